What follows belongs to an exercise in optimizing a design on an open flow for small area; a production flow would make more cautious choices. At most, simulation tests tie the RTL to the original design; equivalence was not proved. Order is by start time. A run may have started before the one above it ended, and the first run may already hold edits. The series may have gaps, and a smaller design here may also do less where the tests do not look. Function not checked in runs 3 to 6: the RTL went through the layout flow alone. The clock port is modelled as an ideal driver; clocking choices that lean on that would not hold on a real chip. Power figures rest on the tool's default switching activity, not on a simulated workload.

==> design.v <==
module clock_divider(reset, clk, enable, clkdiv4);
  input reset, clk, enable;
  output clkdiv4;
  reg [1:0] cnt;
  assign clkdiv4 = (cnt==2'd3);
  always@ (posedge reset or posedge clk)
    if (reset) cnt <= 0;
    else if(enable) 
      if(clkdiv4) cnt <= 0; 
		else cnt <= cnt + 1;
endmodule
module TwentyFiveMHz(clk, reset, en_nxt);
	input clk, reset;
	output en_nxt;
	wire clk25MHz;
	clock_divider i1 (reset, clk, 1'b1, clk25MHz);
	assign en_nxt = clk25MHz;
endmodule
module HorizontalCnt(vga_clk, en, reset, HcntValue, VcntEnable);
	input vga_clk, en, reset;
	output reg [9:0] HcntValue;
	output reg VcntEnable;
	always @(posedge vga_clk or posedge reset) begin
		if (reset) begin
			HcntValue <= 0;
			VcntEnable <= 0;
		end
		else if (en) begin
			if(HcntValue < 800) begin
				HcntValue <= HcntValue + 1;
				VcntEnable <= 0;
			end
			else begin
				HcntValue <= 0;
				VcntEnable <=1;
			end
		end
	end
endmodule
module VerticalCnt(vga_clk, en, reset, VcntEnable, VcntValue);
	input vga_clk, en, reset, VcntEnable;
	output reg [8:0] VcntValue;
	always @(posedge vga_clk or posedge reset) begin
		if (reset) VcntValue <= 0;
		else if (en) begin
			if(VcntEnable == 1'b1)
				if(VcntValue < 449) VcntValue <= VcntValue + 1;
				else VcntValue <= 0;				
		end
	end
endmodule
module kbd_protocol (reset, clk, en, ps2clk, ps2data, scancode, enable);
  input        reset, clk, en, ps2clk, ps2data;
  output [7:0] scancode;
  output reg enable;
  reg    [7:0] scancode;
  reg    [7:0] ps2clksamples;  
  always @(posedge clk or posedge reset)
    if (reset) ps2clksamples <= 8'd0;
      else if (en) ps2clksamples <= {ps2clksamples[7:0], ps2clk};
  wire fall_edge;  
  assign fall_edge = (ps2clksamples[7:4] == 4'hF) & (ps2clksamples[3:0] == 4'h0);
  reg    [9:0] shift;    
  reg    [3:0] cnt;      
  reg          f0;       
  always @(posedge clk or posedge reset)
    begin
    if (reset) 
      begin
        enable   <= 1'd0;
        cnt      <= 4'd0;
        scancode <= 8'd0;
        shift    <= 10'd0;
        f0       <= 1'b0;
      end  
     else if (en)
      begin
       enable <= 1'd0;
       if (fall_edge)
         begin
           if (cnt == 4'd10)  
             begin
               cnt <= 0;
               if ((shift[0] == 0) && (ps2data == 1) && (^shift[9:1]==1))  
                 begin
                   if (f0)  
                     begin
                       scancode <= shift[8:1];
                       f0       <= 0;
                       enable    <= 1;
                     end
                    else if (shift[8:1] == 8'hF0) f0 <= 1'b1;
                 end  
             end
            else
             begin
               shift <= {ps2data, shift[9:1]};  
               cnt <= cnt+1;
             end
         end
      end
    end
endmodule
module vgasync(reset, clk25, en, HcntValue, VcntValue, hsync, vsync, r, g, b, scancode, enable);
input clk25, en, enable, reset;
input [7:0] scancode;
input [9:0] HcntValue;
input [8:0] VcntValue;
output hsync, vsync;
output [2:0] r, g, b;
wire [3:0] section;
reg [8:0] r_rgb1, r_rgb2, r_rgb3, r_rgb4, r_rgb5, r_rgb6;
reg [4:0] zone;
reg [2:0] red1, green1, blue1;
reg [2:0] red2, green2, blue2;
reg [2:0] red3, green3, blue3;
reg [2:0] red4, green4, blue4;
reg [2:0] red5, green5, blue5;
reg [2:0] red6, green6, blue6;
reg r_check1, g_check1, b_check1;
reg r_check2, g_check2, b_check2;
reg r_check3, g_check3, b_check3;
reg r_check4, g_check4, b_check4;
reg r_check5, g_check5, b_check5;
reg r_check6, g_check6, b_check6;
assign hsync = (HcntValue > (16 - 1) && HcntValue < (16 + 96 - 1)) ? 0:1;  
assign vsync = (VcntValue > (12 - 1) && VcntValue < (12 + 2 - 1)) ? 1:0;  
assign section =	 (HcntValue > (16 + 96 + 48) && HcntValue <= ((16 + 96 + 48) + 213) && VcntValue > (12 + 2 + 35) && VcntValue <= ((12 + 2 + 35) + 200)) ? 4'd1 :																	
					    (HcntValue > ((16 + 96 + 48) + 213) && HcntValue <= ((16 + 96 + 48) + 2 * 213) && VcntValue > (12 + 2 + 35) && VcntValue <= ((12 + 2 + 35) + 200)) ? 4'd2 : 
					    (HcntValue > ((16 + 96 + 48) + 2 * 213) && HcntValue <= ((16 + 96 + 48) + 3 * 213) && VcntValue > (12 + 2 + 35) && VcntValue <= ((12 + 2 + 35) + 200)) ? 4'd3 : 
					    (HcntValue > (16 + 96 + 48) && HcntValue <= ((16 + 96 + 48) + 213) && VcntValue > ((12 + 2 + 35) + 200) && VcntValue <= ((12 + 2 + 35) + 2 * 200)) ? 4'd4 : 
                	 (HcntValue > ((16 + 96 + 48) + 213) && HcntValue <= ((16 + 96 + 48) + 2 * 213) && VcntValue > ((12 + 2 + 35) + 200) && VcntValue <= ((12 + 2 + 35) + 2 * 200)) ? 4'd5 : 
					    (HcntValue > ((16 + 96 + 48) + 2 * 213) && HcntValue <= ((16 + 96 + 48) + 3 * 213) && VcntValue > ((12 + 2 + 35) + 200) && VcntValue <= ((12 + 2 + 35) + 2 * 200)) ? 4'd6 : 4'd0;
always @(posedge clk25 or posedge reset) 
begin
	if(reset)
		begin
			zone<=0;
			{red1, green1, blue1, r_check1, g_check1, b_check1, r_rgb1} <= 21'd0;
			{red2, green2, blue2, r_check2, g_check2, b_check2, r_rgb2} <= 21'd0;
			{red3, green3, blue3, r_check3, g_check3, b_check3, r_rgb3} <= 21'd0;
			{red4, green4, blue4, r_check4, g_check4, b_check4, r_rgb4} <= 21'd0;
			{red5, green5, blue5, r_check5, g_check5, b_check5, r_rgb5} <= 21'd0;
			{red6, green6, blue6, r_check6, g_check6, b_check6, r_rgb6} <= 21'd0;
		end
	else if(en && enable)
	begin
		zone <=(scancode == 8'h16) ? 4'd1 :  
				 (scancode == 8'h1E) ? 4'd2 :  
				 (scancode == 8'h26) ? 4'd3 :  
				 (scancode == 8'h25) ? 4'd4 :  
				 (scancode == 8'h2E) ? 4'd5 :  
				 (scancode == 8'h36) ? 4'd6 :  
				 (scancode == 8'h76) ? 4'd0 : zone; 
		if(zone==1)
			begin
			if (scancode==8'h2D) begin  
					if(!r_check1) begin
						red1 <= (red1 + 3'd1);
						if(red1 == 3'd6) r_check1 <= 1;
					end
					else if(r_check1) begin
						red1 <= (red1 - 3'd1);
						if(red1 == 3'd1) r_check1 <= 0;
					end				
            end
			else if (scancode == 8'h34) begin  
					if(!g_check1) begin
						green1 <= (green1 + 3'd1);
						if(green1 == 3'd6) g_check1 <= 1;
					end
					else if(g_check1) begin
						green1 <= (green1 - 3'd1);
						if(green1 == 3'd1) g_check1 <= 0;
					end
            end
			else if(scancode == 8'h32) begin  
					if(!b_check1) begin
						blue1 <= (blue1 + 3'd1);
						if(blue1 == 3'd6) b_check1 <= 1;
					end
					else if(b_check1) begin
						blue1 <= (blue1 - 3'd1);
						if(blue1 == 3'd1) b_check1 <= 0;
					end
        end
		  r_rgb1 <= {blue1, green1, red1};
			end
		if(zone==2)
			begin
			if (scancode == 8'h2D) begin  
					if(!r_check2) begin
						red2 <= (red2 + 3'd1);
						if(red2 == 3'd6) r_check2 <= 1;
					end
					else if(r_check2) begin
						red2 <= (red2 - 3'd1);
						if(red2 == 3'd1) r_check2 <= 0;
					end				
            end
			else if (scancode == 8'h34) begin  
					if(!g_check2) begin
						green2 <= (green2 + 3'd1);
						if(green2 == 3'd6) g_check2 <= 1;
					end
					else if(g_check2) begin
						green2 <= (green2 - 3'd1);
						if(green2 == 3'd1) g_check2 <= 0;
					end
            end
			else if(scancode == 8'h32) begin  
					if(!b_check2) begin
						blue2 <= (blue2 + 3'd1);
						if(blue2 == 3'd6) b_check2 <= 1;
					end
					else if(b_check2) begin
						blue2 <= (blue2 - 3'd1);
						if(blue2 == 3'd1) b_check2 <= 0;
					end
         end
		  r_rgb2 <= {blue2, green2, red2};
			end
		if(zone==3) 
			begin
			if (scancode == 8'h2D) begin  
					if(!r_check3) begin
						red3 <= (red3 + 3'd1);
						if(red3 == 3'd6) r_check3 <= 1;
					end
					else if(r_check3) begin
						red3 <= (red3 - 3'd1);
						if(red3 == 3'd1) r_check3 <= 0;
					end				
            end
			else if (scancode == 8'h34) begin  
					if(!g_check3) begin
						green3 <= (green3 + 3'd1);
						if(green3 == 3'd6) g_check3 <= 1;
					end
					else if(g_check3) begin
						green3 <= (green3 - 3'd1);
						if(green3 == 3'd1) g_check3 <= 0;
					end
            end
			else if(scancode == 8'h32) begin  
					if(!b_check3) begin
						blue3 <= (blue3 + 3'd1);
						if(blue3 == 3'd6) b_check3 <= 1;
					end
					else if(b_check3) begin
						blue3 <= (blue3 - 3'd1);
						if(blue3 == 3'd1) b_check3 <= 0;
					end
         end
		  r_rgb3 <= {blue3, green3, red3};
		  end
		if(zone==4) 
			begin
			if (scancode == 8'h2D) begin  
					if(!r_check4) begin
						red4 <= (red4 + 3'd1);
						if(red4 == 3'd6) r_check4 <= 1;
					end
					else if(r_check4) begin
						red4 <= (red4 - 3'd1);
						if(red4 == 3'd1) r_check4 <= 0;
					end				
            end
			else if (scancode == 8'h34) begin  
					if(!g_check4) begin
						green4 <= (green4 + 3'd1);
						if(green4 == 3'd6) g_check4 <= 1;
					end
					else if(g_check4) begin
						green4 <= (green4 - 3'd1);
						if(green4 == 3'd1) g_check4 <= 0;
					end
            end
			else if(scancode == 8'h32) begin  
					if(!b_check4) begin
						blue4 <= (blue4 + 3'd1);
						if(blue4 == 3'd6) b_check4 <= 1;
					end
					else if(b_check4) begin
						blue4 <= (blue4 - 3'd1);
						if(blue4 == 3'd1) b_check4 <= 0;
					end
         end
		  r_rgb4 <= {blue4, green4, red4};
			end
		if(zone==5) 
			begin
			if (scancode == 8'h2D) begin  
					if(!r_check5) begin
						red5 <= (red5 + 3'd1);
						if(red5 == 3'd6) r_check5 <= 1;
					end
					else if(r_check5) begin
						red5 <= (red5 - 3'd1);
						if(red5 == 3'd1) r_check5 <= 0;
					end				
            end
			else if (scancode == 8'h34) begin  
					if(!g_check5) begin
						green5 <= (green5 + 3'd1);
						if(green5 == 3'd6) g_check5 <= 1;
					end
					else if(g_check5) begin
						green5 <= (green5 - 3'd1);
						if(green5 == 3'd1) g_check5 <= 0;
					end
            end
			else if(scancode == 8'h32) begin  
					if(!b_check5) begin
						blue5 <= (blue5 + 3'd1);
						if(blue5 == 3'd6) b_check5 <= 1;
					end
					else if(b_check5) begin
						blue5 <= (blue5 - 3'd1);
						if(blue5 == 3'd1) b_check5 <= 0;
					end
         end
		  r_rgb5 <= {blue5, green5, red5};
			end
		if(zone==6) 
			begin
			if (scancode == 8'h2D) begin  
					if(!r_check6) begin
						red6 <= (red6 + 3'd1);
						if(red6 == 3'd6) r_check6 <= 1;
					end
					else if(r_check6) begin
						red6 <= (red6 - 3'd1);
						if(red6 == 3'd1) r_check6 <= 0;
					end				
            end
			else if (scancode == 8'h34) begin  
					if(!g_check6) begin
						green6 <= (green6 + 3'd1);
						if(green6 == 3'd6) g_check6 <= 1;
					end
					else if(g_check6) begin
						green6 <= (green6 - 3'd1);
						if(green6 == 3'd1) g_check6 <= 0;
					end
            end
			else if(scancode == 8'h32) begin  
					if(!b_check6) begin
						blue6 <= (blue6 + 3'd1);
						if(blue6 == 3'd6) b_check6 <= 1;
					end
					else if(b_check6) begin
						blue6 <= (blue6 - 3'd1);
						if(blue6 == 3'd1) b_check6 <= 0;
					end
         end
		  r_rgb6 <= {blue6, green6, red6};
			end
		if(zone == 0)  
			begin
				r_rgb1 <= 9'b000000000;
				r_rgb2 <= 9'b000000000;
				r_rgb3 <= 9'b000000000;
				r_rgb4 <= 9'b000000000;
				r_rgb5 <= 9'b000000000;
				r_rgb6 <= 9'b000000000;
			end
		end
end
assign {b, g, r} = (section == 4'd1) ? r_rgb1 :
						 (section == 4'd2) ? r_rgb2 :
						 (section == 4'd3) ? r_rgb3 :
						 (section == 4'd4) ? r_rgb4 :
						 (section == 4'd5) ? r_rgb5 :
						 (section == 4'd6) ? r_rgb6 : {3'h0, 3'h0, 3'h0};
endmodule
module top(reset, clk, ps2clk, ps2data, hsync, vsync, red, green, blue);
	input reset, clk;
	input ps2clk, ps2data;
	output hsync, vsync;
	output [2:0] red, green, blue;
	wire [9:0] Hcount;
	wire [8:0] Vcount;
	wire clk25;
	wire Venable;
	wire enable;
	wire [7:0]scancode;
	TwentyFiveMHz cl25(clk, reset, clk25);
	HorizontalCnt hcnt(clk, clk25, reset, Hcount, Venable);
	VerticalCnt vcnt(clk, clk25, reset, Venable, Vcount);
	kbd_protocol kbdp (reset, clk, clk25, ps2clk, ps2data, scancode, enable);
	vgasync vga(reset, clk, clk25, Hcount, Vcount, hsync, vsync, red, green, blue, scancode, enable);
endmodule
==> run.sh <==
#!/bin/bash
# synth_recipe.tcl (not shown) runs the flow's synth.tcl, then flattens the netlist and writes it again
# the make line also repeats each setting of config.mk as NAME=value (left out here)
make -C /OpenROAD-flow-scripts/flow DESIGN_CONFIG=/design/flow/config.mk WORK_HOME=/design/flow/orfs CLKGATE_MAP_FILE= SYNTH_SCRIPT=/design/flow/synth_recipe.tcl finish
==> config.mk <==
export PLATFORM = sky130hd
export DESIGN_NAME = top
export DESIGN_NICKNAME = top
export VERILOG_FILES = /design/flow/design.v
export SDC_FILE = /design/flow/constraint.sdc
export NUM_CORES = 4
export LEC_CHECK = 0
export CAP_MARGIN = 20
export CORE_MARGIN = 2
export CORE_UTILIZATION = 40
export SLEW_MARGIN = 20
==> constraint.sdc <==
create_clock -name core_clock -period 10.0 [get_ports {clk}]
set_input_delay 2.0000 -clock core_clock [delete_from_list [all_inputs] [get_ports {clk}]]
set_output_delay 2.0000 -clock core_clock [all_outputs]
set_load 0.01 [all_outputs]
==> results.cfg, run 1 <==
[status]
status = finished clean

[placed_design]
io_buffers = 14
place_area_um2 = 10300
place_congestion = 0.888
dp_slack_ns = 4.69
dp_hpwl_mm = 14.4

[floorplanning]
initial_core_util_pct = 40.6
coreArea_um2 = 24200
die_w_um = 161
dieArea_um2 = 25900
ioPinCount = 15
die_y_um = 161
rows = 57

[global_routing]
first_global_vias = 6843
gr-usage-all-layers_pct = 16.6
grt_max_degree = 76
grt-ovfl-total = 0
antenna_found_initial = 1
grt_pass1_wl_mm = 34.5

[sta]
fin_setup_tns_ns = 0
setup_viol = 0
fin_crit_ns = 5.81
finalWorstSetupSlack_ns = 4.19
worst_pin_slew_ns = 0.944
whs_ns = 0.437
timing.fmax_mhz = 172
hold_violations = 0
fin_worst_skew_ns = 0.0142
maxSlewHeadroom_pct = 37.0
drv_slew = 0
period_share_pct = 58.1
rsz0062_at_grt = false

[synth]
async_flop_share_pct = 100
synthCells = 1001
synth_top_area_share_pct = 46.5
syn_nets = 1087
synth_edf_count = 0
synthTopCellsByArea = dfrtp_1 (46%), ha_1 (10%), nand2_1 (6.1%)
synthDistinctLibCells = 69
syn_avg_cell_area_um2 = 9.84
yosysWarnings = 5
yosysSeqAreaShare_pct = 46.5
ys_seq_elements = 183
syn_area_um2 = 9850
yosysTopAreaCell = dfrtp_1
synth-main-ff-cell = dfrtp_1

[setup_path]
cp-start-kind = flop
worstPathCellList = inv_1 -> ha_1 -> o21bai_1 -> a211oi_2 -> a2111o_1 -> or2_0 -> o21ai_1 -> a32oi_1 -> clkdlybuf4s50_1
cp-end-kind = output port
criticalPathCategory = reg2out
crit_slowest_cell = clkdlybuf4s50_1
required_ns = 8.00
arrival_ns = 3.81
cpPeakStageDelay_ns = 0.62
r2r_start = cl25.i1.cnt[0]
rr_worst_depth = 8
cp-startpoint = vcnt.VcntValue[1]
crit_fanout = 19

[clock_tree]
clock-sinks = 183
clockRootBuffer = clkbuf_16
postCtsSetupBuffers = 0
clkLatencyLatePin_ns = 0.44
clk_pin_slew_ns = 0.07
cts_hold_buffers = 0
post_cts_resized = 0
numCtsBuffers = 17
cts_tree = built
h-tree-depth = 4
cts_buffer_depth = 2

[run]
cap_violations = 0

[worst_hold_path]
min_path_cells = 1
hold_path.class = reg2reg
min_from = cl25.i1.cnt[0]

[pwr]
max-vdd-ir-drop_uv = 103
leakage_uw = 0.00477
p_total_uw = 1490
powerDensity_nw_per_um2 = 137

[cells_and_area]
regArea_um2 = 4580
layout-drive-gt1-share_pct = 7.59
final_cell_area_um2 = 10900
nFillCells = 2341
nets = 1088
multi_input_area_um2 = 4910
syn_to_final_growth_pct = 10.7

[routing]
drtIter0Drc = 384
ant_nets = 0
wl_per_cell_um = 15.2
drc = 0
vias = 6932
first_pass_iters = 5
viasPerCell = 5.17
finalWirelength_mm = 20.3
[synthesized netlist by cell type, types with 3 or more instances]
master and count:
a21oi_1 53, a22o_1 13, a31o_1 8, a32oi_1 8, and3_1 4, buf_2 9
clkbuf_1 21, dfrtp_1 183, ha_1 82, inv_1 51, mux2_2 27, mux2i_1 18
nand2_1 160, nand2b_1 5, nand3_1 12, nand3b_1 4, nand4_1 8, nand4b_1 3
nor2_1 61, nor2b_1 12, nor3_1 24, nor3b_1 3, o21a_1 10, o21ai_0 84
o21ai_1 16, o31ai_1 7, xnor2_1 24, xor2_1 41
[report_power, final]
group / switching, µW / internal, µW / total [µW]
sequential: 1.48 / 741 / 743
clock: 316 / 414 / 730
combinational: 15.0 / 3.07 / 18.0
total: 333 / 1160 / 1490
[metal layers]
metal  part of all wire [%]  vias up  track usage (%)
li1                       -     3445                -
met1                     50     3361             23.7
met2                     46      102             25.6
met3                    3.0       24             2.38
met4                    1.7        0             6.29
met5                      0        -                0
[cells by family after synthesis]
| kind of cell | share of synthesized area (%) |
|---|---|
| compound gates | 14.3 |
| xor+xnor | 5.78 |
| fa+ha+maj | 10.4 |
| buf+inv | 3.67 |
| flops | 46.5 |
| mux | 4.92 |
| simple gates | 14.5 |
[final cells by class]
| type | instances | area share (%) |
|---|---|---|
| multi-input combinational | 731 | 45.0 |
| sequential | 183 | 42.0 |
| clock buffer | 18 | 4.03 |
| tap | 324 | 3.72 |
| clock inverter | 14 | 1.88 |
| inverter | 51 | 1.80 |
| timing repair buffer | 18 | 1.56 |
| antenna | 1 | 0.0229 |
[metrics by stage]
| step | utilization, % | std cells |
|---|---|---|
| final | 45.0 | 1340 |
| after global routing | 45.0 | 1339 |
| after CTS | 45.0 | 1339 |
| after detailed placement | 42.3 | 1307 |
| after global placement | 42.3 | 1307 |
| after floorplan | - | 1001 |
[sequential cells by signal, indices dropped and copies added (netlist names), 4 cells and up]
signal	flops
vga.r_rgb4	9
vga.r_rgb3	9
vga.r_rgb2	9
vga.r_rgb5	9
hcnt.HcntValue	10
vcnt.VcntValue	9
kbdp.cnt	4
kbdp.scancode	8
vga.r_rgb6	9
kbdp.ps2clksamples	8
vga.r_rgb1	9
kbdp.shift	10
[critical path, delay by kind of cell, from the launching register on]
kind | cells | cell delay [ns]
AO/OA/AOI/OAI | 5 | 1.53
adder cells (fa/ha/maj) | 1 | 0.19
AND/OR/NAND/NOR | 1 | 0.45
flip-flops | 1 | 0.51
buffers and inverters | 2 | 0.70
[placed cells by master (no fill, tap or decap), types with 27 or more instances in the layout]
cell and instances:
a21oi_1 53, dfrtp_1 183, ha_1 82, inv_1 50, mux2_2 27, nand2_1 160
nor2_1 61, o21ai_0 84, xor2_1 41
[worst paths after layout]
check | end | slack (ns)
setup reg to reg | vga.g_check3 | 7.36
hold / removal | cl25.i1.cnt[0] | 0.44
max in group asynchronous | vga.g_check6 | 6.78
min in group asynchronous | kbdp.cnt[2] | 1.93
setup / recovery | red[2] | 4.19
hold reg to reg | cl25.i1.cnt[0] | 0.44
==> inputs of run 2 (changes only) <==
==> design.v (replaced) <==
module TwentyFiveMHz(clk, reset, en_nxt);
	input clk, reset;
	output en_nxt;
	reg [1:0] cnt;
	assign en_nxt = &cnt;
	always @(posedge clk or posedge reset)
		if (reset) cnt <= 2'd0;
		else cnt <= cnt + 2'd1;
endmodule
module HorizontalCnt(vga_clk, en, reset, HcntValue, VcntEnable);
	input vga_clk, en, reset;
	output reg [9:0] HcntValue;
	output reg VcntEnable;
	wire wrap = HcntValue[9] & HcntValue[8] & HcntValue[5];
	always @(posedge vga_clk or posedge reset) begin
		if (reset) begin
			HcntValue <= 10'd0;
			VcntEnable <= 1'b0;
		end
		else if (en) begin
			HcntValue <= wrap ? 10'd0 : HcntValue + 10'd1;
			VcntEnable <= wrap;
		end
	end
endmodule
module VerticalCnt(vga_clk, en, reset, VcntEnable, VcntValue);
	input vga_clk, en, reset, VcntEnable;
	output reg [8:0] VcntValue;
	wire wrap = VcntValue[8] & VcntValue[7] & VcntValue[6] & VcntValue[0];
	always @(posedge vga_clk or posedge reset) begin
		if (reset) VcntValue <= 9'd0;
		else if (en & VcntEnable) VcntValue <= wrap ? 9'd0 : VcntValue + 9'd1;
	end
endmodule
module kbd_protocol(reset, clk, en, ps2clk, ps2data, key, strobe);
	input reset, clk, en, ps2clk, ps2data;
	output [7:0] key;
	output reg strobe;
	reg [3:0] st;
	wire fall = st[3];
	always @(posedge clk or posedge reset)
		if (reset) st <= 4'd0;
		else if (en) begin
			case (st)
				4'd0, 4'd1, 4'd2, 4'd3: st <= ps2clk ? st + 4'd1 : 4'd0;
				4'd4:                   st <= ps2clk ? 4'd4 : 4'd5;
				4'd5, 4'd6, 4'd7:       st <= ps2clk ? 4'd1 : st + 4'd1;
				default:                st <= ps2clk ? 4'd1 : 4'd0;
			endcase
		end
	reg [3:0] cnt;       
	reg [8:0] sr;        
	reg par;             
	reg f0;              
	wire last = cnt[3] & cnt[1];                
	wire shift = ~(cnt[3] & (cnt[1] | cnt[0]));  
	assign key = sr[8:1];
	always @(posedge clk)
		if (en & fall) begin
			if (shift) sr <= {ps2data, sr[8:1]};
			par <= (cnt == 4'd0) ? ps2data : par ^ ps2data;
		end
	always @(posedge clk or posedge reset)
		if (reset) begin
			cnt <= 4'd0;
			f0 <= 1'b0;
			strobe <= 1'b0;
		end
		else if (en) begin
			strobe <= 1'b0;
			if (fall) begin
				if (last) begin
					cnt <= 4'd0;
					if (~sr[0] & ps2data & par) begin
						if (f0) begin
							strobe <= 1'b1;
							f0 <= 1'b0;
						end
						else if (sr[8:1] == 8'hF0) f0 <= 1'b1;
					end
				end
				else cnt <= cnt + 4'd1;
			end
		end
endmodule
module vgasync(reset, clk, en, HcntValue, VcntValue, hsync, vsync, r, g, b, key, strobe);
	input clk, en, strobe, reset;
	input [7:0] key;
	input [9:0] HcntValue;
	input [8:0] VcntValue;
	output hsync, vsync;
	output [2:0] r, g, b;
	function ge10(input [9:0] x, input [9:0] k);
		integer i;
		begin
			ge10 = 1'b1;
			for (i = 0; i < 10; i = i + 1)
				ge10 = k[i] ? (x[i] & ge10) : (x[i] | ge10);
		end
	endfunction
	wire [9:0] H = HcntValue;
	wire [8:0] V = VcntValue;
	assign hsync = ~(ge10(H, 10'd16) & ~ge10(H, 10'd111));
	assign vsync = (V == 9'd12);
	wire v50 = ge10({1'b0, V}, 10'd50);
	wire v250 = ge10({1'b0, V}, 10'd250);
	wire h161 = ge10(H, 10'd161);
	wire h374 = ge10(H, 10'd374);
	wire h587 = ge10(H, 10'd587);
	wire h800 = H[9] & H[8] & H[5];
	wire row1 = v50 & ~v250;
	wire row2 = v250;
	wire col1 = h161 & ~h374;
	wire col2 = h374 & ~h587;
	wire col3 = h587 & ~h800;
	reg [2:0] zone;
	wire kstb = en & strobe;
	always @(posedge clk or posedge reset)
		if (reset) zone <= 3'd0;
		else if (kstb)
			case (key)
				8'h16: zone <= 3'd1;
				8'h1E: zone <= 3'd2;
				8'h26: zone <= 3'd3;
				8'h25: zone <= 3'd4;
				8'h2E: zone <= 3'd5;
				8'h36: zone <= 3'd6;
				8'h76: zone <= 3'd0;
				default: ;
			endcase
	wire [1:0] cls = (key == 8'h2D) ? 2'd1 :
	                 (key == 8'h34) ? 2'd2 :
	                 (key == 8'h32) ? 2'd3 : 2'd0;
	wire blank = kstb & (zone == 3'd0);
	wire [12:0] shown [1:6];    
	genvar w;
	generate
		for (w = 1; w <= 6; w = w + 1) begin : win
			window wn(.clk(clk), .reset(reset), .we(kstb & (zone == w)),
			          .blank(blank), .cls(cls), .shown(shown[w]));
		end
	endgenerate
	function [2:0] level(input [3:0] c);
		reg [2:0] m;
		begin
			case (c[2:0])
				3'b000: m = 3'd0;
				3'b001: m = 3'd1;
				3'b011: m = 3'd2;
				3'b110: m = 3'd3;
				3'b101: m = 3'd4;
				3'b010: m = 3'd5;
				3'b100: m = 3'd6;
				default: m = 3'bxxx;
			endcase
			level = c[3] ? ~m : m;
		end
	endfunction
	wire [6:1] sel = {row2 & col3, row2 & col2, row2 & col1,
	                  row1 & col3, row1 & col2, row1 & col1};
	reg [11:0] s;
	integer k;
	always @* begin
		s = 12'd0;
		for (k = 1; k <= 6; k = k + 1)
			s = s | ({12{sel[k] & ~shown[k][12]}} & shown[k][11:0]);
	end
	assign r = level(s[3:0]);
	assign g = level(s[7:4]);
	assign b = level(s[11:8]);
endmodule
module window(clk, reset, we, blank, cls, shown);
	input clk, reset, we, blank;
	input [1:0] cls;
	output [12:0] shown;
	reg [2:0] sr, sg, sb;
	reg dr, dg, db;
	reg [1:0] tag;
	reg clr;
	wire er = we & ~tag[1] & tag[0];
	wire eg = we & tag[1] & ~tag[0];
	wire eb = we & tag[1] & tag[0];
	always @(posedge clk or posedge reset)
		if (reset) begin
			{sr, sg, sb, dr, dg, db, tag, clr} <= 15'd0;
		end
		else begin
			if (er) begin
				sr <= {sr[1:0], ~(sr[2] ^ sr[1])};
				dr <= dr ^ (sr[2] & ~sr[1] & ~sr[0]);
			end
			if (eg) begin
				sg <= {sg[1:0], ~(sg[2] ^ sg[1])};
				dg <= dg ^ (sg[2] & ~sg[1] & ~sg[0]);
			end
			if (eb) begin
				sb <= {sb[1:0], ~(sb[2] ^ sb[1])};
				db <= db ^ (sb[2] & ~sb[1] & ~sb[0]);
			end
			if (we) tag <= cls;
			if (we) clr <= 1'b0;
			else if (blank) clr <= 1'b1;
		end
	assign shown = {clr, db, sb, dg, sg, dr, sr};
endmodule
module top(reset, clk, ps2clk, ps2data, hsync, vsync, red, green, blue);
	input reset, clk;
	input ps2clk, ps2data;
	output hsync, vsync;
	output [2:0] red, green, blue;
	wire tick;
	wire [9:0] Hcount;
	wire [8:0] Vcount;
	wire Venable;
	wire kstrobe;
	wire [7:0] key;
	TwentyFiveMHz cl25(clk, reset, tick);
	HorizontalCnt hcnt(clk, tick, reset, Hcount, Venable);
	VerticalCnt vcnt(clk, tick, reset, Venable, Vcount);
	kbd_protocol kbdp(reset, clk, tick, ps2clk, ps2data, key, kstrobe);
	vgasync vga(reset, clk, tick, Hcount, Vcount, hsync, vsync, red, green, blue, key, kstrobe);
endmodule
==> run 2 against run 1 <==
  * Largest power group is now the clock network
  * Combinational power is 86% higher
  * First-iteration DRC count is 30% lower
  * Critical endpoint is now red[1]
  * Sequential share of layout area is 1.2 points lower
  * Highest routed layer unchanged
  * Die area is 24% lower
  * Maximum frequency is 3.5% lower
  * Sequential cell count is 48 lower
  * Critical path type unchanged
==> results.cfg, run 2 <==
[setup_path]
required_ns = 8.00
criticalPathCategory = reg2out
cp-start-kind = flop
rr_worst_depth = 6
cp-end-kind = output port
arrival_ns = 4.01
crit_fanout = 17

[clock_tree]
numCtsBuffers = 17
cts_hold_buffers = 0
clock-sinks = 135
postCtsSetupBuffers = 0
cts_tree = built
clk_pin_slew_ns = 0.06
clockRootBuffer = clkbuf_16
h-tree-depth = 4
cts_buffer_depth = 2
clkLatencyLatePin_ns = 0.42
post_cts_resized = 0

[synth]
synthDistinctLibCells = 66
yosysSeqAreaShare_pct = 46.1
synthCells = 706
post-synth-top-count-cell = dfrtp_1
yosysTopAreaCell = dfrtp_1
synth_commonest_cells = dfrtp_1 (125), nand2_1 (61), mux2_2 (50)
yosysWarnings = 6
synth_edf_count = 10
synth_top_area_share_pct = 42.1
synth-main-ff-cell = dfrtp_1
syn_avg_cell_area_um2 = 10.5
ys_seq_elements = 135
async_flop_share_pct = 92.6
syn_area_um2 = 7430
syn_nets = 741
synthTopCellsByArea = dfrtp_1 (42%), mux2_2 (7.6%), ha_1 (5.2%)

[routing]
drc = 0
finalWirelength_mm = 15.8
first_pass_iters = 4
drtIter0Drc = 267
wl_per_cell_um = 16.5
viasPerCell = 5.61
ant_nets = 0
vias = 5362

[pwr]
powerDensity_nw_per_um2 = 152
leakage_uw = 0.00362
p_total_uw = 1280
max-vdd-ir-drop_uv = 125
p_comb_share_pct = 2.6
p_switching_uw = 279
clkPwrFrac_pct = 53.4
swShare_pct = 21.8
internal_power_uw = 1000
seq_power_share_pct = 44.0

[placed_design]
dp_hpwl_mm = 11.3
place_congestion = 0.818
dpl.cell_count = 924
io_buffers = 14

[cells_and_area]
num_antenna_cells = 0
final_cell_mix = dfrtp_1 (125), nand2_1 (61), mux2_2 (50), inv_1 (43), o21ai_0 (39)
fin_cells = 956
layout-drive-gt1-share_pct = 14.9
nets = 749
syn_to_final_growth_pct = 13.1
finish.utilization_pct = 46.5
final_common_cell = dfrtp_1
largestRegisters = vga.win.wn.sb x18, vga.win.wn.sg x18, vga.win.wn.sr x18

[sta]
fin_setup_tns_ns = 0
whs_ns = 0.421
hold_violations = 0
timing.fmax_mhz = 166
fin_worst_skew_ns = 0.00946
rsz0062_at_grt = false
setup_viol = 0
drv_slew = 0
worst_pin_slew_ns = 0.893
maxSlewHeadroom_pct = 40.5
fin_crit_ns = 6.01
period_share_pct = 60.1

[global_routing]
grt-ovfl-total = 0
first_global_vias = 5249
gr-usage-all-layers_pct = 16.7
grt_max_degree = 69
grt_pass1_wl_mm = 26.2
antenna_found_initial = 0

[floorplanning]
coreArea_um2 = 18100
ioPinCount = 15
die_w_um = 140
dieArea_um2 = 19700
rows = 49
initial_core_util_pct = 41.1
die_y_um = 140

[worst_hold_path]
hold_path.class = reg2reg
min_path_cells = 1

[status]
status = finished clean

[run]
cap_violations = 0
-- run 2: changes by cell type after synthesis, moves of 23 or more --
cell,change
a21oi_1,-40
dfrtp_1,-58
ha_1,-51
mux2_2,+23
nand2_1,-99
nor2_1,-24
o21ai_0,-45
xor2_1,-25
-- run 2: final timing paths --
path / end / slack [ns] / startpoint
setup / recovery: red[1] / 3.99 / vcnt.VcntValue[2]
hold / removal: cl25.cnt[0] / 0.42 / cl25.cnt[0]
setup reg to reg: vga.win[5].wn.sr[0] / 7.09 / cl25.cnt[0]
hold reg to reg: cl25.cnt[0] / 0.42 / cl25.cnt[0]
max in group asynchronous: vga.win[2].wn.clr / 6.59 / reset
min in group asynchronous: vga.win[3].wn.sr[0] / 2.04 / reset
-- run 2: metal layers --
layer / track usage [%] / routed length [µm]
met5: 0 / 0
met4: 5.10 / 169
met3: 4.21 / 543
met2: 26.9 / 7460
met1: 22.3 / 7620
-- run 2: critical path, cell delays in order (launching register included) --
cell and delay (ns):
dfrtp_1 0.47, o211a_1 0.28, a221oi_2 0.27, buf_4 0.27, nor4b_4 0.70, a22o_1 0.28, a211oi_2 0.10, nor4b_1 0.20
nor4_1 0.40, clkdlybuf4s50_1 0.61
-- run 2: final cells by class --
cell class,count,area [µm²]
Clock buffer,18,450
Clock inverter,14,194
Sequential cell,135,3430
Fill cell,1593,9680
Tap cell,229,287
Timing Repair Buffer,18,170
Multi-Input combinational cell,498,3710
Inverter,44,168
-- run 2: logic make-up (layout without fill, tap and decap cells) --
kind of cell | Yosys count | count (layout) | share of synthesized area [%]
simple gates | 244 | 244 | 18.9
buf+inv | 73 | 94 | 4.21
xor+xnor | 31 | 31 | 3.65
compound gates | 141 | 141 | 14.1
mux | 51 | 51 | 7.71
fa+ha+maj | 31 | 31 | 5.22
flops | 135 | 135 | 46.1
-- run 2: through the flow --
step	cell area, µm²	worst slack, ns
after global placement	7750	4.57
final	8400	3.99
after floorplan	7430	4.67
after detailed placement	7760	4.44
after CTS	8400	3.97
after global routing	8400	3.74
-- run 2: power by group through the flow --
stage | clock network, µW | registers, µW | logic, µW
finish | 683 | 564 | 33.5
global route | 721 | 564 | 39.7
CTS | 695 | 563 | 34.7
detailed placement | 0 | 573 | 34.8
global placement | 0 | 572 | 31.3
floorplan | 0 | 571 | 24.9
==> inputs of run 3 (changes only) <==
--- a/design.v
+++ b/design.v
@@ -146,10 +146,10 @@
 			case (c[2:0])
 				3'b000: m = 3'd0;
-				3'b001: m = 3'd1;
+				3'b101: m = 3'd1;
 				3'b011: m = 3'd2;
-				3'b110: m = 3'd3;
-				3'b101: m = 3'd4;
-				3'b010: m = 3'd5;
-				3'b100: m = 3'd6;
+				3'b010: m = 3'd3;
+				3'b110: m = 3'd4;
+				3'b100: m = 3'd5;
+				3'b111: m = 3'd6;
 				default: m = 3'bxxx;
 			endcase
@@ -157,13 +157,11 @@
 		end
 	endfunction
-	wire [6:1] sel = {row2 & col3, row2 & col2, row2 & col1,
-	                  row1 & col3, row1 & col2, row1 & col1};
-	reg [11:0] s;
-	integer k;
-	always @* begin
-		s = 12'd0;
-		for (k = 1; k <= 6; k = k + 1)
-			s = s | ({12{sel[k] & ~shown[k][12]}} & shown[k][11:0]);
-	end
+	wire [11:0] t1 = ({12{col1 & ~shown[1][12]}} & shown[1][11:0]) |
+	                 ({12{col2 & ~shown[2][12]}} & shown[2][11:0]) |
+	                 ({12{col3 & ~shown[3][12]}} & shown[3][11:0]);
+	wire [11:0] t2 = ({12{col1 & ~shown[4][12]}} & shown[4][11:0]) |
+	                 ({12{col2 & ~shown[5][12]}} & shown[5][11:0]) |
+	                 ({12{col3 & ~shown[6][12]}} & shown[6][11:0]);
+	wire [11:0] s = ({12{row1}} & t1) | ({12{row2}} & t2);
 	assign r = level(s[3:0]);
 	assign g = level(s[7:4]);
@@ -187,14 +185,14 @@
 		else begin
 			if (er) begin
-				sr <= {sr[1:0], ~(sr[2] ^ sr[1])};
-				dr <= dr ^ (sr[2] & ~sr[1] & ~sr[0]);
+				sr <= {~sr[0], sr[2] ^ sr[1], ~sr[1]};
+				dr <= dr ^ (sr[2] & sr[1] & sr[0]);
 			end
 			if (eg) begin
-				sg <= {sg[1:0], ~(sg[2] ^ sg[1])};
-				dg <= dg ^ (sg[2] & ~sg[1] & ~sg[0]);
+				sg <= {~sg[0], sg[2] ^ sg[1], ~sg[1]};
+				dg <= dg ^ (sg[2] & sg[1] & sg[0]);
 			end
 			if (eb) begin
-				sb <= {sb[1:0], ~(sb[2] ^ sb[1])};
-				db <= db ^ (sb[2] & ~sb[1] & ~sb[0]);
+				sb <= {~sb[0], sb[2] ^ sb[1], ~sb[1]};
+				db <= db ^ (sb[2] & sb[1] & sb[0]);
 			end
 			if (we) tag <= cls;
--- a/config.mk
+++ b/config.mk
@@ -9,3 +9,5 @@
 export CORE_MARGIN = 2
 export CORE_UTILIZATION = 40
+export CTS_BUF_LIST = sky130_fd_sc_hd__clkbuf_8
+export CTS_CLUSTER_SIZE = 30
 export SLEW_MARGIN = 20
==> run 3 against run 2 <==
  * Largest cell class unchanged
  * Highest routed layer unchanged
  * First-iteration DRC count is 18% higher
  * Combinational power is 71% higher
  * Critical path depth is 2 higher
  * Final cell count is 0.63% higher
==> results.cfg, run 3 <==
[synth]
syn_avg_cell_area_um2 = 10.0
yosysSeqAreaShare_pct = 48.0
yosysTopAreaCell = dfrtp_1
synth-main-ff-cell = dfrtp_1
yosysWarnings = 6
yosys.area_share.simple_pct = 18.6
synth_xor_area_share_pct = 4.42
synth-adder-area-share_pct = 5.43
post-synth-top-count-cell = dfrtp_1
synthDistinctLibCells = 57
synth_top_family_by_area = simple AND/OR/NAND/NOR gates
synthCells = 713
synth_commonest_cells = dfrtp_1 (125), nand2_1 (93), nor2_1 (59)
syn_area_um2 = 7140
synth_edf_count = 10
synthTopCellsByArea = dfrtp_1 (44%), ha_1 (5.4%), nand2_1 (4.9%)
async_flop_share_pct = 92.6
synthMuxAreaShare_pct = 4.22
ys_seq_elements = 135
syn_nets = 748
synth_top_area_share_pct = 43.8
synth_compound_area_share_pct = 16.3

[clock_tree]
post_cts_resized = 0
clk_pin_slew_ns = 0.07
postCtsSetupBuffers = 0
clkLatencyLatePin_ns = 0.44
clock-sinks = 135
h-tree-depth = 4
clockRootBuffer = clkbuf_8
cts_tree = built
numCtsBuffers = 17
cts_buffer_depth = 2
cts_hold_buffers = 0

[global_routing]
grt_max_degree = 68
grt-ovfl-total = 0
grt_pass1_wl_mm = 25.5
antenna_found_initial = 0
first_global_vias = 5289
gr-usage-all-layers_pct = 17.3

[sta]
fin_crit_ns = 6.26
fin_worst_skew_ns = 0.00916
drv_slew = 0
rsz0062_at_grt = false
worst_pin_slew_ns = 1.08
hold_violations = 0
setup_viol = 0
timing.fmax_mhz = 160
period_share_pct = 62.6
finalWorstSetupSlack_ns = 3.74
maxSlewHeadroom_pct = 28.0
fin_setup_tns_ns = 0

[setup_path]
r2r_slack_ns = 7.23
required_ns = 8.00
cp-start-kind = flop
cp-end-kind = output port
crit_fanout = 24
cpPeakStageDelay_ns = 0.96
criticalPathCategory = reg2out
rr_worst_depth = 6
crit_slowest_cell = a32o_1
arrival_ns = 4.26
crit_buf_inv = 2
worstPathCellList = ha_1 -> inv_1 -> ha_1 -> nor2b_1 -> o31ai_1 -> a32o_1 -> a32oi_1 -> o211a_1 -> nor4b_1 -> nor4_1 -> clkdlybuf4s50_1
critical_path_depth = 11
path_delay_family = compound AO/OA/AOI/OAI gates
critical_path.most_common_cell = ha_1

[floorplanning]
die_y_um = 138
ioPinCount = 15
dieArea_um2 = 18900
die_w_um = 138
coreArea_um2 = 17400
initial_core_util_pct = 41.1
rows = 48

[routing]
ant_nets = 0
viasPerCell = 5.56
dr_wl_met2_mm = 6.99
wl_per_cell_um = 15.5
met1_length_mm = 7.16
drc = 0
first_pass_iters = 4
wl_met3_um = 391
drtIter0Drc = 316
finalWirelength_mm = 14.9
vias = 5350
top_layer_used = met4

[pwr]
powerDensity_nw_per_um2 = 132
leakage_uw = 0.00361
max-vdd-ir-drop_uv = 89.1

[cells_and_area]
final_common_cell = dfrtp_1
syn_to_final_growth_pct = 9.90
final_cell_mix = dfrtp_1 (125), nand2_1 (93), nor2_1 (59), o21ai_0 (56), ha_1 (31)
fin_cells = 962
layout-drive-gt1-share_pct = 8.96
largestRegisters = vga.win.wn.sb x18, vga.win.wn.sg x18, vga.win.wn.sr x18
num_antenna_cells = 0
nets = 761
nFillCells = 1616

[worst_hold_path]
hold_path.class = reg2reg
min_path_cells = 1

[placed_design]
dpl.cell_count = 932
place_congestion = 0.833
dp_slack_ns = 4.20
io_buffers = 14
dp_hpwl_mm = 10.6

[run]
cap_violations = 0

[status]
status = finished clean
[run 3: per-layer routing]
layer	up-vias	global-route usage [%]
met4	0	8.08
li1	2606	-
met1	2621	22.4
met5	-	0
met3	26	3.02
met2	97	28.3
[run 3: layout make-up]
type | count | area [µm²] | share of cell area [%]
clock buffer | 22 | 303 | 3.86
clock inverter | 8 | 58.8 | 0.749
inverter | 24 | 92.6 | 1.18
multi-input combinational | 528 | 3500 | 44.6
sequential | 135 | 3430 | 43.7
tap | 225 | 282 | 3.59
timing repair buffer | 20 | 185 | 2.36
[run 3: power by group]
group          internal (µW)  switching (µW)
sequential               556            7.20
clock                    222             196
combinational           22.0            35.2
[run 3: per-stage QoR]
stage / power, µW / hold slack [ns] / instance area [µm²] / util, %
6_report: 1040 / 0.428 / 7850 / 45.2
2_1_floorplan: 617 / 0.401 / 7140 / -
3_5_place_dp: 631 / 0.420 / 7490 / 43.1
5_1_grt: 1080 / 0.459 / 7850 / 45.2
4_1_cts: 1050 / 0.431 / 7850 / 45.2
3_3_place_gp: 627 / 0.411 / 7490 / 43.1
[run 3: logic make-up (layout without fill, tap and decap cells)]
family | count (synthesis) | count (layout)
simple gates | 269 | 269
compound gates | 165 | 165
flops | 135 | 135
buf+inv | 50 | 74
xor+xnor | 36 | 36
fa+ha+maj | 31 | 31
mux | 27 | 27
[run 3: worst register-to-register path, cell delays in order, from the launching register on]
cell and delay (ns):
dfrtp_1 0.35, ha_1 0.59, nand2_1 0.29, nor3_1 0.57, and2_1 0.29, nand3b_1 0.24
mux2_2 0.34
[run 3: path summary, 6_finish.rpt]
| check | startpoint | to |
|---|---|---|
| max in group asynchronous | reset | vga.win[4].wn.clr |
| setup reg to reg | cl25.cnt[0] | vga.win[4].wn.sg[1] |
| setup / recovery | hcnt.HcntValue[0] | red[0] |
| min in group asynchronous | reset | vga.win[5].wn.sr[0] |
| hold / removal | cl25.cnt[0] | cl25.cnt[0] |
| hold reg to reg | cl25.cnt[0] | cl25.cnt[0] |
==> inputs of run 4 (changes only) <==
--- a/config.mk
+++ b/config.mk
@@ -9,5 +9,4 @@
 export CORE_MARGIN = 2
 export CORE_UTILIZATION = 40
-export CTS_BUF_LIST = sky130_fd_sc_hd__clkbuf_8
-export CTS_CLUSTER_SIZE = 30
+export CTS_BUF_LIST = sky130_fd_sc_hd__clkbuf_4
 export SLEW_MARGIN = 20
==> run 4 against run 3 <==
  * Die area is the same
  * First-iteration DRC count shrank 15%
  * Routed wire length shrank 0.70%
  * Final area shrank 1.7%
  * Synthesized area is the same
  * Critical path depth is the same
  * Critical path type unchanged
  * Largest cell class unchanged
  * Largest power group unchanged
==> results.cfg, run 4 <==
[clock_tree]
cts_tree = built
postCtsSetupBuffers = 0
numCtsBuffers = 17
clkLatencyLatePin_ns = 0.55
cts_buffer_depth = 2
post_cts_resized = 0
clk_pin_slew_ns = 0.11
h-tree-depth = 4
clock-sinks = 135
clockRootBuffer = clkbuf_4
cts_hold_buffers = 0

[routing]
vias = 5318
first_pass_iters = 5
finalWirelength_mm = 14.8
drc = 0
ant_nets = 0
drtIter0Drc = 269
wl_per_cell_um = 15.4
viasPerCell = 5.52

[global_routing]
grt_max_degree = 68
grt_pass1_wl_mm = 25.4
antenna_found_initial = 1
first_global_vias = 5239
gr-usage-all-layers_pct = 17.3
grt-ovfl-total = 0

[floorplanning]
rows = 48
initial_core_util_pct = 41.1
die_w_um = 138
ioPinCount = 15
die_y_um = 138
dieArea_um2 = 18900
coreArea_um2 = 17400

[synth]
yosysSeqAreaShare_pct = 48.0
synthDistinctLibCells = 57
syn_nets = 748
synth_top_area_share_pct = 43.8
synthCells = 713
post-synth-top-count-cell = dfrtp_1
synth_commonest_cells = dfrtp_1 (125), nand2_1 (93), nor2_1 (59)
yosysTopAreaCell = dfrtp_1
syn_avg_cell_area_um2 = 10.0
async_flop_share_pct = 92.6
synthTopCellsByArea = dfrtp_1 (44%), ha_1 (5.4%), nand2_1 (4.9%)
synth_edf_count = 10
ys_seq_elements = 135
syn_area_um2 = 7140
synth-main-ff-cell = dfrtp_1
yosysWarnings = 6

[cells_and_area]
final_common_cell = dfrtp_1
regArea_um2 = 3430
largestRegisters = vga.win.wn.sb x18, vga.win.wn.sg x18, vga.win.wn.sr x18
multi_input_area_um2 = 3500
fin_cells = 963
syn_to_final_growth_pct = 8.01
final_cell_area_um2 = 7710
layout-drive-gt1-share_pct = 8.96
nFillCells = 1645
final_cell_mix = dfrtp_1 (125), nand2_1 (93), nor2_1 (59), o21ai_0 (56), ha_1 (31)
nets = 761

[setup_path]
cpPeakStageDelay_ns = 0.96
crit_fanout = 24
cp-start-kind = flop
crit_slowest_cell = a32o_1
cp-end-kind = output port
critical_path.most_common_cell = ha_1
worstPathCellList = ha_1 -> inv_1 -> ha_1 -> nor2b_1 -> o31ai_1 -> a32o_1 -> a32oi_1 -> o211a_1 -> nor4b_1 -> nor4_1 -> clkdlybuf4s50_1
required_ns = 8.00
criticalPathCategory = reg2out
arrival_ns = 4.36

[status]
status = finished clean

[sta]
hold_violations = 0
worst_pin_slew_ns = 1.09
maxSlewHeadroom_pct = 27.3
fin_crit_ns = 6.36
period_share_pct = 63.6
drv_slew = 0
fin_worst_skew_ns = 0.0172
rsz0062_at_grt = false
whs_ns = 0.434
fin_setup_tns_ns = 0
setup_viol = 0
timing.fmax_mhz = 157

[worst_hold_path]
hold_path.class = reg2reg

[placed_design]
dp_hpwl_mm = 10.6
io_buffers = 14
place_area_um2 = 7490
dpl.cell_count = 932
place_congestion = 0.833

[run]
cap_violations = 0

[pwr]
p_total_uw = 936
max-vdd-ir-drop_uv = 63.1
powerDensity_nw_per_um2 = 121
leakage_uw = 0.00353
==> run 4: cell counts after synthesis <==
Identical to the previous run, type by type.
==> run 4: area by class of cell <==
type,instances,area share [%]
multi-input combinational,528,45.4
sequential,135,44.5
inverter,24,1.20
clock buffer,22,2.14
timing repair buffer,20,2.40
antenna,1,0.0324
clock inverter,8,0.762
tap,225,3.65
==> run 4: power breakdown <==
part           leakage [µW]  internal [µW]  switching, µW
logic               0.00158           22.0           35.0
clock network      0.000131            130            186
registers           0.00182            556           7.17
total               0.00353            707            229
==> run 4: layer usage <==
metal,global-route usage (%),vias up,wire length [µm]
met1,22.5,2601,7110
li1,-,2613,-
met2,28.0,77,6880
met5,0,-,0
met3,3.13,27,413
met4,8.25,0,443
==> run 4: cell families after synthesis <==
group	Yosys count	share of synthesized area (%)
mux	27	4.22
fa+ha+maj	31	5.43
xor+xnor	36	4.42
compound gates	165	16.3
simple gates	269	18.6
flops	135	48.0
buf+inv	50	3.00
==> run 4: per-stage QoR <==
step | worst slack (ns) | utilization (%)
5_1_grt | 3.24 | 44.4
4_1_cts | 3.59 | 44.4
3_5_place_dp | 4.20 | 43.1
6_report | 3.64 | 44.4
2_1_floorplan | 4.67 | -
3_3_place_gp | 4.36 | 43.1
==> run 4: worst paths after layout <==
kind | to | from | slack [ns] | cells after the start
worst max-delay path | red[0] | hcnt.HcntValue[0] | 3.64 | 11
worst min-delay path | cl25.cnt[0] | cl25.cnt[0] | 0.43 | 1
worst max register to register | vga.win[4].wn.dg | cl25.cnt[0] | 7.24 | 7
worst min register to register | cl25.cnt[0] | cl25.cnt[0] | 0.43 | 1
max in group asynchronous | vga.win[1].wn.sg[0] | reset | 6.74 | 3
min in group asynchronous | vga.win[5].wn.sr[0] | reset | 1.96 | 2
==> run 4: worst max-delay path, delay by kind of cell, from the launching register on <==
kind	cells	cell delay (ns)
AND/OR/NAND/NOR	3	0.50
flip-flops	1	0.41
AO/OA/AOI/OAI	4	1.87
adder cells (fa/ha/maj)	2	0.37
buffers and inverters	2	0.66
==> inputs of run 5 (changes only) <==
==> flow/run.sh (new file) <==
#!/bin/bash
# Own layout flow: the standard synthesis, then its combinational logic
# re-mapped by ABC for area (flip-flops kept as they are), then the standard
# layout steps with a clock tree built without dummy loads.
set -euo pipefail
W=$(pwd)
R=$W/orfs/results/$FLOW_PLATFORM/top/base
CTS="-sink_clustering_enable -repair_clock_nets -dont_use_dummy_load -buf_list sky130_fd_sc_hd__clkbuf_4"

bash standard.sh synth > $W/flow_synth.log 2>&1
cp $R/1_2_yosys.v $R/1_2_yosys_std.v
LIB=$FLOW_HOME/platforms/$FLOW_PLATFORM/lib/sky130_fd_sc_hd__tt_025C_1v80.lib \
IN=$R/1_2_yosys_std.v OUT=$R/1_2_yosys.v TOP=$FLOW_TOP \
  yosys -c $W/flow/remap.tcl > $W/flow_remap.log 2>&1
rm -f $R/1_synth.odb $R/1_synth.sdc
bash standard.sh "CTS_ARGS=$CTS" finish > $W/flow_finish.log 2>&1
==> flow/remap.tcl (new file) <==
# Re-map the combinational logic of the standard synthesis netlist for area.
# Flip-flop cells stay black boxes, so every register keeps its name and cell.
yosys read_liberty -ignore_miss_func $::env(LIB)
yosys blackbox sky130_fd_sc_hd__df* sky130_fd_sc_hd__edf* sky130_fd_sc_hd__sdf* sky130_fd_sc_hd__dl*
yosys read_verilog $::env(IN)
yosys hierarchy -top $::env(TOP)
yosys flatten
yosys opt -purge
set dont_use {}
foreach c {probe_p_8 probec_p_8 lpflow_bleeder_1 lpflow_clkbufkapwr_1 lpflow_clkbufkapwr_16
  lpflow_clkbufkapwr_2 lpflow_clkbufkapwr_4 lpflow_clkbufkapwr_8 lpflow_clkinvkapwr_1
  lpflow_clkinvkapwr_16 lpflow_clkinvkapwr_2 lpflow_clkinvkapwr_4 lpflow_clkinvkapwr_8
  lpflow_decapkapwr_12 lpflow_decapkapwr_3 lpflow_decapkapwr_4 lpflow_decapkapwr_6
  lpflow_decapkapwr_8 lpflow_inputiso0n_1 lpflow_inputiso0p_1 lpflow_inputiso1n_1
  lpflow_inputiso1p_1 lpflow_inputisolatch_1 lpflow_isobufsrc_1 lpflow_isobufsrc_16
  lpflow_isobufsrc_2 lpflow_isobufsrc_4 lpflow_isobufsrc_8 lpflow_isobufsrckapwr_16
  lpflow_lsbuf_lh_hl_isowell_tap_1 lpflow_lsbuf_lh_hl_isowell_tap_2
  lpflow_lsbuf_lh_hl_isowell_tap_4 lpflow_lsbuf_lh_isowell_4 lpflow_lsbuf_lh_isowell_tap_1
  lpflow_lsbuf_lh_isowell_tap_2 lpflow_lsbuf_lh_isowell_tap_4} {
  lappend dont_use -dont_use sky130_fd_sc_hd__$c
}
yosys abc -liberty $::env(LIB) {*}$dont_use -script "+&get -n; &st; &dc2; &syn2; &dch -f; &nf -R 1000 -p; &put"
yosys opt_clean -purge
yosys blackbox =sky130_fd_sc_hd__*
yosys stat -liberty $::env(LIB)
yosys write_verilog -noattr -nohex -nodec $::env(OUT)
==> standard.sh (new file) <==
#!/bin/bash
# synth_recipe.tcl (not shown) runs the flow's synth.tcl, then flattens the netlist and writes it again
# the make line also repeats each setting of config.mk as NAME=value (left out here)
make -C /OpenROAD-flow-scripts/flow DESIGN_CONFIG=/design/flow/config.mk WORK_HOME=/design/flow/orfs CLKGATE_MAP_FILE= SYNTH_SCRIPT=/design/flow/synth_recipe.tcl "${@:-finish}"
--- a/config.mk
+++ b/config.mk
@@ -9,4 +9,3 @@
 export CORE_MARGIN = 2
 export CORE_UTILIZATION = 40
-export CTS_BUF_LIST = sky130_fd_sc_hd__clkbuf_4
 export SLEW_MARGIN = 20
removed: run.sh
==> run 5 against run 4 <==
  * Routed wire length fell by 14%
  * Critical path depth rose by 1
  * Critical endpoint is now blue[2]
  * Core utilization rose by 0.61 points
  * Setup slack improved by 0.12 ns
  * Critical path type unchanged
==> results.cfg, run 5 <==
[routing]
drtIter0Drc = 470
first_pass_iters = 5
drc = 0
finalWirelength_mm = 12.7
viasPerCell = 5.55
ant_nets = 0
vias = 4598
wl_per_cell_um = 15.4

[clock_tree]
cts_buffer_depth = 2
clockRootBuffer = clkbuf_4
clk_pin_slew_ns = 0.08
post_cts_resized = 0
postCtsSetupBuffers = 0
cts_tree = built
clock-sinks = 135
h-tree-depth = 4
clkLatencyLatePin_ns = 0.53
cts_hold_buffers = 0
numCtsBuffers = 17

[sta]
worst_pin_slew_ns = 1.06
fin_worst_skew_ns = 0.0496
timing.fmax_mhz = 160
whs_ns = 0.471
fin_crit_ns = 6.24
drv_slew = 0
rsz0062_at_grt = false
fin_setup_tns_ns = 0
period_share_pct = 62.4
maxSlewHeadroom_pct = 29.1
setup_viol = 0
hold_violations = 0
finalWorstSetupSlack_ns = 3.76

[pwr]
clkPwrFrac_pct = 29.2
leakage_uw = 0.00270
internal_power_uw = 642
max-vdd-ir-drop_uv = 87.1
swShare_pct = 22.8
p_switching_uw = 189
powerDensity_nw_per_um2 = 126
seq_power_share_pct = 67.8
p_comb_share_pct = 3.0

[placed_design]
place_area_um2 = 6460
io_buffers = 14
dp_slack_ns = 4.34
dp_hpwl_mm = 8.74
place_congestion = 0.786

[floorplanning]
initial_core_util_pct = 41.4
dieArea_um2 = 16100
coreArea_um2 = 14600
die_w_um = 127
ioPinCount = 15
rows = 44
die_y_um = 127

[status]
status = finished clean

[cells_and_area]
layout-drive-gt1-share_pct = 3.58
nets = 649
final_cell_mix = dfrtp_1 (125), nor2_1 (108), a21oi_1 (74), nand2_1 (65), xnor2_1 (41)
largestRegisters = vga.win.wn.sb x18, vga.win.wn.sg x18, vga.win.wn.sr x18
syn_to_final_growth_pct = 8.93
final_cell_area_um2 = 6600
final_common_cell = dfrtp_1

[setup_path]
required_ns = 8.00
crit_fanout = 12
rr_worst_depth = 8
r2r_start = cl25.cnt[0]
crit_slowest_cell = or4_1
worstPathCellList = or4_1 -> o21a_1 -> o21a_1 -> o21ai_0 -> nor2_1 -> a222oi_1 -> o21ai_0 -> a21oi_1 -> nor2b_1 -> nor2_1 -> xor2_1 -> clkdlybuf4s50_1
r2r-end = vga.win[2].wn.dr
cpPeakStageDelay_ns = 0.55
arrival_ns = 4.24
r2r_slack_ns = 6.68
cp-start-kind = flop
cp-end-kind = output port
criticalPathCategory = reg2out

[run]
cap_violations = 0

[global_routing]
grt-ovfl-total = 0
antenna_found_initial = 1
grt_max_degree = 84
grt_pass1_wl_mm = 21.5
first_global_vias = 4310
gr-usage-all-layers_pct = 16.8

[worst_hold_path]
hold_path.class = reg2reg
min_from = vga.win[4].wn.db
min_path_cells = 1
whs_endpoint = vga.win[4].wn.db

[synth]
syn_area_um2 = 6060
synthCells = 609
syn_nets = 613
yosysWarnings = 6
syn_avg_cell_area_um2 = 9.94
[run 5: cell types whose count changed in the layout (fill, tap and decap cells not counted), sizes merged, moves of 16 or more]
cell	delta
xor2	-18
mux2	-25
nand3b	-16
nor2	+49
o21ai	-36
nand4	+17
ha	-31
inv	-23
a21oi	+56
nand2	-28
a222oi	+18
xnor2	+30
a32oi	-25
[run 5: power by group through the flow]
stage	Combinational, µW	Clock (µW)	Sequential [µW]
after global routing	28.8	278	566
after floorplan	18.8	0	573
final	24.7	243	564
after detailed placement	25.4	0	575
after global placement	24.2	0	574
after CTS	25.4	254	564
[run 5: layout make-up]
| type | count | area [µm²] |
|---|---|---|
| Inverter | 7 | 28.8 |
| Sequential cell | 135 | 3430 |
| Multi-Input combinational cell | 467 | 2610 |
| Tap cell | 184 | 230 |
| Antenna cell | 1 | 2.50 |
| Timing Repair Buffer | 17 | 166 |
| Fill cell | 1404 | 8050 |
| Clock buffer | 17 | 128 |
[run 5: how the worst max path moves through the flow]
stage                                  from       to  slack [ns]  cells after the start
after floorplan           hcnt.HcntValue[4]   red[2]        5.29                     11
after global placement    hcnt.HcntValue[4]   red[0]        4.46                     12
after detailed placement  hcnt.HcntValue[4]   red[0]        4.34                     12
final                     hcnt.HcntValue[4]  blue[2]        3.76                     12
after CTS                 hcnt.HcntValue[4]   red[0]        3.76                     12
after global routing      hcnt.HcntValue[4]  blue[2]        3.37                     12
[run 5: routing by layer]
| layer | GRT usage (%) | wire length (µm) |
|---|---|---|
| met5 | 0 | 0 |
| met4 | 4.33 | 106 |
| met3 | 4.69 | 489 |
| met2 | 26.5 | 6020 |
| met1 | 23.0 | 6110 |
[run 5: metrics by stage]
step / util [%] / std cells / power (µW)
6_report: 45.0 / 828 / 832
3_3_place_gp: 44.1 / 810 / 598
2_1_floorplan: - / 609 / 591
4_1_cts: 45.0 / 827 / 844
3_5_place_dp: 44.1 / 810 / 600
5_1_grt: 45.0 / 828 / 873
[run 5: critical path: cells and delay by family, from the launching register on]
family / cells / cell delay (ns)
simple gates: 4 / 1.09
xor+xnor: 1 / 0.16
flops: 1 / 0.47
compound gates: 6 / 1.46
buf+inv: 1 / 0.55
==> inputs of run 6 (changes only) <==
--- a/config.mk
+++ b/config.mk
@@ -8,4 +8,4 @@
 export CAP_MARGIN = 20
 export CORE_MARGIN = 2
-export CORE_UTILIZATION = 40
+export CORE_UTILIZATION = 65
 export SLEW_MARGIN = 20
==> run 6 against run 5 <==
  * Largest power group unchanged
  * Via count is 0.20% higher
  * Final area decreased by 1.4%
  * Setup slack improved by 0.092 ns
  * Largest cell class unchanged
  * Sequential share of layout area rose by 0.73 points
  * Still clean on timing, DRC and antenna
  * First-iteration DRC count is 27% lower
  * Routed wire length fell by 1.9%
  * Critical path depth stayed put
  * Combinational power barely moved
  * Sequential power is essentially flat
  * Synthesized area unchanged
  * Hold slack improved by 0.0064 ns
  * Critical endpoint is now red[0]
  * Die area is 37% lower
==> results.cfg, run 6 <==
[clock_tree]
cts_tree = built
clock-sinks = 135
post_cts_resized = 0
numCtsBuffers = 17
clk_pin_slew_ns = 0.10
h-tree-depth = 4
postCtsSetupBuffers = 0
cts_hold_buffers = 0
cts_buffer_depth = 2
clockRootBuffer = clkbuf_4
clkLatencyLatePin_ns = 0.51

[placed_design]
io_buffers = 14
place_congestion = 0.808
dp_hpwl_mm = 8.77

[pwr]
max-vdd-ir-drop_uv = 104
leakage_uw = 0.00271
powerDensity_nw_per_um2 = 127
p_total_uw = 825

[global_routing]
grt-ovfl-total = 0
grt_pass1_wl_mm = 21.0
first_global_vias = 4427
use_met1_pct = 36.2
use_met2_pct = 44.2
grt_max_degree = 87
grt_busiest_layer = met2
use_met3_pct = 5.83
antenna_found_initial = 0
gr-usage-all-layers_pct = 26.9

[sta]
setup_viol = 0
rsz0062_at_grt = false
drv_slew = 0
worst_pin_slew_ns = 1.01
maxSlewHeadroom_pct = 32.1
fin_setup_tns_ns = 0
fin_worst_skew_ns = 0.0367
fin_crit_ns = 6.15
period_share_pct = 61.5
timing.fmax_mhz = 163
hold_violations = 0

[floorplanning]
ioPinCount = 15
dieArea_um2 = 10100
initial_core_util_pct = 66.2
die_y_um = 101
die_w_um = 101
rows = 35
coreArea_um2 = 9150

[cells_and_area]
num_antenna_cells = 0
final_common_cell = dfrtp_1
final_cell_mix = dfrtp_1 (125), nor2_1 (108), a21oi_1 (74), nand2_1 (65), xnor2_1 (41)
syn_to_final_growth_pct = 7.42
layout-drive-gt1-share_pct = 3.57
largestRegisters = vga.win.wn.sb x18, vga.win.wn.sg x18, vga.win.wn.sr x18
nFillCells = 705
nets = 650

[setup_path]
cp-end-kind = output port
criticalPathCategory = reg2out
arrival_ns = 4.15
worstPathCellList = or4_1 -> o21a_1 -> o21a_1 -> o21ai_0 -> nor2_1 -> a22oi_1 -> o21ai_0 -> a221oi_1 -> a21oi_1 -> a21oi_1 -> xnor2_1 -> clkdlybuf4s50_1
crit_slowest_cell = clkdlybuf4s50_1
path_delay_family = compound AO/OA/AOI/OAI gates
required_ns = 8.00
cpPeakStageDelay_ns = 0.56
cp-start-kind = flop
crit_fanout = 12
crit_buf_inv = 1

[routing]
drc = 0
vias = 4607
finalWirelength_mm = 12.5
viasPerCell = 6.10
drtIter0Drc = 341
first_pass_iters = 6
ant_nets = 0
wl_per_cell_um = 16.5

[worst_hold_path]
hold_path.class = reg2reg

[synth]
syn_avg_cell_area_um2 = 9.94
syn_nets = 613
synthCells = 609
syn_area_um2 = 6060
yosysWarnings = 6

[status]
status = finished clean

[run]
cap_violations = 0
[run 6: layout make-up]
cell class / instances / area (µm²) / share of cell area [%]
sequential: 135 / 3430 / 52.7
multi-input combinational: 467 / 2610 / 40.1
timing repair buffer: 18 / 174 / 2.67
tap: 111 / 139 / 2.14
clock buffer: 17 / 128 / 1.96
inverter: 7 / 28.8 / 0.442
[run 6: through the flow]
step / utilization (%) / worst slack, ns / hold WS (ns) / cells / cell area [µm²]
floorplan: - / 5.29 / 0.441 / 609 / 6060
global placement: 69.6 / 4.59 / 0.456 / 738 / 6370
detailed placement: 69.6 / 4.40 / 0.465 / 738 / 6370
CTS: 71.0 / 3.82 / 0.482 / 755 / 6490
global route: 71.1 / 3.40 / 0.499 / 755 / 6500
finish: 71.1 / 3.85 / 0.477 / 755 / 6500
[run 6: routing by layer]
metal / up-vias / share of wire [%]
met4: 0 / 0.83
met2: 117 / 49
li1: 2270 / -
met5: - / 0
met1: 2210 / 45
met3: 10 / 5.0
[run 6: path summary, 6_finish.rpt]
| check | from | cells after the start | end | slack [ns] |
|---|---|---|---|---|
| setup / recovery | hcnt.HcntValue[4] | 12 | red[0] | 3.85 |
| hold / removal | vga.win[4].wn.dg | 1 | vga.win[4].wn.dg | 0.48 |
| setup reg to reg | cl25.cnt[0] | 8 | vga.win[2].wn.dr | 6.77 |
| hold reg to reg | vga.win[4].wn.dg | 1 | vga.win[4].wn.dg | 0.48 |
| max in group asynchronous | reset | 3 | vga.win[4].wn.dg | 6.97 |
| min in group asynchronous | reset | 2 | vcnt.VcntValue[6] | 1.89 |
[run 6: where the power goes]
| group | total (µW) | internal [µW] | switching (µW) | leakage (µW) |
|---|---|---|---|---|
| Clock | 236 | 77.9 | 159 | 0.0000782 |
| Sequential | 564 | 556 | 7.79 | 0.00179 |
| Combinational | 24.6 | 8.40 | 16.2 | 0.000841 |
| Total | 825 | 642 | 183 | 0.00271 |
==> inputs of run 7 (changes only) <==
--- a/design.v
+++ b/design.v
@@ -114,23 +114,26 @@
 	wire col2 = h374 & ~h587;
 	wire col3 = h587 & ~h800;
+	wire kstb = en & strobe;
+	wire [3:0] hi = key[7:4], lo = key[3:0];
+	wire h1 = hi == 4'h1, h2 = hi == 4'h2, h3 = hi == 4'h3, h7 = hi == 4'h7;
+	wire l6 = lo == 4'h6, le = lo == 4'hE, l5 = lo == 4'h5;
+	wire m1 = h1 & l6, m2 = h1 & le, m3 = h2 & l6, m4 = h2 & l5;
+	wire m5 = h2 & le, m6 = h3 & l6, m0 = h7 & l6;
+	wire zk = m0 | m1 | m2 | m3 | m4 | m5 | m6;
+	wire kr = h2 & (lo == 4'hD), kg = h3 & (lo == 4'h4), kb = h3 & (lo == 4'h2);
 	reg [2:0] zone;
-	wire kstb = en & strobe;
-	always @(posedge clk or posedge reset)
-		if (reset) zone <= 3'd0;
-		else if (kstb)
-			case (key)
-				8'h16: zone <= 3'd1;
-				8'h1E: zone <= 3'd2;
-				8'h26: zone <= 3'd3;
-				8'h25: zone <= 3'd4;
-				8'h2E: zone <= 3'd5;
-				8'h36: zone <= 3'd6;
-				8'h76: zone <= 3'd0;
-				default: ;
-			endcase
-	wire [1:0] cls = (key == 8'h2D) ? 2'd1 :
-	                 (key == 8'h34) ? 2'd2 :
-	                 (key == 8'h32) ? 2'd3 : 2'd0;
-	wire blank = kstb & (zone == 3'd0);
+	reg [1:0] tag;
+	wire z0 = (zone == 3'd0);
+	always @(posedge clk or posedge reset)
+		if (reset) begin
+			zone <= 3'd0;
+			tag <= 2'd0;
+		end
+		else if (kstb) begin
+			if (zk) zone <= {m4 | m5 | m6, m2 | m3 | m6, m1 | m3 | m5};
+			tag <= z0 ? 2'd0 : {kg | kb, kr | kb};
+		end
+	wire blank = kstb & z0;
+	wire [3:1] step = {3{kstb}} & {tag == 2'd3, tag == 2'd2, tag == 2'd1};
 	wire [12:0] shown [1:6];    
 	genvar w;
@@ -138,5 +141,5 @@
 		for (w = 1; w <= 6; w = w + 1) begin : win
 			window wn(.clk(clk), .reset(reset), .we(kstb & (zone == w)),
-			          .blank(blank), .cls(cls), .shown(shown[w]));
+			          .blank(blank), .step(step), .shown(shown[w]));
 		end
 	endgenerate
@@ -168,18 +171,17 @@
 	assign b = level(s[11:8]);
 endmodule
-module window(clk, reset, we, blank, cls, shown);
+module window(clk, reset, we, blank, step, shown);
 	input clk, reset, we, blank;
-	input [1:0] cls;
+	input [3:1] step;
 	output [12:0] shown;
 	reg [2:0] sr, sg, sb;
 	reg dr, dg, db;
-	reg [1:0] tag;
 	reg clr;
-	wire er = we & ~tag[1] & tag[0];
-	wire eg = we & tag[1] & ~tag[0];
-	wire eb = we & tag[1] & tag[0];
-	always @(posedge clk or posedge reset)
-		if (reset) begin
-			{sr, sg, sb, dr, dg, db, tag, clr} <= 15'd0;
+	wire er = we & step[1];
+	wire eg = we & step[2];
+	wire eb = we & step[3];
+	always @(posedge clk or posedge reset)
+		if (reset) begin
+			{sr, sg, sb, dr, dg, db, clr} <= 13'd0;
 		end
 		else begin
@@ -196,5 +198,4 @@
 				db <= db ^ (sb[2] & sb[1] & sb[0]);
 			end
-			if (we) tag <= cls;
 			if (we) clr <= 1'b0;
 			else if (blank) clr <= 1'b1;
--- a/config.mk
+++ b/config.mk
@@ -8,4 +8,4 @@
 export CAP_MARGIN = 20
 export CORE_MARGIN = 2
-export CORE_UTILIZATION = 65
+export CORE_UTILIZATION = 40
 export SLEW_MARGIN = 20
==> run 7 against run 6 <==
  * Total power down 5.6%
  * Hold slack lost 0.0015 ns
  * Sequential power fell by 7.4%
  * Sequential cell count decreased by 10
  * Maximum frequency increased by 0.85%
  * Clock-buffer cell count is the same
  * Routed wire length decreased by 3.3%
  * Synthesized area decreased by 5.3%
  * Synthesized cell count is 7.7% lower
  * Final cell count grew 2.6%
  * Via count is 6.3% lower
  * First-iteration DRC count rose by 13%
  * Largest cell class unchanged
  * Largest power group unchanged
==> results.cfg, run 7 <==
[status]
status = finished clean

[sta]
fin_setup_tns_ns = 0
drv_slew = 0
rsz0062_at_grt = false
fin_worst_skew_ns = 0.0451
maxSlewHeadroom_pct = 33.2
worst_pin_slew_ns = 0.999
period_share_pct = 61.0
hold_violations = 0
setup_viol = 0
timing.fmax_mhz = 164
fin_crit_ns = 6.10

[setup_path]
cp-start-kind = flop
crit_fanout = 12
arrival_ns = 4.10
criticalPathCategory = reg2out
required_ns = 8.00
cp-end-kind = output port

[routing]
drtIter0Drc = 385
finalWirelength_mm = 12.1
first_pass_iters = 9
viasPerCell = 5.57
vias = 4319
wl_per_cell_um = 15.6
drc = 0
ant_nets = 0

[pwr]
p_total_uw = 778
powerDensity_nw_per_um2 = 124
max-vdd-ir-drop_uv = 67.0
leakage_uw = 0.00256

[clock_tree]
numCtsBuffers = 17
post_cts_resized = 0
clkLatencyLatePin_ns = 0.54
cts_buffer_depth = 2
clock-sinks = 125
h-tree-depth = 4
cts_hold_buffers = 0
postCtsSetupBuffers = 0
cts_tree = built
clockRootBuffer = clkbuf_4
clk_pin_slew_ns = 0.09

[floorplanning]
die_w_um = 124
coreArea_um2 = 13900
ioPinCount = 15
dieArea_um2 = 15300
die_y_um = 124
rows = 43
initial_core_util_pct = 41.2

[cells_and_area]
syn_to_final_growth_pct = 9.31
final_cell_mix = dfrtp_1 (115), nor2_1 (81), a21oi_1 (62), nand2_1 (52), xnor2_1 (47)
largestRegisters = vga.win.wn.sb x18, vga.win.wn.sg x18, vga.win.wn.sr x18
layout-drive-gt1-share_pct = 3.70
final_common_cell = dfrtp_1
nets = 601
num_antenna_cells = 0

[synth]
synthCells = 562
syn_area_um2 = 5740
syn_avg_cell_area_um2 = 10.2
yosysWarnings = 6
syn_nets = 566

[placed_design]
io_buffers = 14
dp_hpwl_mm = 8.45
place_congestion = 0.828

[global_routing]
grt_pass1_wl_mm = 20.3
grt-ovfl-total = 0
first_global_vias = 4127
antenna_found_initial = 0
grt_max_degree = 81
gr-usage-all-layers_pct = 17.3

[worst_hold_path]
hold_path.class = reg2reg

[run]
cap_violations = 0
-- run 7: cell count changes in the layout (fill, tap and decap cells not counted), sizes merged, moves of 5 or more --
cell,change
dfrtp,-10
a21oi,-12
xnor2,+6
o21a,-9
nand2b,+5
nor3,+10
nor2,-27
a22o,+5
o22a,+9
nand2,-13
o21ai,-7
-- run 7: cell type report --
cell class	instances	area, µm²
well taps	180	225
multi-input cells	428	2550
flip-flops and latches	125	3180
clock buffers	17	128
repair buffers	16	155
inverters	9	36.3
fillers	1315	7660
-- run 7: metal layers --
| layer | track usage, % | vias up | routed length [µm] |
|---|---|---|---|
| met3 | 4.53 | 15 | 456 |
| met2 | 26.1 | 56 | 5520 |
| met5 | 0 | - | 0 |
| met4 | 6.89 | 0 | 184 |
| met1 | 23.8 | 2106 | 5910 |
| li1 | - | 2142 | - |
-- run 7: critical path, cell delays in order (launching register included) --
cell and delay [ns]:
dfrtp_1 0.48, a211oi_1 0.22, nand2_1 0.09, a211o_1 0.31
a21o_1 0.20, nor2_1 0.72, a222oi_1 0.29, o22ai_1 0.32
nand3_1 0.11, o21ai_0 0.13, xnor2_1 0.15, clkdlybuf4s50_1 0.55
-- run 7: final timing paths --
| check | from | to | slack [ns] | depth (start not counted) |
|---|---|---|---|---|
| setup / recovery | hcnt.HcntValue[5] | blue[0] | 3.90 | 11 |
| max in group asynchronous | reset | vga.win[6].wn.dr | 6.76 | 3 |
| min in group asynchronous | reset | vga.win[1].wn.sb[2] | 1.85 | 2 |
| setup reg to reg | cl25.cnt[1] | kbdp.sr[4] | 7.58 | 5 |
| hold reg to reg | vga.win[4].wn.dr | vga.win[4].wn.dr | 0.48 | 1 |
| hold / removal | vga.win[4].wn.dr | vga.win[4].wn.dr | 0.48 | 1 |
-- run 7: where the power goes --
part | internal, µW | total [µW] | switching (µW)
Clock | 77.5 | 235 | 157
Sequential | 515 | 522 | 6.65
Combinational | 7.57 | 21.6 | 14.0
Total | 600 | 778 | 178
-- run 7: through the flow --
step	area [µm²]	setup slack, ns	cells	util [%]	hold slack (ns)
2_1_floorplan	5740	5.44	562	-	0.442
3_3_place_gp	6130	4.50	758	44.0	0.458
3_5_place_dp	6140	4.45	758	44.1	0.464
4_1_cts	6270	3.84	775	45.0	0.479
5_1_grt	6270	3.63	775	45.0	0.493
6_report	6270	3.90	775	45.0	0.476
==> inputs of run 8 (changes only) <==
--- a/design.v
+++ b/design.v
@@ -7,4 +7,11 @@
 		if (reset) cnt <= 2'd0;
 		else cnt <= cnt + 2'd1;
+endmodule
+module ClearPending(clk, reset, pend);
+	input clk, reset;
+	output reg pend;
+	always @(posedge clk or posedge reset)
+		if (reset) pend <= 1'b1;
+		else pend <= 1'b0;
 endmodule
 module HorizontalCnt(vga_clk, en, reset, HcntValue, VcntEnable);
@@ -33,12 +40,12 @@
 	end
 endmodule
-module kbd_protocol(reset, clk, en, ps2clk, ps2data, key, strobe);
-	input reset, clk, en, ps2clk, ps2data;
+module kbd_protocol(clr, clk, en, ps2clk, ps2data, key, strobe);
+	input clr, clk, en, ps2clk, ps2data;
 	output [7:0] key;
 	output reg strobe;
 	reg [3:0] st;
 	wire fall = st[3];
-	always @(posedge clk or posedge reset)
-		if (reset) st <= 4'd0;
+	always @(posedge clk)
+		if (clr) st <= 4'd0;
 		else if (en) begin
 			case (st)
@@ -61,6 +68,6 @@
 			par <= (cnt == 4'd0) ? ps2data : par ^ ps2data;
 		end
-	always @(posedge clk or posedge reset)
-		if (reset) begin
+	always @(posedge clk)
+		if (clr) begin
 			cnt <= 4'd0;
 			f0 <= 1'b0;
@@ -84,6 +91,6 @@
 		end
 endmodule
-module vgasync(reset, clk, en, HcntValue, VcntValue, hsync, vsync, r, g, b, key, strobe);
-	input clk, en, strobe, reset;
+module vgasync(clr, clk, en, HcntValue, VcntValue, hsync, vsync, r, g, b, key, strobe);
+	input clk, en, strobe, clr;
 	input [7:0] key;
 	input [9:0] HcntValue;
@@ -125,6 +132,6 @@
 	reg [1:0] tag;
 	wire z0 = (zone == 3'd0);
-	always @(posedge clk or posedge reset)
-		if (reset) begin
+	always @(posedge clk)
+		if (clr) begin
 			zone <= 3'd0;
 			tag <= 2'd0;
@@ -140,5 +147,5 @@
 	generate
 		for (w = 1; w <= 6; w = w + 1) begin : win
-			window wn(.clk(clk), .reset(reset), .we(kstb & (zone == w)),
+			window wn(.clk(clk), .clr(clr), .we(kstb & (zone == w)),
 			          .blank(blank), .step(step), .shown(shown[w]));
 		end
@@ -171,17 +178,17 @@
 	assign b = level(s[11:8]);
 endmodule
-module window(clk, reset, we, blank, step, shown);
-	input clk, reset, we, blank;
+module window(clk, clr, we, blank, step, shown);
+	input clk, clr, we, blank;
 	input [3:1] step;
 	output [12:0] shown;
 	reg [2:0] sr, sg, sb;
 	reg dr, dg, db;
-	reg clr;
+	reg blk;
 	wire er = we & step[1];
 	wire eg = we & step[2];
 	wire eb = we & step[3];
-	always @(posedge clk or posedge reset)
-		if (reset) begin
-			{sr, sg, sb, dr, dg, db, clr} <= 13'd0;
+	always @(posedge clk)
+		if (clr) begin
+			{sr, sg, sb, dr, dg, db, blk} <= 13'd0;
 		end
 		else begin
@@ -198,8 +205,8 @@
 				db <= db ^ (sb[2] & sb[1] & sb[0]);
 			end
-			if (we) clr <= 1'b0;
-			else if (blank) clr <= 1'b1;
-		end
-	assign shown = {clr, db, sb, dg, sg, dr, sr};
+			if (we) blk <= 1'b0;
+			else if (blank) blk <= 1'b1;
+		end
+	assign shown = {blk, db, sb, dg, sg, dr, sr};
 endmodule
 module top(reset, clk, ps2clk, ps2data, hsync, vsync, red, green, blue);
@@ -214,8 +221,10 @@
 	wire kstrobe;
 	wire [7:0] key;
+	wire pend;
 	TwentyFiveMHz cl25(clk, reset, tick);
+	ClearPending clr(clk, reset, pend);
 	HorizontalCnt hcnt(clk, tick, reset, Hcount, Venable);
 	VerticalCnt vcnt(clk, tick, reset, Venable, Vcount);
-	kbd_protocol kbdp(reset, clk, tick, ps2clk, ps2data, key, kstrobe);
-	vgasync vga(reset, clk, tick, Hcount, Vcount, hsync, vsync, red, green, blue, key, kstrobe);
-endmodule
+	kbd_protocol kbdp(pend, clk, tick, ps2clk, ps2data, key, kstrobe);
+	vgasync vga(pend, clk, tick, Hcount, Vcount, hsync, vsync, red, green, blue, key, kstrobe);
+endmodule
--- a/flow/run.sh
+++ b/flow/run.sh
@@ -2,5 +2,6 @@
 # Own layout flow: the standard synthesis, then its combinational logic
 # re-mapped by ABC for area (flip-flops kept as they are), then the standard
-# layout steps with a clock tree built without dummy loads.
+# layout steps with a clock tree built without dummy loads and the port
+# buffers swapped to the smallest buffer.
 set -euo pipefail
 W=$(pwd)
@@ -14,3 +15,3 @@
   yosys -c $W/flow/remap.tcl > $W/flow_remap.log 2>&1
 rm -f $R/1_synth.odb $R/1_synth.sdc
-bash standard.sh "CTS_ARGS=$CTS" finish > $W/flow_finish.log 2>&1
+bash standard.sh "CTS_ARGS=$CTS" "PRE_CTS_TCL=$W/flow/portbuf.tcl" finish > $W/flow_finish.log 2>&1
==> flow/portbuf.tcl (new file) <==
# Run before CTS: the port buffers that placement inserted become the
# smallest buffer (every port keeps its buffer).
foreach inst [[ord::get_db_block] getInsts] {
  if {[[$inst getMaster] getName] eq "sky130_fd_sc_hd__clkdlybuf4s50_1"} {
    replace_cell [$inst getName] sky130_fd_sc_hd__buf_1
  }
}
--- a/flow/remap.tcl
+++ b/flow/remap.tcl
@@ -20,6 +20,10 @@
   lappend dont_use -dont_use sky130_fd_sc_hd__$c
 }
-yosys abc -liberty $::env(LIB) {*}$dont_use -script "+&get -n; &st; &dc2; &syn2; &dch -f; &nf -R 1000 -p; &put"
+yosys abc -liberty $::env(LIB) {*}$dont_use -script "+&get -n; &st; &syn3; &dc2; &dch -f; &nf -R 1000 -p; &put"
+yosys splitnets
 yosys opt_clean -purge
+# constants from tie cells and pass-through wires buffered, as the standard synthesis does
+yosys hilomap -singleton -hicell sky130_fd_sc_hd__conb_1 HI -locell sky130_fd_sc_hd__conb_1 LO
+yosys insbuf -buf sky130_fd_sc_hd__buf_4 A X
 yosys blackbox =sky130_fd_sc_hd__*
 yosys stat -liberty $::env(LIB)
==> run 8 against run 7 <==
  * Still clean
  * First-iteration DRC count is 6.8% higher
  * Maximum frequency is 9.6% higher
  * Register-to-register slack worse by 0.32 ns
  * Synthesized cell count is 10% higher
==> results.cfg, run 8 <==
[clock_tree]
clkLatencyLatePin_ns = 0.52
cts_hold_buffers = 0
post_cts_resized = 0
clock-sinks = 126
cts_tree = built
clk_pin_slew_ns = 0.09
postCtsSetupBuffers = 0
numCtsBuffers = 17

[cells_and_area]
nets = 661
final_common_cell = nor2_1
finish.utilization_pct = 44.4
final_cell_mix = nor2_1 (104), dfxtp_1 (93), a21oi_1 (80), nor3_1 (54), a211oi_1 (44)
syn_to_final_growth_pct = 7.84
largestRegisters = vga.win.wn.sb x18, vga.win.wn.sg x18, vga.win.wn.sr x18
final_cell_area_um2 = 5920
layout-drive-gt1-share_pct = 3.36

[setup_path]
r2r_slack_ns = 7.26
required_ns = 8.00
crit_slowest_cell = nor2_1
r2r_start = cl25.cnt[0]
crit_fanout = 12
cpPeakStageDelay_ns = 0.82
arrival_ns = 3.56
cp-start-kind = flop
r2r-end = vga.win[1].wn.dg
worstPathCellList = and3_1 -> nand2_1 -> o21ai_0 -> nor2_1 -> a41oi_1 -> nor2_1 -> a22o_1 -> a21oi_1 -> o21a_1 -> nand2b_1 -> a21oi_1 -> xnor2_1 -> buf_1
rr_worst_depth = 8
cp-end-kind = output port
criticalPathCategory = reg2out

[global_routing]
grt_max_degree = 72
gr-usage-all-layers_pct = 17.9
antenna_found_initial = 1
first_global_vias = 4388
grt_pass1_wl_mm = 20.9
grt-ovfl-total = 0

[routing]
first_pass_iters = 5
viasPerCell = 5.75
wl_per_cell_um = 14.9
drc = 0
ant_nets = 0
finalWirelength_mm = 12.4
drtIter0Drc = 411
vias = 4782

[worst_hold_path]
min_from = vga.win[4].wn.blk
hold_path.class = reg2reg
whs_endpoint = vga.win[4].wn.blk
min_path_cells = 2

[placed_design]
place_area_um2 = 5880
place_congestion = 0.812
dp_hpwl_mm = 8.48
io_buffers = 14
dp_slack_ns = 4.64

[sta]
fin_setup_tns_ns = 0
fin_crit_ns = 5.56
worst_pin_slew_ns = 1.03
fin_worst_skew_ns = 0.0294
drv_slew = 0
hold_violations = 0
timing.fmax_mhz = 180
period_share_pct = 55.6
setup_viol = 0
finalWorstSetupSlack_ns = 4.44
maxSlewHeadroom_pct = 31.0
rsz0062_at_grt = false

[synth]
syn_nets = 625
syn_area_um2 = 5490
synthCells = 621
yosysWarnings = 7
syn_avg_cell_area_um2 = 8.84

[floorplanning]
rows = 42
initial_core_util_pct = 41.1
dieArea_um2 = 14700
die_y_um = 121
coreArea_um2 = 13300
die_w_um = 121
ioPinCount = 15

[run]
cap_violations = 0

[status]
status = finished clean
==> run 8: worst max-delay path, delay by kind of cell, from the launching register on <==
kind                      cells  cell delay (ns)
AOI/OAI and AO/OA             6             0.92
xor gates and xnor gates      1             0.13
buffers and inverters         1             0.16
DFF                           1             0.46
and+or+nand+nor               5             1.39
==> run 8: through the flow <==
| stage | hold WS (ns) | std cells |
|---|---|---|
| after CTS | 0.472 | 831 |
| after floorplan | 0.437 | 621 |
| after global routing | 0.509 | 832 |
| after detailed placement | 0.458 | 814 |
| after global placement | 0.449 | 814 |
| final | 0.471 | 832 |
==> run 8: final cells by class <==
| type | count | area [µm²] |
|---|---|---|
| Inverter | 5 | 18.8 |
| Sequential cell | 126 | 2740 |
| Timing Repair Buffer | 17 | 75.1 |
| Tap cell | 176 | 220 |
| Fill cell | 1333 | 7430 |
| Antenna cell | 1 | 2.50 |
| Clock buffer | 17 | 128 |
| Multi-Input combinational cell | 490 | 2740 |
==> run 8: layer usage <==
metal  part of all wire (%)  up-vias  GRT usage (%)
met5                      0        -              0
met4                    1.5        0           5.89
met3                    3.7       17           4.65
met2                     46       93           28.8
met1                     48     2243           23.4
li1                       -     2429              -
==> run 8: worst max-delay path by stage <==
stage / from / to / cells past startpoint
final: hcnt.HcntValue[5] / blue[0] / 13
after global routing: hcnt.HcntValue[5] / blue[0] / 14
after CTS: hcnt.HcntValue[5] / blue[0] / 13
after detailed placement: hcnt.HcntValue[5] / blue[0] / 13
after global placement: hcnt.HcntValue[5] / blue[0] / 13
after floorplan: hcnt.HcntValue[4] / red[1] / 12
Power of run 8 is not shown: the default activity estimate is doubtful for this run.
==> inputs of run 9 (changes only) <==
--- a/design.v
+++ b/design.v
@@ -15,11 +15,11 @@
 		else pend <= 1'b0;
 endmodule
-module HorizontalCnt(vga_clk, en, reset, HcntValue, VcntEnable);
-	input vga_clk, en, reset;
+module HorizontalCnt(vga_clk, en, clr, HcntValue, VcntEnable);
+	input vga_clk, en, clr;
 	output reg [9:0] HcntValue;
 	output reg VcntEnable;
 	wire wrap = HcntValue[9] & HcntValue[8] & HcntValue[5];
-	always @(posedge vga_clk or posedge reset) begin
-		if (reset) begin
+	always @(posedge vga_clk) begin
+		if (clr) begin
 			HcntValue <= 10'd0;
 			VcntEnable <= 1'b0;
@@ -31,10 +31,10 @@
 	end
 endmodule
-module VerticalCnt(vga_clk, en, reset, VcntEnable, VcntValue);
-	input vga_clk, en, reset, VcntEnable;
+module VerticalCnt(vga_clk, en, clr, VcntEnable, VcntValue);
+	input vga_clk, en, clr, VcntEnable;
 	output reg [8:0] VcntValue;
 	wire wrap = VcntValue[8] & VcntValue[7] & VcntValue[6] & VcntValue[0];
-	always @(posedge vga_clk or posedge reset) begin
-		if (reset) VcntValue <= 9'd0;
+	always @(posedge vga_clk) begin
+		if (clr) VcntValue <= 9'd0;
 		else if (en & VcntEnable) VcntValue <= wrap ? 9'd0 : VcntValue + 9'd1;
 	end
@@ -108,6 +108,6 @@
 	wire [9:0] H = HcntValue;
 	wire [8:0] V = VcntValue;
-	assign hsync = ~(ge10(H, 10'd16) & ~ge10(H, 10'd111));
-	assign vsync = (V == 9'd12);
+	assign hsync = clr | ~(ge10(H, 10'd16) & ~ge10(H, 10'd111));
+	assign vsync = ~clr & (V == 9'd12);
 	wire v50 = ge10({1'b0, V}, 10'd50);
 	wire v250 = ge10({1'b0, V}, 10'd250);
@@ -116,6 +116,6 @@
 	wire h587 = ge10(H, 10'd587);
 	wire h800 = H[9] & H[8] & H[5];
-	wire row1 = v50 & ~v250;
-	wire row2 = v250;
+	wire row1 = ~clr & v50 & ~v250;
+	wire row2 = ~clr & v250;
 	wire col1 = h161 & ~h374;
 	wire col2 = h374 & ~h587;
@@ -224,6 +224,6 @@
 	TwentyFiveMHz cl25(clk, reset, tick);
 	ClearPending clr(clk, reset, pend);
-	HorizontalCnt hcnt(clk, tick, reset, Hcount, Venable);
-	VerticalCnt vcnt(clk, tick, reset, Venable, Vcount);
+	HorizontalCnt hcnt(clk, tick, pend, Hcount, Venable);
+	VerticalCnt vcnt(clk, tick, pend, Venable, Vcount);
 	kbd_protocol kbdp(pend, clk, tick, ps2clk, ps2data, key, kstrobe);
 	vgasync vga(pend, clk, tick, Hcount, Vcount, hsync, vsync, red, green, blue, key, kstrobe);
==> run 9 against run 8 <==
  * Die area is 1.8% lower
  * Final cell count is 2.0% lower
  * Hold slack worse by 0.012 ns
  * First-iteration DRC count is 15% higher
  * Synthesized area is 1.9% lower
==> results.cfg, run 9 <==
[status]
status = finished clean

[clock_tree]
postCtsSetupBuffers = 0
cts_hold_buffers = 0
cts_tree = built
clkLatencyLatePin_ns = 0.54
clock-sinks = 126
clk_pin_slew_ns = 0.10
numCtsBuffers = 17
post_cts_resized = 0

[synth]
syn_area_um2 = 5390
yosysWarnings = 7
synthCells = 606
syn_nets = 610
syn_avg_cell_area_um2 = 8.89

[global_routing]
grt_max_degree = 100
use_met3_pct = 4.28
grt_busiest_layer = met2
grt_pass1_wl_mm = 20.9
gr-usage-all-layers_pct = 18.3
use_met2_pct = 29.2
first_global_vias = 4376
antenna_found_initial = 1
grt-ovfl-total = 0
use_met1_pct = 23.6

[placed_design]
place_congestion = 0.836
dp_hpwl_mm = 8.39
io_buffers = 14
place_area_um2 = 5750
dp_slack_ns = 4.43

[setup_path]
crit_buf_inv = 1
criticalPathCategory = reg2out
rr_worst_depth = 7
critical_path_depth = 13
crit_fanout = 12
cpPeakStageDelay_ns = 0.75
cp-start-kind = flop
required_ns = 8.00
cp-startpoint = hcnt.HcntValue[1]
cp-end-kind = output port
path_delay_family = compound AO/OA/AOI/OAI gates
r2r-end = vga.win[4].wn.dg
r2r_slack_ns = 6.93
r2r_start = cl25.cnt[0]
arrival_ns = 3.80
crit_slowest_cell = nor2_1
critical_path.most_common_cell = nor2_1
worstPathCellList = nor2_1 -> nor2_1 -> o31a_1 -> o31a_1 -> or2_0 -> nor2_1 -> a22o_1 -> a21oi_1 -> o22ai_1 -> o21ai_0 -> o21ai_0 -> xor2_1 -> buf_1

[cells_and_area]
largestRegisters = vga.win.wn.sb x18, vga.win.wn.sg x18, vga.win.wn.sr x18
nets = 644
layout-drive-gt1-share_pct = 2.98
final_cell_area_um2 = 5800
syn_to_final_growth_pct = 7.62
final_cell_mix = dfxtp_1 (113), nor2_1 (97), a21oi_1 (68), nor3_1 (63), and3_1 (40)
final_common_cell = dfxtp_1

[run]
cap_violations = 0

[sta]
whs_ns = 0.459
worst_pin_slew_ns = 1.01
fin_crit_ns = 5.80
hold_violations = 0
fin_setup_tns_ns = 0
finalWorstSetupSlack_ns = 4.20
timing.fmax_mhz = 172
setup_viol = 0
maxSlewHeadroom_pct = 32.7
fin_worst_skew_ns = 0.0257
drv_slew = 0
rsz0062_at_grt = false
period_share_pct = 58.0

[routing]
drc = 0
ant_nets = 0
drtIter0Drc = 472
first_pass_iters = 8
viasPerCell = 5.87
wl_per_cell_um = 15.4
finalWirelength_mm = 12.6
vias = 4788

[floorplanning]
dieArea_um2 = 14400
rows = 42
die_w_um = 120
ioPinCount = 15
coreArea_um2 = 13200
initial_core_util_pct = 40.8
die_y_um = 120

[worst_hold_path]
whs_endpoint = vga.win[4].wn.blk
min_path_cells = 2
min_from = vga.win[4].wn.blk
hold_path.class = reg2reg

[pwr]
p_comb_share_pct = 1.6
max-vdd-ir-drop_uv = 71.3
p_total_uw = 754
leakage_uw = 0.00188
seq_power_share_pct = 67.4
internal_power_uw = 588
powerDensity_nw_per_um2 = 130
swShare_pct = 22.1
clkPwrFrac_pct = 31.0
p_switching_uw = 167
## run 9: how the worst max path moves through the flow
stage                    end  slack, ns
floorplan            blue[0]       5.44
global placement      red[0]       4.49
detailed placement   blue[0]       4.43
CTS                 green[0]       4.17
global route          red[0]       3.95
finish               blue[0]       4.20
## run 9: stage by stage
| step | std cells | utilization, % |
|---|---|---|
| after floorplan | 606 | - |
| after global placement | 797 | 43.6 |
| after detailed placement | 797 | 43.6 |
| after CTS | 814 | 43.9 |
| after global routing | 815 | 43.9 |
| final | 815 | 43.9 |
## run 9: tightest hold or removal path, stage by stage, from the launching register on
cell and delay (ns):
dfxtp_1 0.32, nand2_1 0.05, a21oi_1 0.05
## run 9: power by group through the flow
stage          combinational [µW]  sequential [µW]  clock [µW]
6_report                     12.2              509         234
5_1_grt                      13.9              509         259
4_1_cts                      12.3              509         244
3_5_place_dp                 13.1              520           0
3_3_place_gp                 12.8              520           0
2_1_floorplan                4.27              524           0
## run 9: per-layer routing
metal	wire length, µm	share of wire [%]
met5	0	0
met4	179	1.4
met1	5900	47
met3	545	4.3
met2	5960	47
## run 9: area by class of cell
type                            instances  area [µm²]
Antenna cell                            1        2.50
Inverter                                5        18.8
Timing Repair Buffer                   15        60.1
Multi-Input combinational cell        475        2730
Sequential cell                       126        2640
Fill cell                            1276        7390
Tap cell                              176         220
Clock buffer                           17         128
==> inputs of run 10 (changes only) <==
--- a/config.mk
+++ b/config.mk
@@ -6,6 +6,6 @@
 export NUM_CORES = 4
 export LEC_CHECK = 0
-export CAP_MARGIN = 20
+export CAP_MARGIN = 0
 export CORE_MARGIN = 2
 export CORE_UTILIZATION = 40
-export SLEW_MARGIN = 20
+export SLEW_MARGIN = 0
==> run 10 against run 9 <==
  * Still clean on timing, DRC and antenna
  * Setup slack stayed put
  * Hold slack unchanged
  * Final area unchanged
  * Final cell count stayed put
  * Total power is the same
  * Clock skew is the same
  * Sequential cell count is the same
  * Clock-buffer cell count is the same
  * Global-route usage unchanged
  * Register-to-register slack barely moved
  * Sequential share of layout area is the same
  * Synthesized area unchanged
  * Critical path type unchanged
==> results.cfg, run 10 <==
[pwr]
p_comb_share_pct = 1.6
clkPwrFrac_pct = 31.0
swShare_pct = 22.1
leakage_uw = 0.00188
max-vdd-ir-drop_uv = 71.3
powerDensity_nw_per_um2 = 130
internal_power_uw = 588
p_switching_uw = 167
seq_power_share_pct = 67.4

[setup_path]
cp-end-kind = output port
criticalPathCategory = reg2out
arrival_ns = 3.80
cp-start-kind = flop
crit_fanout = 12
required_ns = 8.00

[worst_hold_path]
hold_path.class = reg2reg

[routing]
wl_met3_um = 545
vias = 4788
finalWirelength_mm = 12.6
met1_length_mm = 5.90
first_pass_iters = 8
dr_wl_met2_mm = 5.96
drc = 0
ant_nets = 0
wl_per_cell_um = 15.4
drtIter0Drc = 472
viasPerCell = 5.87
top_layer_used = met4

[run]
cap_violations = 0

[global_routing]
first_global_vias = 4376
antenna_found_initial = 1
grt_max_degree = 100
grt-ovfl-total = 0
grt_pass1_wl_mm = 20.9
gr-usage-all-layers_pct = 18.3

[cells_and_area]
largestRegisters = vga.win.wn.sb x18, vga.win.wn.sg x18, vga.win.wn.sr x18
final_cell_mix = dfxtp_1 (113), nor2_1 (97), a21oi_1 (68), nor3_1 (63), and3_1 (40)
nets = 644
multi_input_area_um2 = 2730
regArea_um2 = 2640
fin_cells = 815
syn_to_final_growth_pct = 7.62
nFillCells = 1276
layout-drive-gt1-share_pct = 2.98
final_common_cell = dfxtp_1

[placed_design]
dp_hpwl_mm = 8.39
io_buffers = 14
dp_slack_ns = 4.43
dpl.cell_count = 797
place_congestion = 0.836

[floorplanning]
ioPinCount = 15
die_y_um = 120
die_w_um = 120
initial_core_util_pct = 40.8
rows = 42
dieArea_um2 = 14400
coreArea_um2 = 13200

[synth]
synthCells = 606
syn_avg_cell_area_um2 = 8.89
syn_nets = 610
syn_area_um2 = 5390
yosysWarnings = 7

[clock_tree]
postCtsSetupBuffers = 0
numCtsBuffers = 17
cts_tree = built
clkLatencyLatePin_ns = 0.54
post_cts_resized = 0
clk_pin_slew_ns = 0.10
cts_hold_buffers = 0
clock-sinks = 126

[sta]
fin_crit_ns = 5.80
fin_worst_skew_ns = 0.0257
fin_setup_tns_ns = 0
timing.fmax_mhz = 172
rsz0062_at_grt = false
period_share_pct = 58.0
finalWorstSetupSlack_ns = 4.20
hold_violations = 0
maxSlewHeadroom_pct = 32.7
drv_slew = 0
setup_viol = 0
worst_pin_slew_ns = 1.01

[status]
status = finished clean
==> run 10: per-stage QoR <==
stage	hold WS [ns]	util, %	power, µW	cell area, µm²
2_1_floorplan	0.437	-	529	5390
3_3_place_gp	0.445	43.6	533	5750
3_5_place_dp	0.449	43.6	533	5750
4_1_cts	0.462	43.9	765	5790
5_1_grt	0.502	43.9	782	5800
6_report	0.459	43.9	754	5800
==> run 10: power groups by stage <==
stage	Sequential, µW	Combinational, µW	Clock (µW)
floorplan	524	4.27	0
global placement	520	12.8	0
detailed placement	520	13.1	0
CTS	509	12.3	244
global route	509	13.9	259
finish	509	12.2	234
==> run 10: layout make-up <==
type / count / share of cell area (%)
clock buffer: 17 / 2.20
multi-input combinational: 475 / 47.1
inverter: 5 / 0.324
tap: 176 / 3.80
timing repair buffer: 15 / 1.04
antenna: 1 / 0.0432
sequential: 126 / 45.5
==> run 10: final timing paths <==
check	end	from	cells past startpoint	slack, ns
max	blue[0]	hcnt.HcntValue[1]	13	4.20
min in group asynchronous	cl25.cnt[0]	reset	2	1.28
max in group asynchronous	clr.pend	reset	2	8.51
min	vga.win[4].wn.blk	vga.win[4].wn.blk	2	0.46
max reg2reg	vga.win[4].wn.dg	cl25.cnt[0]	7	6.93
min reg2reg	vga.win[4].wn.blk	vga.win[4].wn.blk	2	0.46
==> run 10: worst max-delay path, stage by stage, from the launching register on <==
cell and delay (ns):
dfxtp_1 0.38, nor2_1 0.16, nor2_1 0.07, o31a_1 0.23, o31a_1 0.26, or2_0 0.26, nor2_1 0.75, a22o_1 0.26
a21oi_1 0.04, o22ai_1 0.26, o21ai_0 0.13, o21ai_0 0.10, xor2_1 0.18, buf_1 0.16
==> run 10: per-layer routing <==
metal  vias to the layer above  GRT usage, %
met3                        10          4.28
met2                       107          29.2
met5                         -             0
met4                         0          8.01
li1                       2391             -
met1                      2280          23.6
==> inputs of run 11 (changes only) <==
--- a/config.mk
+++ b/config.mk
@@ -8,4 +8,4 @@
 export CAP_MARGIN = 0
 export CORE_MARGIN = 2
-export CORE_UTILIZATION = 40
+export CORE_UTILIZATION = 60
 export SLEW_MARGIN = 0
==> run 11 against run 10 <==
  * Final cell count decreased by 8.5%
  * Highest routed layer unchanged
  * Still clean on timing, DRC and antenna
  * Synthesized cell count unchanged
  * Final area decreased by 1.5%
==> results.cfg, run 11 <==
[routing]
drtIter0Drc = 448
vias = 4736
ant_nets = 0
viasPerCell = 6.35
finalWirelength_mm = 11.8
first_pass_iters = 8
wl_per_cell_um = 15.8
drc = 0

[sta]
fin_setup_tns_ns = 0
worst_pin_slew_ns = 1.01
timing.fmax_mhz = 176
whs_ns = 0.459
fin_worst_skew_ns = 0.0356
setup_viol = 0
maxSlewHeadroom_pct = 32.9
fin_crit_ns = 5.69
period_share_pct = 56.9
rsz0062_at_grt = false
drv_slew = 0
hold_violations = 0

[setup_path]
criticalPathCategory = reg2out
cp-start-kind = flop
arrival_ns = 3.69
crit_slowest_cell = nor2_1
crit_fanout = 12
critical_path.most_common_cell = nor2_1
cp-end-kind = output port
required_ns = 8.00
worstPathCellList = nor2_1 -> nor2_1 -> o31a_1 -> o31a_1 -> or2_0 -> nor2_1 -> a222oi_1 -> o22a_1 -> o21ai_0 -> o21ai_0 -> xor2_1 -> buf_1
cpPeakStageDelay_ns = 0.71

[global_routing]
grt_pass1_wl_mm = 20.2
grt_max_degree = 100
gr-usage-all-layers_pct = 25.2
first_global_vias = 4308
grt-ovfl-total = 0
antenna_found_initial = 0

[clock_tree]
numCtsBuffers = 17
cts_tree = built
clk_pin_slew_ns = 0.11
clkLatencyLatePin_ns = 0.51
cts_hold_buffers = 0
post_cts_resized = 0
clock-sinks = 126
postCtsSetupBuffers = 0

[cells_and_area]
nFillCells = 771
final_common_cell = dfxtp_1
largestRegisters = vga.win.wn.sb x18, vga.win.wn.sg x18, vga.win.wn.sr x18
num_antenna_cells = 0
nets = 644
syn_to_final_growth_pct = 5.99
final_cell_mix = dfxtp_1 (113), nor2_1 (97), a21oi_1 (68), nor3_1 (63), and3_1 (40)
layout-drive-gt1-share_pct = 2.98

[synth]
yosysWarnings = 7
syn_avg_cell_area_um2 = 8.89
syn_area_um2 = 5390
synthCells = 606
syn_nets = 610

[placed_design]
place_congestion = 0.848
io_buffers = 14
dp_hpwl_mm = 8.13

[status]
status = finished clean

[floorplanning]
coreArea_um2 = 8720
ioPinCount = 15
rows = 34
die_w_um = 98.8
initial_core_util_pct = 61.8
dieArea_um2 = 9750
die_y_um = 98.8

[pwr]
max-vdd-ir-drop_uv = 97.4
powerDensity_nw_per_um2 = 131
leakage_uw = 0.00188

[run]
cap_violations = 0

[worst_hold_path]
hold_path.class = reg2reg
## run 11: power breakdown
part / leakage (µW) / internal [µW] / switching, µW
combinational: 0.000770 / 2.63 / 9.35
clock: 0.0000782 / 77.7 / 149
sequential: 0.00103 / 508 / 0.760
## run 11: per-layer routing
layer  vias to the layer above  global-route usage, %  share of wire, %
li1                       2395                      -                 -
met3                        12                   5.67               5.6
met1                      2213                   36.1                48
met4                         0                   7.06              0.82
met5                         -                      0                 0
met2                       116                   38.5                46
## run 11: layout make-up
cell class                      instances  area [µm²]  area share, %
Multi-Input combinational cell        475        2730           47.8
Clock buffer                           17         128           2.24
Timing Repair Buffer                   15        60.1           1.05
Tap cell                              108         135           2.37
Inverter                                5        18.8          0.329
Sequential cell                       126        2640           46.2
## run 11: path summary, 6_finish.rpt
check | start | end | slack, ns | depth (start not counted)
min in group asynchronous | reset | cl25.cnt[1] | 1.30 | 2
max in group asynchronous | reset | clr.pend | 8.47 | 2
worst max-delay path | hcnt.HcntValue[1] | red[0] | 4.31 | 12
worst min-delay path | vga.win[4].wn.sb[1] | vga.win[4].wn.sb[0] | 0.46 | 1
worst min register to register | vga.win[4].wn.sb[1] | vga.win[4].wn.sb[0] | 0.46 | 1
worst max register to register | cl25.cnt[0] | vga.win[4].wn.dg | 7.03 | 7
## run 11: critical path, delay by kind of cell, from the launching register on
family | cells | cell delay (ns)
AO/OA/AOI/OAI | 6 | 1.36
XOR/XNOR | 1 | 0.14
buffers and inverters | 1 | 0.16
flip-flops | 1 | 0.37
AND/OR/NAND/NOR | 4 | 1.19
## run 11: metrics by stage
| step | instances | util [%] | instance area (µm²) | power [µW] | worst slack [ns] |
|---|---|---|---|---|---|
| after global routing | 746 | 65.5 | 5710 | 775 | 4.00 |
| after floorplan | 606 | - | 5390 | 529 | 5.44 |
| final | 746 | 65.5 | 5710 | 748 | 4.31 |
| after detailed placement | 729 | 65.0 | 5670 | 533 | 4.49 |
| after CTS | 746 | 65.5 | 5710 | 755 | 4.33 |
| after global placement | 729 | 65.0 | 5670 | 533 | 4.57 |
==> inputs of run 12 (changes only) <==
--- a/design.v
+++ b/design.v
@@ -131,12 +131,12 @@
 	reg [2:0] zone;
 	reg [1:0] tag;
-	wire z0 = (zone == 3'd0);
-	always @(posedge clk)
-		if (clr) begin
-			zone <= 3'd0;
+	wire z0 = (zone == 3'd7);
+	always @(posedge clk)
+		if (clr) begin
+			zone <= 3'd7;
 			tag <= 2'd0;
 		end
 		else if (kstb) begin
-			if (zk) zone <= {m4 | m5 | m6, m2 | m3 | m6, m1 | m3 | m5};
+			if (zk) zone <= {key[3] ^ key[6], key[4], key[5] ^ key[0]};
 			tag <= z0 ? 2'd0 : {kg | kb, kr | kb};
 		end
@@ -144,8 +144,18 @@
 	wire [3:1] step = {3{kstb}} & {tag == 2'd3, tag == 2'd2, tag == 2'd1};
 	wire [12:0] shown [1:6];    
+	function [2:0] wcode(input integer w);
+		case (w)
+			1: wcode = 3'd2;    
+			2: wcode = 3'd6;    
+			3: wcode = 3'd1;    
+			4: wcode = 3'd0;    
+			5: wcode = 3'd5;    
+			default: wcode = 3'd3;    
+		endcase
+	endfunction
 	genvar w;
 	generate
 		for (w = 1; w <= 6; w = w + 1) begin : win
-			window wn(.clk(clk), .clr(clr), .we(kstb & (zone == w)),
+			window wn(.clk(clk), .clr(clr), .we(kstb & (zone == wcode(w))),
 			          .blank(blank), .step(step), .shown(shown[w]));
 		end
--- a/flow/remap.tcl
+++ b/flow/remap.tcl
@@ -20,5 +20,5 @@
   lappend dont_use -dont_use sky130_fd_sc_hd__$c
 }
-yosys abc -liberty $::env(LIB) {*}$dont_use -script "+&get -n; &st; &syn3; &dc2; &dch -f; &nf -R 1000 -p; &put"
+yosys abc -liberty $::env(LIB) {*}$dont_use -script "+&get -n; &st; &syn3; &dc2; &dch -f; &nf -R 3000 -p -C 32; &put"
 yosys splitnets
 yosys opt_clean -purge
--- a/config.mk
+++ b/config.mk
@@ -6,6 +6,6 @@
 export NUM_CORES = 4
 export LEC_CHECK = 0
-export CAP_MARGIN = 0
+export CAP_MARGIN = 20
 export CORE_MARGIN = 2
-export CORE_UTILIZATION = 60
-export SLEW_MARGIN = 0
+export CORE_UTILIZATION = 40
+export SLEW_MARGIN = 20
==> run 12 against run 11 <==
  * Core utilization is 22 points lower
  * Setup slack better by 0.043 ns
  * Global-route usage is 6.7 points lower
  * Routed wire length is 10% higher
  * Register-to-register slack better by 0.30 ns
  * First-iteration DRC count is 11% higher
  * Clock skew is 0.014 ns lower
  * Sequential cell count stayed put
  * Maximum frequency is 0.76% higher
  * Die area is 47% higher
  * Critical path depth is 1 lower
  * Critical path type unchanged
  * Largest cell class unchanged
==> results.cfg, run 12 <==
[worst_hold_path]
hold_path.class = reg2reg

[floorplanning]
rows = 42
ioPinCount = 15
die_y_um = 120
coreArea_um2 = 13200
initial_core_util_pct = 40.6
die_w_um = 120
dieArea_um2 = 14300

[global_routing]
grt_pass1_wl_mm = 21.0
grt-ovfl-total = 0
gr-usage-all-layers_pct = 18.5
grt_max_degree = 74
first_global_vias = 4151
antenna_found_initial = 1

[pwr]
max-vdd-ir-drop_uv = 67.7
powerDensity_nw_per_um2 = 130
leakage_uw = 0.00188

[routing]
viasPerCell = 5.94
vias = 4748
ant_nets = 0
first_pass_iters = 6
finalWirelength_mm = 13.0
drc = 0
drtIter0Drc = 497
wl_per_cell_um = 16.2

[synth]
syn_nets = 595
syn_area_um2 = 5360
synthCells = 591
syn_avg_cell_area_um2 = 9.07
yosysWarnings = 7

[setup_path]
path_delay_family = compound AO/OA/AOI/OAI gates
required_ns = 8.00
r2r_slack_ns = 7.33
cpPeakStageDelay_ns = 0.68
crit_fanout = 12
critical_path.most_common_cell = a21o_1
cp-end-kind = output port
cp-start-kind = flop
crit_buf_inv = 1
crit_slowest_cell = nor2_1
worstPathCellList = nand3_1 -> o21bai_1 -> a21oi_1 -> a21o_1 -> nor2_1 -> a222oi_1 -> o32a_1 -> nand2b_1 -> a21o_1 -> xor2_1 -> buf_1
criticalPathCategory = reg2out
arrival_ns = 3.65

[cells_and_area]
final_cell_mix = dfxtp_1 (113), nor2_1 (99), a21oi_1 (60), nor3_1 (50), and3_1 (41)
nets = 629
final_cell_area_um2 = 5780
syn_to_final_growth_pct = 7.79
largestRegisters = vga.win.wn.sb x18, vga.win.wn.sg x18, vga.win.wn.sr x18
layout-drive-gt1-share_pct = 3.21
fin_cells = 800
final_common_cell = dfxtp_1
nFillCells = 1348

[placed_design]
place_area_um2 = 5730
io_buffers = 14
dpl.cell_count = 782
dp_slack_ns = 4.57
dp_hpwl_mm = 9.09
place_congestion = 0.807

[sta]
timing.fmax_mhz = 177
fin_worst_skew_ns = 0.0219
fin_setup_tns_ns = 0
worst_pin_slew_ns = 0.923
drv_slew = 0
whs_ns = 0.470
setup_viol = 0
rsz0062_at_grt = false
maxSlewHeadroom_pct = 38.2
fin_crit_ns = 5.65
hold_violations = 0
finalWorstSetupSlack_ns = 4.35
period_share_pct = 56.5

[clock_tree]
clk_pin_slew_ns = 0.10
numCtsBuffers = 17
cts_tree = built
clock-sinks = 126
clkLatencyLatePin_ns = 0.52
postCtsSetupBuffers = 0
post_cts_resized = 0
cts_hold_buffers = 0

[run]
cap_violations = 0

[status]
status = finished clean
-- run 12: area by class of cell --
class / count / area, µm² / area share, %
inverter: 8 / 30.0 / 0.520
timing repair buffer: 15 / 60.1 / 1.04
sequential: 126 / 2640 / 45.7
clock buffer: 17 / 128 / 2.21
antenna: 1 / 2.50 / 0.0433
tap: 176 / 220 / 3.81
multi-input combinational: 457 / 2700 / 46.7
-- run 12: final timing paths --
kind / to / cells past startpoint / from
max: green[0] / 11 / hcnt.HcntValue[5]
min: kbdp.f0 / 1 / kbdp.f0
max reg2reg: vga.win[5].wn.dr / 8 / cl25.cnt[0]
min reg2reg: kbdp.f0 / 1 / kbdp.f0
max in group asynchronous: clr.pend / 2 / reset
min in group asynchronous: cl25.cnt[0] / 2 / reset
-- run 12: worst register-to-register path: stages (launching register included) --
cell and delay, ns:
dfrtp_1 0.43, and2_0 0.48, nand2_1 0.24, nor2_1 0.13, nand2_1 0.23, nor3_1 0.56, and3_1 0.28, and3_1 0.17
nor3_1 0.05
-- run 12: where the power goes --
part	total [µW]	internal, µW	leakage, µW	switching, µW
Combinational	10.4	2.15	0.000767	8.22
Sequential	510	508	0.00103	2.33
Clock	232	77.6	0.0000782	154
Total	752	588	0.00188	165
-- run 12: through the flow --
| stage | util [%] | total power, µW |
|---|---|---|
| 6_report | 43.8 | 752 |
| 3_5_place_dp | 43.4 | 533 |
| 5_1_grt | 43.8 | 783 |
| 2_1_floorplan | - | 528 |
| 4_1_cts | 43.7 | 760 |
| 3_3_place_gp | 43.4 | 533 |
-- run 12: layer usage --
metal / vias to the layer above / global-route usage [%] / wire (µm)
met4: 0 / 5.88 / 159
li1: 2344 / - / -
met1: 2273 / 26.3 / 6290
met3: 15 / 4.56 / 658
met2: 116 / 27.5 / 5850
met5: - / 0 / 0
==> inputs of run 13 (changes only) <==
--- a/design.v
+++ b/design.v
@@ -18,14 +18,13 @@
 	input vga_clk, en, clr;
 	output reg [9:0] HcntValue;
-	output reg VcntEnable;
+	output VcntEnable;
 	wire wrap = HcntValue[9] & HcntValue[8] & HcntValue[5];
+	assign VcntEnable = wrap;
 	always @(posedge vga_clk) begin
 		if (clr) begin
 			HcntValue <= 10'd0;
-			VcntEnable <= 1'b0;
 		end
 		else if (en) begin
 			HcntValue <= wrap ? 10'd0 : HcntValue + 10'd1;
-			VcntEnable <= wrap;
 		end
 	end
@@ -109,5 +108,6 @@
 	wire [8:0] V = VcntValue;
 	assign hsync = clr | ~(ge10(H, 10'd16) & ~ge10(H, 10'd111));
-	assign vsync = ~clr & (V == 9'd12);
+	wire h0 = (H == 10'd0);
+	assign vsync = ~clr & (V[8:1] == 8'd6) & (V[0] == h0);
 	wire v50 = ge10({1'b0, V}, 10'd50);
 	wire v250 = ge10({1'b0, V}, 10'd250);
==> run 13 against run 12 <==
  * Register-to-register slack better by 0.34 ns
  * Largest power group unchanged
  * Still clean
  * Critical path type unchanged
  * Critical path depth is 1 lower
  * Clock skew up 0.00099 ns
  * Largest cell class unchanged
==> results.cfg, run 13 <==
[sta]
drv_slew = 0
worst_pin_slew_ns = 0.956
whs_ns = 0.476
rsz0062_at_grt = false
fin_setup_tns_ns = 0
maxSlewHeadroom_pct = 36.0
period_share_pct = 58.7
setup_viol = 0
hold_violations = 0
fin_crit_ns = 5.87
timing.fmax_mhz = 170
fin_worst_skew_ns = 0.0229

[pwr]
clkPwrFrac_pct = 30.9
p_total_uw = 748
leakage_uw = 0.00188
swShare_pct = 21.9
seq_power_share_pct = 67.7
p_switching_uw = 164
internal_power_uw = 584
max-vdd-ir-drop_uv = 82.2
p_comb_share_pct = 1.5
powerDensity_nw_per_um2 = 130

[floorplanning]
dieArea_um2 = 14300
rows = 42
die_w_um = 120
die_y_um = 120
initial_core_util_pct = 40.7
coreArea_um2 = 13100
ioPinCount = 15

[synth]
synthCells = 607
syn_nets = 611
yosysWarnings = 7
syn_avg_cell_area_um2 = 8.81
syn_area_um2 = 5350

[setup_path]
cp-start-kind = flop
crit_fanout = 74
criticalPathCategory = reg2out
r2r-end = vga.win[2].wn.dg
required_ns = 8.00
arrival_ns = 3.87
rr_worst_depth = 6
cp-startpoint = clr.pend
cp-end-kind = output port
r2r_slack_ns = 7.67
r2r_start = cl25.cnt[0]

[global_routing]
grt-ovfl-total = 0
first_global_vias = 4313
gr-usage-all-layers_pct = 18.0
antenna_found_initial = 1
grt_pass1_wl_mm = 20.7
grt_max_degree = 75

[routing]
finalWirelength_mm = 11.9
viasPerCell = 5.69
drtIter0Drc = 488
wl_per_cell_um = 14.6
drc = 0
ant_nets = 0
first_pass_iters = 6
vias = 4656

[worst_hold_path]
hold_path.class = reg2reg
whs_endpoint = kbdp.f0
min_path_cells = 1
min_from = kbdp.f0

[placed_design]
place_congestion = 0.772
io_buffers = 14
place_area_um2 = 5730
dp_hpwl_mm = 8.27

[cells_and_area]
final_common_cell = dfxtp_1
layout-drive-gt1-share_pct = 3.43
final_cell_area_um2 = 5780
largestRegisters = vga.win.wn.sb x18, vga.win.wn.sg x18, vga.win.wn.sr x18
nets = 647
syn_to_final_growth_pct = 8.05
nFillCells = 1334
regArea_um2 = 2620
multi_input_area_um2 = 2710
final_cell_mix = dfxtp_1 (112), nor2_1 (96), a21oi_1 (71), nor3_1 (57), a211oi_1 (42)

[clock_tree]
post_cts_resized = 0
cts_hold_buffers = 0
clk_pin_slew_ns = 0.10
postCtsSetupBuffers = 0
numCtsBuffers = 17
clkLatencyLatePin_ns = 0.51
cts_tree = built
clock-sinks = 125

[run]
cap_violations = 0

[status]
status = finished clean
## run 13: worst max-delay path by stage
| stage | to | slack, ns | cells past startpoint |
|---|---|---|---|
| after floorplan | blue[0] | 5.27 | 7 |
| after global placement | blue[1] | 4.43 | 10 |
| after detailed placement | blue[1] | 4.26 | 10 |
| after CTS | blue[1] | 4.06 | 10 |
| after global routing | blue[2] | 3.77 | 10 |
| final | green[0] | 4.13 | 10 |
## run 13: cell type report
cell class / instances / area share [%]
timing repair buffer: 17 / 1.30
tap: 176 / 3.81
inverter: 6 / 0.390
sequential: 125 / 45.3
antenna: 1 / 0.0433
clock buffer: 17 / 2.21
multi-input combinational: 476 / 46.9
## run 13: per-layer routing
metal,vias to the layer above,part of all wire (%),track usage (%)
li1,2383,-,-
met4,0,1.1,6.03
met5,-,0,0
met2,83,46,28.2
met1,2176,48,23.9
met3,14,4.6,4.94
## run 13: per-stage QoR
stage                     cells  utilization (%)  setup WS [ns]
after CTS                   817             43.9           4.06
after global placement      800             43.6           4.43
final                       818             44.0           4.13
after global routing        818             44.0           3.77
after floorplan             607                -           5.27
after detailed placement    800             43.6           4.26
## run 13: worst max-delay path, stage by stage (launching register included)
cell and delay [ns]:
dfstp_2 0.84, buf_4 0.68, o21bai_1 0.29, nor3_1 0.21, buf_4 0.21, a222oi_1 0.35
o21a_1 0.19, nand2b_1 0.06, a21o_1 0.18, xor2_1 0.12, buf_1 0.18
## run 13: power groups by stage
stage / Clock (µW) / Sequential, µW / Combinational, µW
floorplan: 0 / 520 / 4.56
global placement: 0 / 518 / 11.4
detailed placement: 0 / 518 / 11.6
CTS: 241 / 506 / 10.9
global route: 263 / 507 / 12.3
finish: 231 / 506 / 10.8
==> inputs of run 14 (changes only) <==
--- a/flow/run.sh
+++ b/flow/run.sh
@@ -1,7 +1,8 @@
 #!/bin/bash
 # Own layout flow: the standard synthesis, then its combinational logic
-# re-mapped by ABC for area (flip-flops kept as they are), then the standard
-# layout steps with a clock tree built without dummy loads and the port
-# buffers swapped to the smallest buffer.
+# re-mapped by ABC for area (flip-flops kept as they are, flow/remap.tcl),
+# then the standard layout steps with the clock tree built from clkbuf_4
+# without dummy loads and the port buffers swapped to the smallest buffer
+# (flow/portbuf.tcl). Each tool's output goes to a flow_*.log here.
 set -euo pipefail
 W=$(pwd)
==> run 14 against run 13 <==
  * Largest power group unchanged
  * Maximum frequency did not move
  * Critical endpoint unchanged
  * Highest routed layer unchanged
  * Total power did not move
  * Largest cell class unchanged
  * Sequential cell count did not move
==> results.cfg, run 14 <==
[status]
status = finished clean

[cells_and_area]
final_common_cell = dfxtp_1
final_cell_mix = dfxtp_1 (112), nor2_1 (96), a21oi_1 (71), nor3_1 (57), a211oi_1 (42)
multi_input_area_um2 = 2710
layout-drive-gt1-share_pct = 3.43
regArea_um2 = 2620
largestRegisters = vga.win.wn.sb x18, vga.win.wn.sg x18, vga.win.wn.sr x18
nFillCells = 1334
syn_to_final_growth_pct = 8.05
fin_cells = 818
nets = 647

[routing]
ant_nets = 0
drtIter0Drc = 488
first_pass_iters = 6
finalWirelength_mm = 11.9
wl_per_cell_um = 14.6
viasPerCell = 5.69
drc = 0
vias = 4656

[sta]
fin_worst_skew_ns = 0.0229
setup_viol = 0
rsz0062_at_grt = false
fin_setup_tns_ns = 0
fin_crit_ns = 5.87
timing.fmax_mhz = 170
finalWorstSetupSlack_ns = 4.13
hold_violations = 0
maxSlewHeadroom_pct = 36.0
worst_pin_slew_ns = 0.956
drv_slew = 0
period_share_pct = 58.7

[floorplanning]
initial_core_util_pct = 40.7
dieArea_um2 = 14300
die_w_um = 120
die_y_um = 120
ioPinCount = 15
coreArea_um2 = 13100
rows = 42

[global_routing]
use_met2_pct = 28.2
use_met3_pct = 4.94
antenna_found_initial = 1
first_global_vias = 4313
grt-ovfl-total = 0
use_met1_pct = 23.9
gr-usage-all-layers_pct = 18.0
grt_busiest_layer = met2
grt_max_degree = 75
grt_pass1_wl_mm = 20.7

[clock_tree]
clk_pin_slew_ns = 0.10
cts_tree = built
postCtsSetupBuffers = 0
numCtsBuffers = 17
clock-sinks = 125
cts_hold_buffers = 0
post_cts_resized = 0
clkLatencyLatePin_ns = 0.51

[synth]
syn_area_um2 = 5350
yosysWarnings = 7
synthCells = 607
syn_nets = 611
syn_avg_cell_area_um2 = 8.81

[setup_path]
required_ns = 8.00
r2r_slack_ns = 7.67
cp-end-kind = output port
crit_slowest_cell = dfstp_2
arrival_ns = 3.87
critical_path.most_common_cell = buf_4
criticalPathCategory = reg2out
cp-start-kind = flop
crit_fanout = 74
cpPeakStageDelay_ns = 0.84
worstPathCellList = buf_4 -> o21bai_1 -> nor3_1 -> buf_4 -> a222oi_1 -> o21a_1 -> nand2b_1 -> a21o_1 -> xor2_1 -> buf_1

[placed_design]
dp_slack_ns = 4.26
dpl.cell_count = 800
dp_hpwl_mm = 8.27
place_congestion = 0.772
io_buffers = 14

[run]
cap_violations = 0

[pwr]
max-vdd-ir-drop_uv = 82.2
powerDensity_nw_per_um2 = 130
leakage_uw = 0.00188

[worst_hold_path]
hold_path.class = reg2reg
run 14: area by class of cell:
cell class                 count  share of cell area (%)
tap                          176                    3.81
antenna                        1                  0.0433
clock buffer                  17                    2.21
timing repair buffer          17                    1.30
multi-input combinational    476                    46.9
sequential                   125                    45.3
inverter                       6                   0.390
run 14: worst max-delay path: cells and delay by family (launching register included):
family / cells / cell delay (ns)
compound gates: 4 / 1.01
buf+inv: 3 / 1.07
simple gates: 2 / 0.27
xor+xnor: 1 / 0.12
flops: 1 / 0.84
run 14: per-layer routing:
layer  wire length, µm  up-vias
met1              5770     2176
met2              5480       83
met3               547       14
met5                 0        -
met4               130        0
li1                  -     2383
run 14: worst paths after layout:
| path | start | endpoint | cells past startpoint |
|---|---|---|---|
| max | clr.pend | green[0] | 10 |
| min | kbdp.f0 | kbdp.f0 | 1 |
| max reg2reg | cl25.cnt[0] | vga.win[2].wn.dg | 6 |
| min reg2reg | kbdp.f0 | kbdp.f0 | 1 |
| max in group asynchronous | reset | clr.pend | 2 |
| min in group asynchronous | reset | cl25.cnt[0] | 2 |
run 14: power by group:
part           leakage [µW]  internal (µW)  switching, µW
clock network     0.0000782           77.6            153
registers           0.00103            504           2.19
logic              0.000771           2.81           8.04
total               0.00188            584            164
run 14: stage by stage:
stage          total power (µW)  util (%)  hold slack (ns)  instance area [µm²]
6_report                    748      44.0            0.476                 5780
5_1_grt                     783      44.0            0.498                 5780
4_1_cts                     758      43.9            0.477                 5770
3_5_place_dp                530      43.6            0.459                 5730
3_3_place_gp                529      43.6            0.448                 5730
2_1_floorplan               525         -            0.437                 5350

## afterwards: timing with drivers on the ports
No port has a modelled driver above. Below, the same layouts with a new extraction and two added sets of constraints. Step 1 sets driving cells, clkbuf_16 on the clock port and buf_2 on the other inputs (assumed; they add their load-dependent delay and slew). Step 2 moves the port delays by t, midway between the first and last clock arrival at a register: inputs arrive t later, outputs are due t later. That takes back most of the time a late clock gives input paths. a / b / c = no drivers / after step 1 / after step 2; a / b = the first two.
run	t, ns	slack for setup (ns)	hold WS [ns]	worst setup path after step 2	slew at the worst register clock pin (ns)
run 1	0.474	4.194 / 4.150 / 4.624	0.437 / 0.437 / 0.437	register to output	0.08 / 0.08
run 2	0.464	3.986 / 3.942 / 4.406	0.421 / 0.421 / 0.421	register to output	0.06 / 0.06
run 3	0.473	3.743 / 3.704 / 4.177	0.428 / 0.428 / 0.428	register to output	0.08 / 0.08
run 4	0.577	3.637 / 3.599 / 4.176	0.434 / 0.434 / 0.434	register to output	0.12 / 0.12
run 5	0.541	3.761 / 3.722 / 4.264	0.471 / 0.471 / 0.471	register to output	0.12 / 0.12
run 6	0.520	3.853 / 3.820 / 4.340	0.477 / 0.477 / 0.477	register to output	0.12 / 0.12
run 7	0.550	3.905 / 3.872 / 4.422	0.476 / 0.476 / 0.476	register to output	0.12 / 0.12
run 8	0.536	4.439 / 4.406 / 4.941	0.471 / 0.471 / 0.471	register to output	0.10 / 0.10
run 9	0.567	4.203 / 4.165 / 4.732	0.459 / 0.459 / 0.459	register to output	0.10 / 0.10
run 10	0.567	4.203 / 4.165 / 4.732	0.459 / 0.459 / 0.459	register to output	0.10 / 0.10
run 11	0.526	4.309 / 4.276 / 4.803	0.459 / 0.459 / 0.459	register to output	0.11 / 0.11
run 12	0.540	4.353 / 4.319 / 4.858	0.470 / 0.470 / 0.470	register to output	0.10 / 0.10
run 13	0.534	4.132 / 4.098 / 4.633	0.476 / 0.476 / 0.476	register to output	0.11 / 0.11
run 14	0.534	4.132 / 4.098 / 4.633	0.476 / 0.476 / 0.476	register to output	0.11 / 0.11
After both steps setup and hold are still met in every run listed.
